Context: an optimization exercise on an open-source flow, tuned for small area and a short achievable clock period. The choices shown serve that exercise and are no tape-out recipe. Only simulation tests tie the RTL to the original design; equivalence was not proved. Runs are listed by start time; runs that overlapped did not see each other's results, and the first one shown may already differ from the original design. Some runs may be left out. An edit can pass the tests and still lose a function that they never use. Power is estimated from default activity; no workload was simulated.

File: flow/design.v
module rbFIFO(clock,rst,dataIn,push,pop,dataOut,full,empty);
    parameter	    MSBD = 63;
    parameter	    LAST = 31;
    parameter	    MSBA = 4;
    input	    clock;
    input           rst;
    input [MSBD:0]  dataIn;
    input	    push;
    input	    pop;
    output [MSBD:0] dataOut;
    output	    full;
    output	    empty;
    reg [MSBD:0]    mem[0:LAST];
    reg [MSBA:0]    tail;
    reg [MSBA:0]    head;
    reg		    empty;
    reg		    full;
    always @ (posedge clock) begin
	if (rst) begin tail = 0;
			head = 0;
			full = 0;
	              empty = 1;
    end
	else if (push & ~full) begin
	    mem[tail] = dataIn;
	    tail = tail + 1;
	    if (head == tail) full = 1;
	    empty = 0;
	end  
	else if (pop & ~empty) begin
	    head = head + 1;
	    if (tail == head)empty = 1;
	    full = 0;
	end  
    end  
    assign dataOut = mem[head];
endmodule  
File: flow/run.sh
#!/bin/bash
# synth_recipe.tcl (not shown) runs the flow's synth.tcl, then flattens the netlist and writes it again
# the make line also repeats each setting of config.mk as NAME=value (left out here)
make -C /OpenROAD-flow-scripts/flow DESIGN_CONFIG=/design/flow/config.mk WORK_HOME=/design/flow/orfs CLKGATE_MAP_FILE= SYNTH_SCRIPT=/design/flow/synth_recipe.tcl finish
File: flow/config.mk
export PLATFORM = sky130hd
export DESIGN_NAME = rbFIFO
export DESIGN_NICKNAME = rbFIFO
export VERILOG_FILES = /design/flow/design.v
export SDC_FILE = /design/flow/constraint.sdc
export NUM_CORES = 4
export LEC_CHECK = 0
export CAP_MARGIN = 20
export CORE_MARGIN = 2
export CORE_UTILIZATION = 40
export SLEW_MARGIN = 20
File: flow/constraint.sdc
create_clock -name core_clock -period 5.5 [get_ports {clock}]
set_input_delay 1.1000 -clock core_clock [delete_from_list [all_inputs] [get_ports {clock}]]
set_output_delay 1.1000 -clock core_clock [all_outputs]
set_load 0.01 [all_outputs]
==> results of run 1 <==
## Yosys cell counts, types with 8 or more instances
cell	n	area (um2)
mux4_2	491	11100
nor3_1	16	80.1
xnor2_1	10	87.6
edfxtp_1	2048	61500
dfxtp_1	17	340
buf_4	24	180
o22ai_1	242	1510
mux4_1	16	420
nor2_1	48	180
buf_2	75	375
clkbuf_1	31	116
nand2_1	17	63.8
nor4_1	52	325
nand3b_1	10	75.1
buf_6	32	360
mux2i_1	8	80.1
## cell families after synthesis
kind of cell	count (synthesis)
simple gates	190
flops	2065
fa+ha+maj	5
buf+inv	180
compound gates	270
xor+xnor	13
mux	518
## metal layers
| layer | wire length, um | GRT usage (%) | vias to the layer above |
|---|---|---|---|
| met3 | 13800 | 3.18 | 226 |
| met4 | 3270 | 4.56 | 10 |
| met2 | 94400 | 31.4 | 1381 |
| met1 | 81800 | 28.0 | 19906 |
| li1 | - | - | 14718 |
| met5 | 62 | 0 | - |
## cell type report
| cell class | instances | area share (%) |
|---|---|---|
| Antenna cell | 2 | 0.00563 |
| Clock buffer | 250 | 5.81 |
| Sequential cell | 2065 | 69.5 |
| Timing Repair Buffer | 277 | 3.44 |
| Multi-Input combinational cell | 996 | 16.6 |
| Clock inverter | 106 | 1.00 |
| Tap cell | 2526 | 3.55 |
| Inverter | 3 | 0.0127 |
## cell usage in the layout, fill, tap and decap left out, drive strengths merged, types with 4 or more instances in the layout
cell	instances
bufinv	10
a21oi	7
or2	8
mux2i	8
dfxtp	17
o22a	4
nor4	52
mux4	507
nand2	19
nand3	9
xnor2	10
inv	14
clkdlybuf4s50	128
nand2b	4
o21ai	6
nor3	16
nor2b	4
clkbuf	250
nor2	48
o221ai	4
or3	5
nand4	5
clkinv	82
o22ai	242
edfxtp	2048
nand3b	12
ha	5
buf	149
## power by group
| part | switching (uW) | internal, uW |
|---|---|---|
| registers | 26.0 | 17400 |
| clock network | 5760 | 7130 |
| logic | 595 | 472 |
## sequential cells by signal (all words and copies together), names as in the netlist, named ones only
name	flops
mem	2048
head	5
tail	5
empty	1
full	1
## worst max-delay path, delay by kind of cell (launching register included)
kind | cells | cell delay [ps]
compound gates | 1 | 220
buf+inv | 3 | 1010
flops | 1 | 710
simple gates | 3 | 1350
## stage by stage
step | instance area, um2 | instances | total power (uW) | hold WS (ps)
6_report | 89000 | 6225 | 31300 | 551
2_1_floorplan | 77600 | 3241 | 18300 | 501
4_1_cts | 88900 | 6221 | 31600 | 559
3_5_place_dp | 82800 | 5863 | 18800 | 544
5_1_grt | 88900 | 6223 | 32300 | 589
3_3_place_gp | 82800 | 5863 | 18800 | 535
## path summary, 6_finish.rpt
path                                start          end  slack (ps)  cells after the start
worst max-delay path            flip-flop  dataOut[32]         230                      7
worst min-delay path                 full         full         550                      2
worst max register to register       full  mem[22][15]        2520                      5
worst min register to register       full         full         550                      2
==> flow_summary.json, run 1 <==
{
  "synth.avg_cell_area_um2": 23.9,
  "io_pins": 134,
  "crit_path_end_kind": "output port",
  "clockRootBuffer": "clkbuf_16",
  "async_reset_ff_share_pct": 0,
  "setup_violations": 0,
  "finish.utilization_pct": 46.2,
  "critical_path_required_ps": 4400,
  "final_hold_viol_count": 0,
  "clock_sinks": 2065,
  "place_congestion": 0.728,
  "synth_xor_xnor_area_share_pct": 0.147,
  "cpMostUsedCell": "buf_4",
  "peakVddDrop_mv": 0.393,
  "vias": 36241,
  "die_x_um": 444,
  "cts_max_path_buffers": 3,
  "cp_slowest_cell": "dfxtp_1",
  "clk_pin_slew_ps": 60,
  "grt_use_total_pct": 19.5,
  "max_cap_violations": 0,
  "cts_tree": "built",
  "synth_area_um2": 77600,
  "dp_hpwl_mm": 96.2,
  "timing.fmax_mhz": 190,
  "nets": 3612,
  "portBuffers": 133,
  "synth_top_family_by_area": "multiplexers",
  "syn_nets": 3314,
  "yosys.area_share.simple_pct": 1.35,
  "initial_core_util_pct": 40.3,
  "worstSetupPathType": "reg -> out",
  "grt_first_pass_wirelength_mm": 273,
  "regArea_um2": 61900,
  "antenna_found_initial": 13,
  "power_density_nw_per_um2": 352,
  "drtIter0Drc": 4420,
  "ys_warn_count": 1,
  "ys_types": 49,
  "start_kind": "flip-flop",
  "post_cts_buffers": 2,
  "multi_input_area_um2": 14800,
  "via_per_inst": 5.82,
  "synth_compound_area_share_pct": 2.19,
  "syn_to_final_growth_pct": 14.6,
  "grt_setup_unrepaired": "no",
  "grt_overflow": 0,
  "status": "finished clean",
  "grt_pass1_vias": 36605,
  "synthMuxAreaShare_pct": 14.9,
  "hold_class": "reg -> reg",
  "cts_made_buffers": 196,
  "die_area_um2": 198000,
  "drc": 0,
  "first_pass_iters": 6,
  "synth_seq_cells": 2065,
  "synth_ff_type": "edfxtp_1",
  "layout_min_cycle_time_ps": 5270,
  "post_cts_resized": 0,
  "netlist_instances": 3241,
  "worstMarginPinSlew_ps": 1090,
  "h-tree-depth": 4,
  "crit_path_cell_trace": "nor2b_1, nand2_4, buf_4, o22ai_1, nor4_1, buf_4, clkdlybuf4s50_1",
  "ctsHoldBuffers": 0,
  "routed_wl_mm": 193,
  "finalCritPeriodShare_pct": 95.9,
  "dp_slack_ps": 874,
  "drive_above_1_share_pct": 25.6,
  "ys_seq_area_share_pct": 79.7,
  "rows": 161,
  "fill_cells": 15743,
  "setup_ws_ps": 227,
  "die_h_um": 444,
  "synth_edf_count": 2048,
  "worstPathArrival_ps": 4170,
  "slew_headroom_pct": 27.3,
  "placeableCoreArea_um2": 193000,
  "leakagePower_uw": 0.0264,
  "wire_per_inst_um": 31.1,
  "finalMaxSlewViolations": 0,
  "synthAdderAreaFrac_pct": 0.0806,
  "ant_nets": 0,
  "finalSetupTns_ps": 0,
  "clock_latency_ps": 840,
  "critical-path-max-stage-delay_ps": 710,
  "grt_max_degree": 97,
  "cp_max_fo": 26,
  "finClkSkew_ps": 20.5
}
==> inputs of run 2 (changes only) <==
==> flow/design.v (replaced) <==
module rbFIFO(clock,rst,dataIn,push,pop,dataOut,full,empty);
    input         clock;
    input         rst;
    input  [63:0] dataIn;
    input         push;
    input         pop;
    output [63:0] dataOut;
    output        full;
    output        empty;
    reg    [63:0] mem [1:31];
    reg    [63:0] dout;
    reg     [4:0] rt;       
    reg     [4:0] rh;       
    reg           full;
    reg           empty;
    function [4:0] inc;
        input [4:0] s;
        inc = {s[3:0], s[4] ^ s[2]};
    endfunction
    wire [4:0] rt_inc    = inc(rt);
    wire [4:0] rh_inc    = inc(rh);
    wire       ram_empty = (rh == rt) & ~full;    
    wire       afull     = (rt_inc == rh);         
    wire       push_eff  = push & ~full;
    wire       pop_eff   = pop & ~empty & ~push_eff;
    reg  [31:1] wsel;
    reg  [31:1] rsel;
    integer i;
    always @* begin
        for (i = 1; i < 32; i = i + 1) begin
            wsel[i] = (rt == i) & ~full;
            rsel[i] = (rh == i);
        end
    end
    reg [63:0] rdata;
    always @* begin
        rdata = 64'd0;
        for (i = 1; i < 32; i = i + 1)
            rdata = rdata | (mem[i] & {64{rsel[i]}});
    end
    always @(posedge clock) begin
        for (i = 1; i < 32; i = i + 1)
            if (wsel[i]) mem[i] <= dataIn;
    end
    always @(posedge clock) begin
        if (empty)
            dout <= dataIn;
        else if (pop_eff & ~ram_empty)
            dout <= rdata;
    end
    always @(posedge clock) begin
        if (rst) begin
            rt    <= 5'd1;
            rh    <= 5'd1;
            full  <= 1'b0;
            empty <= 1'b1;
        end else if (push_eff) begin
            if (~empty) rt <= rt_inc;
            full  <= afull;
            empty <= 1'b0;
        end else if (pop_eff) begin
            if (ram_empty) empty <= 1'b1;
            else rh <= rh_inc;
            full <= 1'b0;
        end
    end
    assign dataOut = dout;
endmodule
==> run 2 against run 1 <==
Still clean; global-route usage is 4.2 points higher; first-iteration DRC count is 40% higher; sequential share of layout area is 0.98 points higher; die area fell by 0.88%; power decreased by 0.25%; synthesized cell count grew 37%; critical path depth unchanged; final cell count increased by 16%; setup slack better by 1500 ps; count of clock-buffer cells in the layout grew 5; register-to-register slack got worse by 780 ps; critical path type is now reg -> reg; largest cell class unchanged; largest power group unchanged.
==> flow_summary.json, run 2 <==
{
  "grt_setup_unrepaired": "no",
  "startpoint": "rh[1]",
  "leakagePower_uw": 0.0267,
  "antenna_found_initial": 17,
  "nets": 4649,
  "ys_seq_area_share_pct": 80.3,
  "switching_share_pct": 20.4,
  "cts_max_path_buffers": 3,
  "critical_path_required_ps": 6060,
  "place_area_um2": 81600,
  "drc": 0,
  "p_switching_uw": 6390,
  "grt_pass1_vias": 44099,
  "power.internal_uw": 24900,
  "io_pins": 134,
  "grt_max_degree": 131,
  "finish.utilization_pct": 45.9,
  "post_cts_resized": 0,
  "crit_end": "dout[30]",
  "finalSetupTns_ps": 0,
  "grt_overflow": 0,
  "ys_warn_count": 2,
  "slew_headroom_pct": 22.6,
  "fin_area_um2": 87600,
  "routed_wl_mm": 237,
  "synth_seq_cells": 2060,
  "grt_use_total_pct": 23.7,
  "cpMostUsedCell": "buf_4",
  "finClkSkew_ps": 33.8,
  "drive_above_1_share_pct": 10.2,
  "layout_min_cycle_time_ps": 3760,
  "synth.most_common_cell": "edfxtp_1",
  "worstPathArrival_ps": 4320,
  "place_congestion": 0.793,
  "r2r-start": "rh[1]",
  "critPathBufInv": 2,
  "wire_per_inst_um": 32.6,
  "drtIter0Drc": 6171,
  "die_x_um": 443,
  "cts_made_buffers": 196,
  "setup_ws_ps": 1740,
  "cp_max_fo": 36,
  "via_per_inst": 6.35,
  "worstSetupPathType": "reg -> reg",
  "final_hold_viol_count": 0,
  "initial_core_util_pct": 40.4,
  "ys_types": 60,
  "r2r_end": "dout[30]",
  "placeableCoreArea_um2": 191000,
  "clockRootBuffer": "clkbuf_16",
  "die_area_um2": 196000,
  "rows": 160,
  "crit_path_end_kind": "flip-flop",
  "first_pass_iters": 5,
  "dp_slack_ps": 1740,
  "synth_area_leaders": "edfxtp_1, nand3_1, a22oi_1",
  "synth_edf_count": 2048,
  "grt_first_pass_wirelength_mm": 334,
  "r2r_slack_ps": 1740,
  "worstMarginPinSlew_ps": 1160,
  "synth_common_cells": "edfxtp_1, nand3_1, a22oi_1",
  "post_cts_buffers": 0,
  "power_density_nw_per_um2": 357,
  "syn_to_final_growth_pct": 13.8,
  "cp_slowest_cell": "or4b_4",
  "finalCritPeriodShare_pct": 68.3,
  "vias": 46026,
  "ctsHoldBuffers": 0,
  "h-tree-depth": 4,
  "final_common_cell": "edfxtp_1",
  "peakVddDrop_mv": 0.279,
  "async_reset_ff_share_pct": 0,
  "cp.depth": 7,
  "dp_hpwl_mm": 118,
  "ant_nets": 0,
  "reg2regPathDepth": 7,
  "synth.avg_cell_area_um2": 17.3,
  "clock_sinks": 2060,
  "portBuffers": 133,
  "clk_pin_slew_ps": 70,
  "pwr-share-seq_pct": 56.1,
  "yosysTopAreaCell": "edfxtp_1",
  "synth_top_area_share_pct": 80.0,
  "critPathTopFamily": "simple AND/OR/NAND/NOR gates",
  "status": "finished clean",
  "setup_violations": 0,
  "synth_ff_type": "edfxtp_1",
  "combPwrFrac_pct": 2.7,
  "cts_tree": "built",
  "hold_class": "reg -> reg",
  "timing.fmax_mhz": 266,
  "finalMaxSlewViolations": 0,
  "critical-path-max-stage-delay_ps": 850,
  "pwr-share-clk_pct": 41.2,
  "die_h_um": 443,
  "final_cell_mix": "edfxtp_1, nand3_1, a22oi_1",
  "start_kind": "flip-flop",
  "crit_path_cell_trace": "buf_4, or4b_4, buf_4, o221ai_1, a221o_1, or4_1, o32a_1",
  "syn_nets": 4524,
  "max_cap_violations": 0,
  "clock_latency_ps": 830,
  "netlist_instances": 4456,
  "largest_register_ffs": 1984,
  "synth_area_um2": 76900
}
[run 2: metal layers]
metal,up-vias,track usage [%],share of wire [%],routed length (um)
met5,-,0,0.047,111
li1,18711,-,-,-
met3,435,4.15,9.8,23200
met2,2731,38.6,48,113000
met4,18,7.28,3.0,7060
met1,24131,32.5,39,92800
[run 2: area by class of cell]
cell class              count  area, um2
diodes                      2       5.00
clock buffers             255       5250
clock inverters           101        732
fillers                 16202     103000
inverters                   4       20.0
multi-input cells        2057      14100
flip-flops and latches   2060      61700
well taps                2511       3140
repair buffers            262       2580
[run 2: power groups by stage]
| stage | clock network [uW] | registers, uW | logic [uW] |
|---|---|---|---|
| 5_1_grt | 13600 | 17500 | 907 |
| 4_1_cts | 13000 | 17500 | 859 |
| 6_report | 12900 | 17500 | 853 |
| 3_3_place_gp | 0 | 17900 | 838 |
| 2_1_floorplan | 0 | 17800 | 261 |
| 3_5_place_dp | 0 | 17900 | 856 |
[run 2: per-stage QoR]
step	hold WS, ps	power (uW)	cells
3_5_place_dp	609	18700	6891
3_3_place_gp	601	18700	6890
2_1_floorplan	556	18100	4456
4_1_cts	627	31400	7247
6_report	624	31300	7252
5_1_grt	644	32000	7252
[run 2: worst min path at each step]
stage | startpoint | end | cells after the start
after floorplan | full | full | 2
after global placement | rt[1] | rt[2] | 2
after detailed placement | rt[1] | rt[2] | 2
after CTS | rt[1] | rt[2] | 2
after global routing | rt[1] | rt[2] | 2
final | rt[1] | rt[2] | 2
[run 2: cell families after synthesis]
logic type / after synthesis / synth area share (%)
buffers and inverters: 339 / 1.89
flip-flops: 2060 / 80.3
AND/OR/NAND/NOR: 1204 / 8.42
multiplexers: 152 / 1.99
AO/OA/AOI/OAI: 690 / 7.29
XOR/XNOR: 11 / 0.125
[run 2: worst reg2reg max path, stage by stage, from the launching register on]
cell and delay [ps]:
dfxtp_1 510, buf_4 410, or4b_4 850, buf_4 440
o221ai_1 180, a221o_1 310, or4_1 500, o32a_1 300
==> inputs of run 3 (changes only) <==
--- a/flow/config.mk
+++ b/flow/config.mk
@@ -6,6 +6,8 @@
 export NUM_CORES = 4
 export LEC_CHECK = 0
+export ABC_CLOCK_PERIOD_IN_PS = 2500
 export CAP_MARGIN = 20
 export CORE_MARGIN = 2
 export CORE_UTILIZATION = 40
+export SETUP_SLACK_MARGIN = 3.0
 export SLEW_MARGIN = 20
==> run 3 against run 2 <==
Final cell count increased by 6.6%; critical path type unchanged; still clean on timing, DRC and antenna; highest routed layer unchanged; sequential power about the same; largest cell class unchanged; register-to-register slack improved by 880 ps; utilization up 4.4 points; largest power group unchanged; via count increased by 13%; flip-flop and latch count unchanged; synthesized area unchanged; combinational power grew 22%; fmax up 30%; final area up 9.6%.
==> flow_summary.json, run 3 <==
{
  "worstPathArrival_ps": 3490,
  "wire_per_inst_um": 39.4,
  "p_switching_uw": 6690,
  "cts_tree": "built",
  "synth_common_cells": "edfxtp_1, nand3_1, a22oi_1",
  "grt_max_degree": 79,
  "max_cap_violations": 0,
  "combPwrFrac_pct": 3.3,
  "finalCritPeriodShare_pct": 52.4,
  "finalMaxSlewViolations": 0,
  "synth_area_um2": 76900,
  "synth.most_common_cell": "edfxtp_1",
  "die_h_um": 443,
  "ant_nets": 0,
  "place_congestion": 0.787,
  "clock_sinks": 2060,
  "pwr-share-seq_pct": 55.5,
  "peakVddDrop_mv": 0.272,
  "drive_above_1_share_pct": 23.1,
  "grt_overflow": 0,
  "power.internal_uw": 24900,
  "final_common_cell": "edfxtp_1",
  "ctsHoldBuffers": 0,
  "syn_nets": 4524,
  "critical_path_required_ps": 6100,
  "io_pins": 134,
  "first_pass_iters": 6,
  "grt_setup_unrepaired": "yes",
  "yosysTopAreaCell": "edfxtp_1",
  "r2r_slack_ps": 2620,
  "timing.fmax_mhz": 347,
  "syn_to_final_growth_pct": 24.7,
  "final_cell_mix": "edfxtp_1, nand3_1, a22oi_1",
  "grt-busiest-layer": "met2",
  "synth_seq_cells": 2060,
  "setup_violations": 0,
  "leakagePower_uw": 0.0306,
  "dp_hpwl_mm": 117,
  "clk_pin_slew_ps": 60,
  "use_met2_pct": 43.7,
  "clockRootBuffer": "clkbuf_16",
  "start_kind": "flip-flop",
  "final_cell_count_no_fill": 7732,
  "placeableCoreArea_um2": 191000,
  "netlist_instances": 4456,
  "ys_warn_count": 2,
  "synth.avg_cell_area_um2": 17.3,
  "h-tree-depth": 4,
  "rows": 160,
  "dp_cells": 6891,
  "ys_types": 60,
  "slew_headroom_pct": 24.4,
  "cts_max_path_buffers": 3,
  "fill_cells": 15165,
  "portBuffers": 133,
  "pwr-share-clk_pct": 41.2,
  "synth_area_leaders": "edfxtp_1, nand3_1, a22oi_1",
  "largest_register_ffs": 1984,
  "finalSetupTns_ps": 0,
  "cp_max_fo": 6,
  "crit_path_end_kind": "flip-flop",
  "hold_class": "reg -> reg",
  "worstSetupPathType": "reg -> reg",
  "vias": 51938,
  "finClkSkew_ps": 72.3,
  "cts_made_buffers": 196,
  "drc": 0,
  "clock_latency_ps": 870,
  "synth_edf_count": 2048,
  "use_met1_pct": 37.9,
  "die_x_um": 443,
  "synth_ff_type": "edfxtp_1",
  "routed_wl_mm": 304,
  "drtIter0Drc": 9690,
  "grt_first_pass_wirelength_mm": 396,
  "regArea_um2": 61800,
  "die_area_um2": 196000,
  "async_reset_ff_share_pct": 0,
  "synth_top_area_share_pct": 80.0,
  "grt_use_total_pct": 29.3,
  "layout_min_cycle_time_ps": 2880,
  "multi_input_area_um2": 15400,
  "grt_util_met3_pct": 9.80,
  "switching_share_pct": 21.2,
  "power_density_nw_per_um2": 329,
  "status": "finished clean",
  "ys_seq_area_share_pct": 80.3,
  "grt_pass1_vias": 47428,
  "antenna_found_initial": 30,
  "worstMarginPinSlew_ps": 1130,
  "via_per_inst": 6.72,
  "final_hold_viol_count": 0,
  "nets": 5121,
  "initial_core_util_pct": 40.4
}
## run 3: cell count changes in the layout (fill, tap and decap cells not counted), moves of 37 or more
cell | before | now
or4_1 | 55 | 12
clkdlybuf4s50_1 | 114 | 35
buf_16 | 3 | 94
nand3_1 | 685 | 646
or4_4 | 0 | 43
nand3_2 | 0 | 37
buf_4 | 100 | 234
buf_12 | 25 | 125
buf_6 | 0 | 89
buf_2 | 19 | 75
## run 3: layout make-up
cell class                 instances  share of cell area, %
sequential                      2060                   64.4
inverter                           4                 0.0326
timing repair buffer             698                   9.97
clock inverter                    93                  0.766
clock buffer                     259                   5.47
antenna                           14                 0.0365
tap                             2511                   3.28
timing repair inverter             2                 0.0209
multi-input combinational       2091                   16.0
## run 3: kinds of logic after synthesis
kind of cell / Yosys count / share of synthesized area, %
DFF: 2060 / 80.3
and+or+nand+nor: 1204 / 8.42
AOI/OAI and AO/OA: 690 / 7.29
buffers and inverters: 339 / 1.89
muxes: 152 / 1.99
xor gates and xnor gates: 11 / 0.125
## run 3: power groups by stage
stage          logic (uW)  clock network [uW]  registers, uW
4_1_cts               965               13000          17500
5_1_grt              1070               13600          17500
6_report             1040               13000          17500
3_5_place_dp          853                   0          17900
3_3_place_gp          835                   0          17900
2_1_floorplan         265                   0          17800
## run 3: path summary, 6_finish.rpt
path,startpoint,to,cells after the start
min,full,full,2
max reg2reg,rh[4],dout[35],9
min reg2reg,full,full,2
max,rh[4],dout[35],9
## run 3: per-stage QoR
stage | instance area (um2) | worst slack, ps | total power [uW] | utilization [%] | hold slack [ps]
2_1_floorplan | 77000 | 2400 | 18100 | - | 561
3_3_place_gp | 81500 | 1720 | 18700 | 42.8 | 584
3_5_place_dp | 81600 | 1650 | 18700 | 42.8 | 587
4_1_cts | 94100 | 2750 | 31500 | 49.4 | 558
5_1_grt | 95900 | 2620 | 32200 | 50.3 | 592
6_report | 95900 | 2620 | 31600 | 50.3 | 557
## run 3: timing repair
| item | in CTS | in global routing |
|---|---|---|
| buffers inserted | 272 | 65 |
| hold endpoints to repair | 0 | 0 |
| pin swaps | 175 | 132 |
| endpoints found under the setup margin | 1578 | 673 |
| gates cloned | 115 | 22 |
| gates resized for setup | 688 | 178 |
## run 3: per-layer routing
metal,vias to the layer above,part of all wire (%),routed length (um)
met2,4730,43,132000
met4,40,6.7,20400
met3,1079,16,47600
met5,-,0.10,312
met1,26326,34,104000
li1,19763,-,-
## run 3: critical path, cell delays in order, from the launching register on
cell and delay, ps:
dfxtp_4 380, buf_12 140, buf_12 140, buf_12 120
buf_16 160, mux2i_2 260, o221ai_1 160, a221o_1 310
or4_4 570, o32a_1 340
==> inputs of run 4 (changes only) <==
--- a/flow/config.mk
+++ b/flow/config.mk
@@ -9,5 +9,5 @@
 export CAP_MARGIN = 20
 export CORE_MARGIN = 2
-export CORE_UTILIZATION = 40
+export CORE_UTILIZATION = 65
 export SETUP_SLACK_MARGIN = 3.0
 export SLEW_MARGIN = 20
==> run 4 against run 3 <==
Still clean; wire length down 14%; clock power is essentially flat; power down 0.29%; critical path type unchanged; critical endpoint is now dout[25]; largest cell class unchanged.
==> flow_summary.json, run 4 <==
{
  "routed_wl_mm": 262,
  "critPathTopFamily": "simple AND/OR/NAND/NOR gates",
  "die_x_um": 348,
  "final_common_cell": "edfxtp_1",
  "start_kind": "flip-flop",
  "grt_pass1_vias": 46719,
  "synth_ff_type": "edfxtp_1",
  "io_pins": 134,
  "synth_top_area_share_pct": 80.0,
  "first_pass_iters": 8,
  "drive_above_1_share_pct": 19.6,
  "cts_max_path_buffers": 3,
  "initial_core_util_pct": 65.3,
  "synth_seq_cells": 2060,
  "grt_use_total_pct": 43.1,
  "total_power_uw": 31500,
  "h-tree-depth": 4,
  "portBuffers": 133,
  "leakagePower_uw": 0.0291,
  "finalSetupTns_ps": 0,
  "worstMarginPinSlew_ps": 1180,
  "critical-path-max-stage-delay_ps": 420,
  "grt_first_pass_wirelength_mm": 358,
  "synth.most_common_cell": "edfxtp_1",
  "syn_to_final_growth_pct": 18.9,
  "clock_latency_ps": 840,
  "setup_violations": 0,
  "clock_sinks": 2060,
  "final_cell_mix": "edfxtp_1, nand3_1, a22oi_1",
  "ys_types": 60,
  "die_area_um2": 121000,
  "dp_hpwl_mm": 108,
  "drtIter0Drc": 9692,
  "ys_warn_count": 2,
  "finalMaxSlewViolations": 0,
  "power_density_nw_per_um2": 344,
  "synth_edf_count": 2048,
  "cp_slowest_cell": "or4_4",
  "status": "finished clean",
  "layout_min_cycle_time_ps": 2780,
  "fill_cells": 6349,
  "finClkSkew_ps": 27.5,
  "grt_max_degree": 133,
  "peakVddDrop_mv": 0.351,
  "ys_seq_area_share_pct": 80.3,
  "crit_path_end_kind": "flip-flop",
  "worstSetupPathType": "reg -> reg",
  "async_reset_ff_share_pct": 0,
  "die_h_um": 348,
  "drc": 0,
  "slew_headroom_pct": 21.0,
  "cts_made_buffers": 196,
  "synth_area_um2": 76900,
  "cts_tree": "built",
  "placeableCoreArea_um2": 118000,
  "synth_common_cells": "edfxtp_1, nand3_1, a22oi_1",
  "clk_pin_slew_ps": 60,
  "wire_per_inst_um": 39.9,
  "vias": 49877,
  "timing.fmax_mhz": 360,
  "cpMostUsedCell": "buf_12",
  "max_cap_violations": 0,
  "worstPathArrival_ps": 3340,
  "grt_setup_unrepaired": "yes",
  "antenna_found_initial": 18,
  "rows": 126,
  "netlist_instances": 4456,
  "nets": 4929,
  "critPathBufInv": 5,
  "yosysTopAreaCell": "edfxtp_1",
  "synth.avg_cell_area_um2": 17.3,
  "finalCritPeriodShare_pct": 50.5,
  "crit_path_cell_trace": "buf_12, buf_6, and3b_4, and2_4, buf_12, buf_12, buf_6, a221o_1, or4_4, o32a_1",
  "synth_area_leaders": "edfxtp_1, nand3_1, a22oi_1",
  "place_congestion": 0.812,
  "via_per_inst": 7.59,
  "cp_max_fo": 5,
  "final_hold_viol_count": 0,
  "critical_path_required_ps": 6060,
  "grt_overflow": 0,
  "syn_nets": 4524,
  "clockRootBuffer": "clkbuf_16",
  "ant_nets": 0,
  "hold_class": "reg -> reg",
  "largest_register_ffs": 1984
}
-- run 4: cell counts after synthesis --
No cell type changed its count.
-- run 4: routing by layer --
layer  part of all wire, %  global-route usage [%]
met5                 0.056                       0
met1                    33                    58.8
met2                    44                    64.1
met3                    15                    11.1
met4                   7.0                    24.4
-- run 4: path summary, 6_finish.rpt --
| check | endpoint | cells past startpoint | slack, ps | from |
|---|---|---|---|---|
| max | dout[25] | 10 | 2720 | rh[0] |
| min reg2reg | rt[1] | 2 | 580 | rt[0] |
| max reg2reg | dout[25] | 10 | 2720 | rh[0] |
| min | rt[1] | 2 | 580 | rt[0] |
-- run 4: what timing repair did --
action / CTS / global route
cloned: 73 / 7
setup buffers: 167 / 42
pin swaps: 134 / 69
gates resized for setup: 584 / 125
hold buffers: 0 / 0
setup endpoints to repair: 1028 / 804
-- run 4: cell families after synthesis --
group                  Yosys count  synth area share (%)
flip-flops                    2060                  80.3
AND/OR/NAND/NOR               1204                  8.42
AO/OA/AOI/OAI                  690                  7.29
buffers and inverters          339                  1.89
multiplexers                   152                  1.99
XOR/XNOR                        11                 0.125
-- run 4: tightest hold or removal path, cell delays in order, from the launching register on --
cell	delay [ps]
dfxtp_1	390
nand2_1	90
a21oi_1	50
-- run 4: power breakdown --
group / switching [uW] / internal (uW)
registers: 75.6 / 17400
logic: 645 / 314
clock network: 5760 / 7270
total: 6480 / 25000
-- run 4: through the flow --
stage	cell area, um2	instances	hold WS, ps	utilization (%)	setup WS, ps
2_1_floorplan	77000	4456	561	-	2400
6_report	91500	6569	582	77.7	2720
4_1_cts	90600	6509	571	76.9	2780
3_3_place_gp	80300	5909	555	68.2	1880
5_1_grt	91500	6562	609	77.7	2710
3_5_place_dp	80300	5909	560	68.2	1890
-- run 4: cell type report --
type                    instances  area [um2]  share of cell area (%)
repair buffers                513        6450                    7.05
multi-input cells            2086       15200                    16.6
diodes                         10        25.0                  0.0274
clock inverters               121         937                    1.02
well taps                    1536        1920                    2.10
clock buffers                 239        5170                    5.65
inverters                       4        31.3                  0.0342
flip-flops and latches       2060       61800                    67.5
==> inputs of run 5 (changes only) <==
==> flow/design.v (replaced) <==
module rbFIFO(clock,rst,dataIn,push,pop,dataOut,full,empty);
    input         clock;
    input         rst;
    input  [63:0] dataIn;
    input         push;
    input         pop;
    output [63:0] dataOut;
    output        full;
    output        empty;
    reg    [63:0] mem [1:31];
    reg    [63:0] dout;
    reg     [4:0] rt;         
    reg     [4:0] rh;         
    reg    [31:1] rsel;       
    reg           full;
    reg           empty;
    reg           ram_empty;  
    reg           afull;      
    function [4:0] inc;
        input [4:0] s;
        inc = {s[3:0], s[4] ^ s[2]};
    endfunction
    wire push_eff = push & ~full;
    wire pop_eff  = pop & ~empty & ~push_eff;
    wire load     = empty | (pop_eff & ~ram_empty);
    reg [4:0] rt_n, rh_n;
    reg       full_n, empty_n, adv;
    always @* begin
        rt_n    = rt;
        rh_n    = rh;
        full_n  = full;
        empty_n = empty;
        adv     = 1'b0;
        if (rst) begin
            rt_n    = 5'd1;
            rh_n    = 5'd1;
            full_n  = 1'b0;
            empty_n = 1'b1;
        end else if (push_eff) begin
            if (~empty) rt_n = inc(rt);
            full_n  = afull;
            empty_n = 1'b0;
        end else if (pop_eff) begin
            if (ram_empty) empty_n = 1'b1;
            else begin
                rh_n = inc(rh);
                adv  = 1'b1;
            end
            full_n = 1'b0;
        end
    end
    integer i;
    always @(posedge clock) begin
        rt        <= rt_n;
        rh        <= rh_n;
        full      <= full_n;
        empty     <= empty_n;
        ram_empty <= (rh_n == rt_n) & ~full_n;
        afull     <= (inc(rt_n) == rh_n);
        if (rst)
            rsel <= 31'd1;
        else if (adv)
            for (i = 1; i < 32; i = i + 1)
                rsel[inc(i)] <= rsel[i];
    end
    always @(posedge clock) begin
        for (i = 1; i < 32; i = i + 1)
            if ((rt == i) & ~full) mem[i] <= dataIn;
    end
    wire [63:0] wd [0:31];
    wire [31:0] sd;
    assign wd[0] = dataIn;
    assign sd[0] = empty;
    genvar g, b;
    generate
        for (g = 1; g < 32; g = g + 1) begin : gw
            assign wd[g] = mem[g];
            assign sd[g] = rsel[g] & ~empty;
        end
    endgenerate
    wire [63:0] rdata;
    wire [63:0] dout_n;
    generate
        for (b = 0; b < 64; b = b + 1) begin : gb
            wire [10:0] n;
            for (g = 0; g < 10; g = g + 1) begin : gs
                rbfifo_aoi222 u (.a0(wd[3*g][b]), .s0(sd[3*g]),
                                 .a1(wd[3*g+1][b]), .s1(sd[3*g+1]),
                                 .a2(wd[3*g+2][b]), .s2(sd[3*g+2]),
                                 .y(n[g]));
            end
            rbfifo_aoi22 u10 (.a0(wd[30][b]), .s0(sd[30]),
                              .a1(wd[31][b]), .s1(sd[31]), .y(n[10]));
            assign rdata[b] = ~&n;
            rbfifo_mux2 um (.a(dout[b]), .b(rdata[b]), .s(load), .y(dout_n[b]));
        end
    endgenerate
    always @(posedge clock)
        dout <= dout_n;
    assign dataOut = dout;
endmodule
module rbfifo_aoi222(a0, s0, a1, s1, a2, s2, y);
    input  a0, s0, a1, s1, a2, s2;
    output y;
    assign y = ~((a0 & s0) | (a1 & s1) | (a2 & s2));
endmodule
module rbfifo_aoi22(a0, s0, a1, s1, y);
    input  a0, s0, a1, s1;
    output y;
    assign y = ~((a0 & s0) | (a1 & s1));
endmodule
module rbfifo_mux2(a, b, s, y);
    input  a, b, s;
    output y;
    assign y = s ? b : a;
endmodule
--- a/flow/config.mk
+++ b/flow/config.mk
@@ -6,5 +6,4 @@
 export NUM_CORES = 4
 export LEC_CHECK = 0
-export ABC_CLOCK_PERIOD_IN_PS = 2500
 export CAP_MARGIN = 20
 export CORE_MARGIN = 2
@@ -12,2 +11,4 @@
 export SETUP_SLACK_MARGIN = 3.0
 export SLEW_MARGIN = 20
+export SYNTH_HIERARCHICAL = 1
+export SYNTH_MINIMUM_KEEP_SIZE = 0
==> run 5 against run 4 <==
Hold slack got worse by 110 ps; highest routed layer unchanged; still clean on timing, DRC and antenna; power increased by 1.5%; wire length decreased by 6.3%; non-clock buffer count decreased by 62; clock power about the same; largest power group unchanged; synthesized cell count decreased by 24%; critical path type unchanged; combinational power increased by 19%; setup slack got worse by 74 ps.
==> flow_summary.json, run 5 <==
{
  "grt_max_degree": 59,
  "worstSetupPathType": "reg -> reg",
  "finalMaxSlewViolations": 0,
  "leakagePower_uw": 0.0279,
  "die_x_um": 338,
  "timing.fmax_mhz": 351,
  "synth_top_family_by_area": "compound AO/OA/AOI/OAI gates",
  "finalSetupTns_ps": 0,
  "first_pass_iters": 11,
  "cpMostUsedCell": "buf_12",
  "cts_max_path_buffers": 3,
  "worstMarginPinSlew_ps": 1160,
  "initial_core_util_pct": 65.6,
  "wire_per_inst_um": 43.2,
  "dp_cells": 5091,
  "synth_common_cells": "edfxtp_1, a222oi_1, nand4_1",
  "synth_edf_count": 1984,
  "status": "finished clean",
  "synthMuxAreaShare_pct": 1.51,
  "cts_tree": "built",
  "synth.most_common_cell": "edfxtp_1",
  "final_cell_mix": "edfxtp_1, a222oi_1, clkbuf_16",
  "portBuffers": 133,
  "rows": 122,
  "synth_area_um2": 72700,
  "grt_setup_unrepaired": "yes",
  "grt_overflow": 0,
  "power.internal_uw": 25500,
  "final_cell_count_no_fill": 5692,
  "clockRootBuffer": "clkbuf_16",
  "grt_use_total_pct": 41.4,
  "grt_pass1_vias": 42260,
  "combPwrFrac_pct": 3.6,
  "regArea_um2": 61800,
  "cts_made_buffers": 194,
  "multi_input_area_um2": 11800,
  "fill_cells": 5666,
  "placeableCoreArea_um2": 111000,
  "start_kind": "flip-flop",
  "worstPathArrival_ps": 3530,
  "antenna_found_initial": 17,
  "finish.utilization_pct": 79.1,
  "synth.avg_cell_area_um2": 21.6,
  "switching_share_pct": 20.2,
  "largest_register_ffs": 1984,
  "critical_path_required_ps": 6180,
  "die_h_um": 338,
  "crit_path_end_kind": "flip-flop",
  "p_switching_uw": 6470,
  "clk_pin_slew_ps": 60,
  "ys_seq_area_share_pct": 84.9,
  "final_hold_viol_count": 0,
  "syn_nets": 3441,
  "layout_min_cycle_time_ps": 2850,
  "finClkSkew_ps": 24.3,
  "syn_to_final_growth_pct": 20.6,
  "pwr-share-clk_pct": 40.9,
  "slew_headroom_pct": 22.7,
  "async_reset_ff_share_pct": 0,
  "clock_latency_ps": 810,
  "synthAdderAreaFrac_pct": 0,
  "yosysTopAreaCell": "edfxtp_1",
  "crit_path_cell_trace": "buf_6, buf_12, buf_12, buf_16, buf_12, buf_12, nor2b_4, buf_12, buf_12, a222oi_1, nand4_1, nor2_2, nand4_1, mux2_4",
  "power_density_nw_per_um2": 365,
  "ant_nets": 0,
  "pwr-share-seq_pct": 55.5,
  "yosys.area_share.simple_pct": 3.08,
  "ys_warn_count": 9,
  "drtIter0Drc": 11479,
  "cp_max_fo": 6,
  "critPathTopFamily": "buffers and inverters",
  "vias": 44832,
  "setup_violations": 0,
  "netlist_instances": 3373,
  "max_cap_violations": 0,
  "final_common_cell": "edfxtp_1",
  "dp_hpwl_mm": 103,
  "finalCritPeriodShare_pct": 51.9,
  "drc": 0,
  "clock_sinks": 2093,
  "routed_wl_mm": 246,
  "hold_class": "reg -> reg",
  "h-tree-depth": 4,
  "critical-path-max-stage-delay_ps": 420,
  "critPathBufInv": 8,
  "nets": 4091,
  "place_congestion": 0.821,
  "die_area_um2": 115000,
  "synth_xor_xnor_area_share_pct": 0.0723,
  "ys_types": 45,
  "synth_seq_cells": 2093,
  "via_per_inst": 7.88,
  "synth_area_leaders": "edfxtp_1, a222oi_1, dfxtp_1",
  "cp_slowest_cell": "a222oi_1",
  "grt_first_pass_wirelength_mm": 326,
  "io_pins": 134,
  "synth_top_area_share_pct": 81.9,
  "synth_compound_area_share_pct": 10.3,
  "drive_above_1_share_pct": 23.3,
  "synth_ff_type": "edfxtp_1",
  "peakVddDrop_mv": 0.383,
  "total_power_uw": 32000
}
run 5: final timing paths:
path	start	depth (start not counted)	end	slack (ps)
setup / recovery	empty	14	dout[31]	2650
hold / removal	rsel[26]	2	rsel[21]	480
setup reg to reg	empty	14	dout[31]	2650
hold reg to reg	rsel[26]	2	rsel[21]	480
run 5: final cells by class:
cell class | instances | area share (%)
clock buffers | 288 | 6.37
flip-flops and latches | 2093 | 70.5
inverters | 3 | 0.0128
well taps | 1488 | 2.12
multi-input cells | 1280 | 13.4
clock inverters | 73 | 0.664
repair buffers | 451 | 6.79
diodes | 16 | 0.0457
run 5: routing by layer:
| metal | vias up | wire length [um] | track usage, % |
|---|---|---|---|
| met3 | 800 | 45100 | 14.2 |
| met1 | 22323 | 80200 | 57.8 |
| met4 | 10 | 14300 | 19.5 |
| li1 | 16971 | - | - |
| met5 | - | 67 | 0 |
| met2 | 4728 | 106000 | 59.5 |
run 5: repair_timing:
action,4_1_cts,5_1_grt
pin swaps,116,107
endpoints found under the setup margin,1279,675
buffers inserted,102,44
hold buffers,0,0
gates cloned,55,22
resized for setup,477,115
run 5: logic make-up (layout without fill, tap and decap cells):
kind of cell,count (synthesis),after routing
compound gates,749,749
buf+inv,23,815
other cells,0,16
xor+xnor,6,6
mux,76,76
simple gates,426,449
flops,2093,2093
run 5: per-module statistics from Yosys, one instance, submodules excluded:
| module | times used | cell area [um2] |
|---|---|---|
| rbFIFO | 1 | 64500 |
| rbfifo_aoi222 | 640 | 10.0 |
| rbfifo_mux2 | 64 | 15.0 |
| rbfifo_aoi22 | 64 | 12.5 |
run 5: per-stage QoR:
stage | hold WS [ps] | cell area, um2 | setup WS (ps)
2_1_floorplan | 440 | 73000 | 2470
3_3_place_gp | 454 | 77400 | 1710
3_5_place_dp | 467 | 77500 | 1570
4_1_cts | 477 | 86600 | 2450
5_1_grt | 499 | 87600 | 2600
6_report | 476 | 87700 | 2650
run 5: worst reg2reg max path: stages (launching register included):
cell and delay (ps):
dfxtp_4 340, buf_6 90, buf_12 110, buf_12 100
buf_16 110, buf_12 110, buf_12 110, nor2b_4 70
buf_12 190, buf_12 190, a222oi_1 420, nand4_1 220
nor2_2 230, nand4_1 150, mux2_4 300
run 5: power by group through the flow:
stage	clock network (uW)	logic (uW)	registers (uW)
after global routing	13700	1190	17700
final	13100	1140	17700
after global placement	0	949	18100
after detailed placement	0	980	18100
after CTS	13100	1080	17700
after floorplan	0	354	18100
==> inputs of run 6 (changes only) <==
--- a/flow/design.v
+++ b/flow/design.v
@@ -13,4 +13,5 @@
     reg     [4:0] rh;         
     reg    [31:1] rsel;       
+    reg    [31:1] wsel;       
     reg           full;
     reg           empty;
@@ -25,5 +26,5 @@
     wire load     = empty | (pop_eff & ~ram_empty);
     reg [4:0] rt_n, rh_n;
-    reg       full_n, empty_n, adv;
+    reg       full_n, empty_n;
     always @* begin
         rt_n    = rt;
@@ -31,5 +32,4 @@
         full_n  = full;
         empty_n = empty;
-        adv     = 1'b0;
         if (rst) begin
             rt_n    = 5'd1;
@@ -43,8 +43,5 @@
         end else if (pop_eff) begin
             if (ram_empty) empty_n = 1'b1;
-            else begin
-                rh_n = inc(rh);
-                adv  = 1'b1;
-            end
+            else rh_n = inc(rh);
             full_n = 1'b0;
         end
@@ -58,13 +55,12 @@
         ram_empty <= (rh_n == rt_n) & ~full_n;
         afull     <= (inc(rt_n) == rh_n);
-        if (rst)
-            rsel <= 31'd1;
-        else if (adv)
-            for (i = 1; i < 32; i = i + 1)
-                rsel[inc(i)] <= rsel[i];
+        for (i = 1; i < 32; i = i + 1)
+            wsel[i] <= (rt_n == i) & ~full_n;
+        for (i = 1; i < 32; i = i + 1)
+            rsel[i] <= (rh_n == i) & ~empty_n;
     end
     always @(posedge clock) begin
         for (i = 1; i < 32; i = i + 1)
-            if ((rt == i) & ~full) mem[i] <= dataIn;
+            if (wsel[i]) mem[i] <= dataIn;
     end
     wire [63:0] wd [0:31];
@@ -76,5 +72,5 @@
         for (g = 1; g < 32; g = g + 1) begin : gw
             assign wd[g] = mem[g];
-            assign sd[g] = rsel[g] & ~empty;
+            assign sd[g] = rsel[g];
         end
     endgenerate
--- a/flow/config.mk
+++ b/flow/config.mk
@@ -9,5 +9,5 @@
 export CORE_MARGIN = 2
 export CORE_UTILIZATION = 65
-export SETUP_SLACK_MARGIN = 3.0
+export SETUP_SLACK_MARGIN = 3.1
 export SLEW_MARGIN = 20
 export SYNTH_HIERARCHICAL = 1
==> run 6 against run 5 <==
Final cell count fell by 4.1%; count of clock-buffer cells in the layout fell by 10; die area rose by 0.52%; synthesized cell count fell by 0.71%; first-iteration DRC count fell by 20%; fmax rose by 18%; sequential share of layout area rose by 4.1 points; via count fell by 6.6%; non-clock buffer count fell by 206; largest cell class unchanged.
==> flow_summary.json, run 6 <==
{
  "antenna_found_initial": 14,
  "nets": 3851,
  "die_x_um": 339,
  "synth_area_um2": 73100,
  "clk_pin_slew_ps": 60,
  "synth_edf_count": 1984,
  "pwr-share-seq_pct": 55.7,
  "die_area_um2": 115000,
  "grt_pass1_vias": 40802,
  "grt_use_total_pct": 37.6,
  "finalCritPeriodShare_pct": 44.0,
  "initial_core_util_pct": 65.2,
  "portBuffers": 133,
  "setup_violations": 0,
  "worstMarginPinSlew_ps": 1160,
  "drive_above_1_share_pct": 18.5,
  "crit_path_end_kind": "flip-flop",
  "drc": 0,
  "synth_seq_cells": 2124,
  "netlist_instances": 3349,
  "finalSetupTns_ps": 0,
  "dp_hpwl_mm": 101,
  "synth.most_common_cell": "edfxtp_1",
  "combPwrFrac_pct": 2.8,
  "leakagePower_uw": 0.0265,
  "hold_ws_ps": 478,
  "syn_nets": 3417,
  "yosysTopAreaCell": "edfxtp_1",
  "status": "finished clean",
  "clockRootBuffer": "clkbuf_16",
  "peakVddDrop_mv": 0.359,
  "start_kind": "flip-flop",
  "worstPathArrival_ps": 3100,
  "h-tree-depth": 4,
  "grt_first_pass_wirelength_mm": 301,
  "io_pins": 134,
  "finClkSkew_ps": 20.1,
  "rows": 123,
  "ys_types": 46,
  "ys_warn_count": 9,
  "routed_wl_mm": 217,
  "synth_ff_type": "edfxtp_1",
  "max_cap_violations": 0,
  "wire_per_inst_um": 39.8,
  "grt_overflow": 0,
  "die_h_um": 339,
  "grt_max_degree": 50,
  "first_pass_iters": 10,
  "hold_class": "reg -> reg",
  "ys_seq_area_share_pct": 85.3,
  "cp_max_fo": 19,
  "finalMaxSlewViolations": 0,
  "synth_top_area_share_pct": 81.5,
  "power.internal_uw": 26000,
  "cts_tree": "built",
  "synth.avg_cell_area_um2": 21.8,
  "slew_headroom_pct": 23.0,
  "layout_min_cycle_time_ps": 2420,
  "place_congestion": 0.800,
  "async_reset_ff_share_pct": 0,
  "pwr-share-clk_pct": 41.5,
  "final_common_cell": "edfxtp_1",
  "final_hold_viol_count": 0,
  "critical_path_required_ps": 6180,
  "finish.utilization_pct": 75.0,
  "via_per_inst": 7.68,
  "power_density_nw_per_um2": 384,
  "clock_sinks": 2124,
  "switching_share_pct": 19.6,
  "p_switching_uw": 6330,
  "placeableCoreArea_um2": 112000,
  "cts_max_path_buffers": 3,
  "largest_register_ffs": 1984,
  "synth_common_cells": "edfxtp_1, a222oi_1, nand4_1",
  "syn_to_final_growth_pct": 15.0,
  "drtIter0Drc": 9202,
  "worstSetupPathType": "reg -> reg",
  "cts_made_buffers": 197,
  "vias": 41889,
  "grt_setup_unrepaired": "yes",
  "synth_area_leaders": "edfxtp_1, a222oi_1, dfxtp_1",
  "ant_nets": 0,
  "clock_latency_ps": 800,
  "final_cell_mix": "edfxtp_1, a222oi_1, clkbuf_16",
  "timing.fmax_mhz": 414
}
run 6: worst paths after layout:
path | depth (start not counted) | to | startpoint | slack (ps)
worst max-delay path | 8 | dout[37] | empty | 3080
worst min-delay path | 1 | dout[31] | dout[31] | 480
worst max register to register | 8 | dout[37] | empty | 3080
worst min register to register | 1 | dout[31] | dout[31] | 480
run 6: kinds of logic (layout without fill, tap and decap cells):
logic type	count (synthesis)	after routing	share of synthesized area, %
AOI/OAI and AO/OA	745	745	10.2
and+or+nand+nor	383	384	2.81
other	0	8	0
xor gates and xnor gates	8	8	0.0959
buffers and inverters	16	615	0.0890
muxes	73	73	1.44
DFF	2124	2124	85.3
run 6: cell type report:
cell class | instances | area (um2)
timing repair buffer | 245 | 2180
sequential | 2124 | 62700
inverter | 5 | 18.8
fill | 6338 | 28000
clock buffer | 278 | 5580
clock inverter | 87 | 803
multi-input combinational | 1210 | 10800
tap | 1500 | 1880
antenna | 8 | 20.0
run 6: critical path, cell delays in order (launching register included):
cell and delay, ps:
dfxtp_4 340, buf_4 180, buf_12 190, buf_8 240, a222oi_1 460, nand4_1 210, nor2_2 230, nand4_1 120
mux2_4 280
run 6: metal layers:
| metal | up-vias | track usage, % | routed length, um |
|---|---|---|---|
| li1 | 16444 | - | - |
| met1 | 21166 | 51.8 | 74000 |
| met2 | 3700 | 57.3 | 100000 |
| met3 | 567 | 10.9 | 33800 |
| met4 | 12 | 16.0 | 8930 |
| met5 | - | 0 | 248 |
run 6: per-module statistics from Yosys (local to each module, per instance):
module | copies in the design | cells | cell area, um2 | flops+latches
rbFIFO | 1 | 2581 | 64900 | 2124
rbfifo_aoi22 | 64 | 1 | 12.5 | 0
rbfifo_aoi222 | 640 | 1 | 10.0 | 0
rbfifo_mux2 | 64 | 1 | 15.0 | 0
run 6: power groups by stage:
stage                     Sequential, uW  Combinational (uW)  Clock [uW]
after floorplan                    18300                 307           0
after global placement             18300                 865           0
after detailed placement           18300                 892           0
after CTS                          18000                 882       13500
after global routing               18000                 959       14100
final                              18000                 901       13400
run 6: repair_timing:
item | CTS | global route
setup buffers | 14 | 2
endpoints found under the hold margin | 0 | 0
pin swaps | 0 | 8
hold buffers | 0 | 0
cloned | 2 | 0
endpoints found under the setup margin | 161 | 77
gates resized for setup | 417 | 42
run 6: per-stage QoR:
| step | setup WS (ps) | power [uW] | cells | instance area (um2) |
|---|---|---|---|---|
| after detailed placement | 1630 | 19200 | 5066 | 77300 |
| after CTS | 3020 | 32300 | 5447 | 83900 |
| after floorplan | 2780 | 18600 | 3349 | 73200 |
| final | 3080 | 32300 | 5457 | 84000 |
| after global placement | 1690 | 19200 | 5066 | 77300 |
| after global routing | 3060 | 33000 | 5451 | 84000 |
==> inputs of run 7 (changes only) <==
--- a/flow/design.v
+++ b/flow/design.v
@@ -47,4 +47,5 @@
         end
     end
+    wire ram_empty_n = (rh_n == rt_n) & ~full_n;
     integer i;
     always @(posedge clock) begin
@@ -53,10 +54,10 @@
         full      <= full_n;
         empty     <= empty_n;
-        ram_empty <= (rh_n == rt_n) & ~full_n;
+        ram_empty <= ram_empty_n;
         afull     <= (inc(rt_n) == rh_n);
         for (i = 1; i < 32; i = i + 1)
             wsel[i] <= (rt_n == i) & ~full_n;
         for (i = 1; i < 32; i = i + 1)
-            rsel[i] <= (rh_n == i) & ~empty_n;
+            rsel[i] <= (rh_n == i) & ~ram_empty_n;
     end
     always @(posedge clock) begin
@@ -67,5 +68,5 @@
     wire [31:0] sd;
     assign wd[0] = dataIn;
-    assign sd[0] = empty;
+    assign sd[0] = ram_empty;
     genvar g, b;
     generate
==> run 7 against run 6 <==
Still clean; count of clock-buffer cells in the layout rose by 7; wire length fell by 2.7%; sequential power about the same; clock skew is 2.3 ps lower; synthesized cell count down 0.30%; critical path type unchanged; highest routed layer unchanged.
==> flow_summary.json, run 7 <==
{
  "synth_area_um2": 73100,
  "synth_seq_cells": 2124,
  "worstPathArrival_ps": 3170,
  "netlist_instances": 3339,
  "cp_slowest_cell": "or3_4",
  "critical-path-max-stage-delay_ps": 400,
  "final_cell_mix": "edfxtp_1, a222oi_1, clkbuf_16",
  "slew_headroom_pct": 25.1,
  "power.internal_uw": 25800,
  "finish.utilization_pct": 75.5,
  "io_pins": 134,
  "clock_latency_ps": 800,
  "syn_to_final_growth_pct": 14.8,
  "finalMaxSlewViolations": 0,
  "start_kind": "flip-flop",
  "routed_wl_mm": 211,
  "grt_max_degree": 53,
  "grt_pass1_vias": 41105,
  "status": "finished clean",
  "async_reset_ff_share_pct": 0,
  "ys_seq_area_share_pct": 85.4,
  "worstSetupPathType": "reg -> reg",
  "yosysTopAreaCell": "edfxtp_1",
  "setup_violations": 0,
  "synth_edf_count": 1984,
  "cts_made_buffers": 196,
  "synth.most_common_cell": "edfxtp_1",
  "final_common_cell": "edfxtp_1",
  "via_per_inst": 7.64,
  "antenna_found_initial": 8,
  "nets": 3838,
  "combPwrFrac_pct": 3.7,
  "portBuffers": 133,
  "pwr-share-seq_pct": 55.9,
  "largest_register_ffs": 1984,
  "cts_max_path_buffers": 3,
  "syn_nets": 3407,
  "drive_above_1_share_pct": 19.0,
  "initial_core_util_pct": 65.7,
  "grt_use_total_pct": 36.5,
  "power_density_nw_per_um2": 385,
  "place_congestion": 0.793,
  "layout_min_cycle_time_ps": 2480,
  "hold_class": "reg -> reg",
  "grt_first_pass_wirelength_mm": 296,
  "h-tree-depth": 4,
  "peakVddDrop_mv": 0.342,
  "crit_path_cell_trace": "buf_6, nand2b_4, or3_4, buf_4, buf_4, o311ai_2, nor4_4, buf_4, buf_12, buf_16, nor4_4",
  "drtIter0Drc": 9556,
  "final_hold_viol_count": 0,
  "crit_path_end_kind": "flip-flop",
  "cts_tree": "built",
  "drc": 0,
  "ys_types": 43,
  "synth.avg_cell_area_um2": 21.9,
  "placeableCoreArea_um2": 111000,
  "synth_common_cells": "edfxtp_1, a222oi_1, nand4_1",
  "synth_top_area_share_pct": 81.5,
  "leakagePower_uw": 0.0264,
  "critical_path_required_ps": 6190,
  "clock_sinks": 2124,
  "pwr-share-clk_pct": 40.4,
  "first_pass_iters": 15,
  "hold_ws_ps": 478,
  "ys_warn_count": 9,
  "synth_area_leaders": "edfxtp_1, a222oi_1, dfxtp_1",
  "die_h_um": 339,
  "wire_per_inst_um": 38.9,
  "switching_share_pct": 20.0,
  "clk_pin_slew_ps": 70,
  "vias": 41502,
  "die_area_um2": 115000,
  "die_x_um": 339,
  "grt_setup_unrepaired": "yes",
  "timing.fmax_mhz": 404,
  "cpMostUsedCell": "buf_4",
  "grt_overflow": 0,
  "cp_max_fo": 8,
  "synth_ff_type": "edfxtp_1",
  "ant_nets": 0,
  "max_cap_violations": 0,
  "finalSetupTns_ps": 0,
  "p_switching_uw": 6480,
  "finClkSkew_ps": 17.8,
  "worstMarginPinSlew_ps": 1120,
  "clockRootBuffer": "clkbuf_16",
  "dp_hpwl_mm": 102,
  "rows": 122,
  "finalCritPeriodShare_pct": 45.0
}
-- run 7: changes by cell type after synthesis, sizes merged, moves of 6 or more --
cell,before,now
buf,4,10
nand2,11,17
nor3,0,11
a21oi,15,4
nor2,132,109
nor4,5,20
-- run 7: cells by family (layout without fill, tap and decap cells) --
| family | Yosys count | in the layout | synth area share (%) |
|---|---|---|---|
| other | 0 | 5 | 0 |
| AOI/OAI and AO/OA | 722 | 722 | 10.0 |
| xor gates and xnor gates | 9 | 9 | 0.108 |
| muxes | 71 | 71 | 1.41 |
| DFF | 2124 | 2124 | 85.4 |
| buffers and inverters | 24 | 624 | 0.142 |
| and+or+nand+nor | 389 | 389 | 2.92 |
-- run 7: final cells by class --
| cell class | count | area, um2 |
|---|---|---|
| flip-flops and latches | 2124 | 62700 |
| multi-input cells | 1191 | 10900 |
| clock buffers | 285 | 5570 |
| inverters | 7 | 32.5 |
| diodes | 5 | 12.5 |
| repair buffers | 250 | 2130 |
| fillers | 6240 | 27300 |
| clock inverters | 82 | 621 |
| well taps | 1488 | 1860 |
-- run 7: path summary, 6_finish.rpt --
check / from / end / slack, ps / cells after the start
setup / recovery: empty / rsel[31] / 3020 / 11
hold / removal: dout[40] / dout[40] / 480 / 1
setup reg to reg: empty / rsel[31] / 3020 / 11
hold reg to reg: dout[40] / dout[40] / 480 / 1
-- run 7: Yosys stat by module, one instance, submodules excluded --
module / area [um2] / flip-flops and latches / times used
rbFIFO: 64900 / 2124 / 1
rbfifo_aoi22: 12.5 / 0 / 64
rbfifo_aoi222: 10.0 / 0 / 640
rbfifo_mux2: 15.0 / 0 / 64
-- run 7: repair_timing --
item                       CTS  global route
hold buffers                 0             0
gates resized for setup    410            94
pin swaps                    8            17
buffers inserted            19             7
setup endpoints to repair  181            78
gates cloned                 3             0
-- run 7: worst max-delay path: cells and delay by family, from the launching register on --
family	cells	cell delay (ps)
AND/OR/NAND/NOR	4	870
AO/OA/AOI/OAI	1	340
buffers and inverters	6	830
flip-flops	1	340
-- run 7: per-stage QoR --
step	worst slack, ps	instance area, um2	power (uW)	instances
global placement	1530	77200	19500	5030
CTS	3030	83500	32300	5419
detailed placement	1460	77200	19600	5030
floorplan	2630	73200	18900	3339
global route	2910	83900	33100	5428
finish	3020	83900	32300	5432
-- run 7: layer usage --
metal	part of all wire [%]	vias up	track usage, %
li1	-	16405	-
met1	34	20955	51.1
met2	47	3674	56.9
met3	16	464	9.40
met4	3.6	4	13.0
met5	0.014	-	0
-- run 7: power by group through the flow --
| stage | sequential, uW | combinational (uW) | clock [uW] |
|---|---|---|---|
| global route | 18100 | 1260 | 13800 |
| finish | 18100 | 1190 | 13100 |
| floorplan | 18400 | 444 | 0 |
| global placement | 18400 | 1150 | 0 |
| CTS | 18100 | 1150 | 13100 |
| detailed placement | 18400 | 1190 | 0 |
==> inputs of run 8 (changes only) <==
--- a/flow/config.mk
+++ b/flow/config.mk
@@ -9,4 +9,6 @@
 export CORE_MARGIN = 2
 export CORE_UTILIZATION = 65
+export CTS_CLUSTER_DIAMETER = 100
+export CTS_CLUSTER_SIZE = 30
 export SETUP_SLACK_MARGIN = 3.1
 export SLEW_MARGIN = 20
==> run 8 against run 7 <==
Flip-flop and latch count unchanged; clock skew increased by 8.9 ps; critical path type is now in -> reg; utilization decreased by 3.5 points; highest routed layer is now met4.
==> flow_summary.json, run 8 <==
{
  "cp_slowest_cell": "mux2i_4",
  "final_hold_viol_count": 0,
  "finClkSkew_ps": 26.6,
  "first_pass_iters": 11,
  "portBuffers": 133,
  "grt_util_met3_pct": 7.89,
  "clockRootBuffer": "clkbuf_16",
  "synth_top_area_share_pct": 81.5,
  "final_common_cell": "edfxtp_1",
  "synth_area_leaders": "edfxtp_1, a222oi_1, dfxtp_1",
  "grt_setup_unrepaired": "yes",
  "place_area_um2": 77200,
  "ys_types": 43,
  "rows": 122,
  "syn_nets": 3407,
  "hold_class": "reg -> reg",
  "synth_compound_area_share_pct": 10.0,
  "netlist_instances": 3339,
  "layout_min_cycle_time_ps": 2510,
  "grt_use_total_pct": 35.7,
  "leakagePower_uw": 0.0245,
  "largest_register_ffs": 1984,
  "syn_to_final_growth_pct": 9.54,
  "clk_pin_slew_ps": 110,
  "synth.most_common_cell": "edfxtp_1",
  "synthAdderAreaFrac_pct": 0,
  "dp_hpwl_mm": 102,
  "grt-busiest-layer": "met2",
  "crit_path_cell_trace": "buf_2, nor3b_4, buf_6, mux2i_4, or2_4, nor2_2, a211oi_2, nor4_4, buf_4, buf_6, buf_12, nor4_4",
  "drtIter0Drc": 9903,
  "cp_max_fo": 8,
  "grt_max_degree": 53,
  "vias": 40610,
  "synth_xor_xnor_area_share_pct": 0.108,
  "fin_area_um2": 80000,
  "routed_wl_mm": 209,
  "setup_violations": 0,
  "drive_above_1_share_pct": 16.4,
  "initial_core_util_pct": 65.7,
  "synth_top_family_by_area": "compound AO/OA/AOI/OAI gates",
  "critical-path-max-stage-delay_ps": 290,
  "start_kind": "input pin",
  "place_congestion": 0.793,
  "synth_area_um2": 73100,
  "critical_path_required_ps": 6100,
  "synthMuxAreaShare_pct": 1.41,
  "critPathTopFamily": "simple AND/OR/NAND/NOR gates",
  "ys_seq_area_share_pct": 85.4,
  "async_reset_ff_share_pct": 0,
  "placeableCoreArea_um2": 111000,
  "max_cap_violations": 0,
  "drc": 0,
  "ys_warn_count": 9,
  "clock_latency_ps": 710,
  "peakVddDrop_mv": 0.250,
  "crit_path_end_kind": "flip-flop",
  "synth_seq_cells": 2124,
  "synth_ff_type": "edfxtp_1",
  "cts_max_path_buffers": 3,
  "timing.fmax_mhz": 398,
  "total_power_uw": 26600,
  "status": "finished clean",
  "worstHoldPathCells": 1,
  "synth_edf_count": 1984,
  "cp.depth": 12,
  "use_met2_pct": 55.7,
  "via_per_inst": 7.80,
  "finalCritPeriodShare_pct": 45.7,
  "wire_per_inst_um": 40.0,
  "grt_first_pass_wirelength_mm": 289,
  "die_x_um": 339,
  "power_density_nw_per_um2": 332,
  "nets": 3729,
  "yosysTopAreaCell": "edfxtp_1",
  "finalMaxSlewViolations": 0,
  "cts_tree": "built",
  "die_area_um2": 115000,
  "synth.avg_cell_area_um2": 21.9,
  "die_h_um": 339,
  "yosys.area_share.simple_pct": 2.92,
  "antenna_found_initial": 5,
  "critPathBufInv": 5,
  "use_met1_pct": 51.1,
  "reg2regPathDepth": 12,
  "final_cell_mix": "edfxtp_1, a222oi_1, nand4_1",
  "cts_made_buffers": 80,
  "worstMarginPinSlew_ps": 1140,
  "ant_nets": 0,
  "slew_headroom_pct": 23.8,
  "finalSetupTns_ps": 0,
  "clock_sinks": 2124,
  "grt_pass1_vias": 39741,
  "finish.utilization_pct": 72.0,
  "synth_common_cells": "edfxtp_1, a222oi_1, nand4_1",
  "h-tree-depth": 3,
  "final_cell_count_no_fill": 5208,
  "grt_overflow": 0,
  "worstSetupPathType": "in -> reg",
  "worstPathArrival_ps": 3120,
  "dp_cells": 5030,
  "io_pins": 134
}
## run 8: cell counts after synthesis
No cell type changed its count.
## run 8: kinds of logic after synthesis
group | count (synthesis)
multiplexers | 71
AO/OA/AOI/OAI | 722
flip-flops | 2124
XOR/XNOR | 9
buffers and inverters | 24
AND/OR/NAND/NOR | 389
## run 8: final cells by class
type	count	area, um2
Sequential cell	2124	62700
Inverter	7	32.5
Antenna cell	3	7.51
Tap cell	1488	1860
Timing Repair Buffer	257	2190
Multi-Input combinational cell	1191	11000
Clock buffer	137	2240
Fill cell	6681	31100
Clock inverter	1	8.76
## run 8: final timing paths
kind,from,slack [ps],endpoint
worst min-delay path,dout[34],480,dout[34]
worst max-delay path,push,2990,rsel[30]
worst min register to register,dout[34],480,dout[34]
worst max register to register,full,3020,rsel[30]
## run 8: routing by layer
layer | vias up | wire (um)
met5 | - | 0
met4 | 0 | 8190
met3 | 438 | 30500
met2 | 3364 | 97400
met1 | 20803 | 72400
li1 | 16005 | -
## run 8: timing repair
item	in CTS	in global routing
hold buffers	0	0
endpoints found under the setup margin	184	102
gates cloned	3	1
resized for setup	384	128
setup buffers	20	13
pin swaps	12	24
## run 8: stage by stage
| stage | setup slack (ps) | hold WS, ps |
|---|---|---|
| after floorplan | 2630 | 533 |
| after global placement | 1530 | 472 |
| after detailed placement | 1460 | 469 |
| after CTS | 3090 | 488 |
| after global routing | 2930 | 500 |
| final | 2990 | 485 |
## run 8: modules after synthesis (local to each module, per instance)
module         copies in the design  flops+latches  cell area (um2)
rbFIFO                            1           2124            64900
rbfifo_aoi222                   640              0             10.0
rbfifo_mux2                      64              0             15.0
rbfifo_aoi22                     64              0             12.5
## run 8: power breakdown
| part | switching [uW] | internal (uW) |
|---|---|---|
| Sequential | 208 | 17800 |
| Combinational | 688 | 530 |
| Clock | 4500 | 2830 |
| Total | 5400 | 21200 |
==> inputs of run 9 (changes only) <==
--- a/flow/design.v
+++ b/flow/design.v
@@ -22,42 +22,42 @@
         inc = {s[3:0], s[4] ^ s[2]};
     endfunction
+    wire ram_one = (inc(rh) == rt);          
+    wire ram_29  = (inc(inc(rt)) == rh);     
+    reg [31:1] hcur, hnxt, tcur, tnxt;       
+    integer i;
+    always @* begin
+        for (i = 1; i < 32; i = i + 1) begin
+            hcur[i]      = (rh == i);
+            hnxt[inc(i)] = (rh == i);
+            tcur[i]      = (rt == i);
+            tnxt[inc(i)] = (rt == i);
+        end
+    end
     wire push_eff = push & ~full;
     wire pop_eff  = pop & ~empty & ~push_eff;
-    wire load     = empty | (pop_eff & ~ram_empty);
-    reg [4:0] rt_n, rh_n;
-    reg       full_n, empty_n;
-    always @* begin
-        rt_n    = rt;
-        rh_n    = rh;
-        full_n  = full;
-        empty_n = empty;
-        if (rst) begin
-            rt_n    = 5'd1;
-            rh_n    = 5'd1;
-            full_n  = 1'b0;
-            empty_n = 1'b1;
-        end else if (push_eff) begin
-            if (~empty) rt_n = inc(rt);
-            full_n  = afull;
-            empty_n = 1'b0;
-        end else if (pop_eff) begin
-            if (ram_empty) empty_n = 1'b1;
-            else rh_n = inc(rh);
-            full_n = 1'b0;
-        end
-    end
-    wire ram_empty_n = (rh_n == rt_n) & ~full_n;
-    integer i;
+    wire tadv     = push_eff & ~empty;       
+    wire hadv     = pop_eff & ~ram_empty;    
+    wire load     = empty | hadv;            
+    wire full_n      = ~rst & (push_eff ? afull : (~pop_eff & full));
+    wire empty_n     = rst | (~push_eff & (pop_eff ? ram_empty : empty));
+    wire ram_empty_n = rst | (push_eff ? empty : (pop_eff ? (ram_empty | ram_one) : ram_empty));
+    wire afull_n     = ~rst & (push_eff ? ram_29 : (pop_eff ? full : afull));
     always @(posedge clock) begin
-        rt        <= rt_n;
-        rh        <= rh_n;
         full      <= full_n;
         empty     <= empty_n;
         ram_empty <= ram_empty_n;
-        afull     <= (inc(rt_n) == rh_n);
-        for (i = 1; i < 32; i = i + 1)
-            wsel[i] <= (rt_n == i) & ~full_n;
-        for (i = 1; i < 32; i = i + 1)
-            rsel[i] <= (rh_n == i) & ~ram_empty_n;
+        afull     <= afull_n;
+        if (rst) begin
+            rt <= 5'd1;
+            rh <= 5'd1;
+        end else begin
+            if (tadv) rt <= inc(rt);
+            if (hadv) rh <= inc(rh);
+        end
+        rsel <= (hadv ? hnxt : hcur) & {31{~ram_empty_n}};
+        if (rst)
+            wsel <= 31'd1;
+        else
+            wsel <= (tadv ? tnxt : tcur) & {31{~full_n}};
     end
     always @(posedge clock) begin
@@ -67,13 +67,13 @@
     wire [63:0] wd [0:31];
     wire [31:0] sd;
-    assign wd[0] = dataIn;
-    assign sd[0] = ram_empty;
     genvar g, b;
     generate
         for (g = 1; g < 32; g = g + 1) begin : gw
-            assign wd[g] = mem[g];
-            assign sd[g] = rsel[g];
+            assign wd[g-1] = mem[g];
+            assign sd[g-1] = rsel[g];
         end
     endgenerate
+    assign wd[31] = dataIn;
+    assign sd[31] = ram_empty;
     wire [63:0] rdata;
     wire [63:0] dout_n;
==> run 9 against run 8 <==
Critical path depth shrank 5; final cell count is 3.1% higher; count of clock-buffer cells in the layout up 8; critical endpoint is now dout[6]; highest routed layer is now met5.
==> flow_summary.json, run 9 <==
{
  "die_area_um2": 117000,
  "synthAdderAreaFrac_pct": 0,
  "clockRootBuffer": "clkbuf_16",
  "die_x_um": 342,
  "synth_top_family_by_area": "compound AO/OA/AOI/OAI gates",
  "status": "finished clean",
  "yosysTopAreaCell": "edfxtp_1",
  "largest_register_ffs": 1984,
  "synth_area_um2": 74100,
  "ys_seq_area_share_pct": 84.2,
  "grt_use_total_pct": 35.8,
  "netlist_instances": 3484,
  "hold_ws_ps": 488,
  "dp_hpwl_mm": 104,
  "grt_overflow": 0,
  "final_hold_viol_count": 0,
  "hold_class": "reg -> reg",
  "layout_min_cycle_time_ps": 2380,
  "synth_common_cells": "edfxtp_1, a222oi_1, nand4_1",
  "cts_tree": "built",
  "worstSetupPathType": "in -> reg",
  "setup_violations": 0,
  "r2r_slack_ps": 3140,
  "worstPathArrival_ps": 2970,
  "timing.fmax_mhz": 420,
  "peakVddDrop_mv": 0.256,
  "synth.most_common_cell": "edfxtp_1",
  "portBuffers": 133,
  "synth_area_leaders": "edfxtp_1, a222oi_1, dfxtp_1",
  "vias": 41852,
  "syn_to_final_growth_pct": 9.15,
  "synth_xor_xnor_area_share_pct": 0.160,
  "max_cap_violations": 0,
  "synthMuxAreaShare_pct": 1.37,
  "finish.utilization_pct": 71.7,
  "cts_max_path_buffers": 3,
  "r2r_end": "dout[10]",
  "yosys.area_share.simple_pct": 3.49,
  "drive_above_1_share_pct": 15.4,
  "start_kind": "input pin",
  "first_pass_iters": 11,
  "crit_path_end_kind": "flip-flop",
  "grt_first_pass_wirelength_mm": 294,
  "leakagePower_uw": 0.0249,
  "setup_ws_ps": 3120,
  "wire_per_inst_um": 39.1,
  "async_reset_ff_share_pct": 0,
  "ant_nets": 0,
  "nets": 3869,
  "grt_max_degree": 46,
  "synth_ff_type": "edfxtp_1",
  "ys_types": 66,
  "worstMarginPinSlew_ps": 1100,
  "cp_max_fo": 17,
  "finalSetupTns_ps": 0,
  "startpoint": "pop",
  "synth_top_area_share_pct": 80.4,
  "rows": 123,
  "synth_compound_area_share_pct": 10.5,
  "synth.avg_cell_area_um2": 21.3,
  "initial_core_util_pct": 65.7,
  "antenna_found_initial": 10,
  "grt_setup_unrepaired": "yes",
  "slew_headroom_pct": 26.5,
  "finalMaxSlewViolations": 0,
  "dp_slack_ps": 1830,
  "die_h_um": 342,
  "clock_sinks": 2124,
  "crit_end": "dout[6]",
  "routed_wl_mm": 210,
  "reg2regPathDepth": 4,
  "place_congestion": 0.848,
  "critical_path_required_ps": 6090,
  "clock_latency_ps": 720,
  "ys_warn_count": 9,
  "clk_pin_slew_ps": 110,
  "synth_seq_cells": 2124,
  "drc": 0,
  "final_cell_mix": "edfxtp_1, a222oi_1, nand4_1",
  "placeableCoreArea_um2": 113000,
  "via_per_inst": 7.79,
  "drtIter0Drc": 8959,
  "finalCritPeriodShare_pct": 43.3,
  "grt_pass1_vias": 41052,
  "syn_nets": 3552,
  "r2r-start": "rsel[25]",
  "io_pins": 134,
  "final_common_cell": "edfxtp_1",
  "h-tree-depth": 3,
  "finClkSkew_ps": 28.9,
  "synth_edf_count": 1984,
  "power_density_nw_per_um2": 324,
  "cts_made_buffers": 80
}
==> run 9: changes by cell type in the layout (fill, tap and decap cells not counted), sizes merged, moves of 15 or more <==
cell / previous run / this run
buf: 178 / 210
a21oi: 4 / 28
clkdlybuf4s15: 17 / 1
nor3: 11 / 26
nand2: 17 / 36
nor2: 109 / 90
==> run 9: worst min-delay path by stage <==
stage / cells past startpoint / slack [ps] / startpoint / to
global placement: 1 / 470 / dout[31] / dout[31]
detailed placement: 1 / 480 / dout[42] / dout[42]
finish: 1 / 490 / dout[46] / dout[46]
global route: 1 / 500 / dout[46] / dout[46]
CTS: 1 / 490 / dout[46] / dout[46]
floorplan: 2 / 530 / afull / afull
==> run 9: area by class of cell <==
cell class	instances	area, um2
sequential	2124	62700
fill	6724	31900
multi-input combinational	1314	11600
clock buffer	145	2350
timing repair buffer	276	2310
tap	1500	1880
clock inverter	3	25.0
inverter	5	22.5
antenna	3	7.51
==> run 9: kinds of logic after synthesis <==
| family | Yosys count |
|---|---|
| buf+inv | 48 |
| xor+xnor | 12 |
| mux | 68 |
| flops | 2124 |
| compound gates | 782 |
| simple gates | 450 |
==> run 9: power by group <==
part           leakage (uW)  switching (uW)  internal, uW
clock network       0.00113            4540          2960
logic               0.00461             510           339
registers            0.0191             125         17800
==> run 9: what timing repair did <==
action	4_1_cts	5_1_grt
cloned	2	1
setup buffers	22	14
endpoints found under the setup margin	148	108
hold buffers	0	0
resized for setup	380	50
pin swaps	1	4
==> run 9: per-layer routing <==
| layer | vias to the layer above | part of all wire, % | global-route usage [%] |
|---|---|---|---|
| met2 | 3526 | 47 | 56.3 |
| li1 | 16597 | - | - |
| met4 | 4 | 3.8 | 12.0 |
| met5 | - | 0.017 | 0 |
| met3 | 472 | 15 | 8.30 |
| met1 | 21253 | 34 | 50.3 |
==> run 9: critical path, cell delays in order <==
cell             delay, ps
clkdlybuf4s50_1        550
and2b_2                260
nand3_4                150
nand2b_4               170
buf_12                 150
buf_16                 220
mux2_4                 330
==> run 9: stage by stage <==
stage / power, uW / instances / cell area [um2]
after detailed placement: 19100 / 5179 / 78200
final: 26200 / 5370 / 80900
after floorplan: 18600 / 3484 / 74200
after global placement: 19100 / 5179 / 78200
after CTS: 26300 / 5351 / 80700
after global routing: 26900 / 5369 / 80900
==> run 9: modules after synthesis, one instance, submodules excluded <==
module,flip-flops and latches,area (um2)
rbFIFO,2124,66000
rbfifo_mux2,0,15.0
rbfifo_aoi22,0,12.5
rbfifo_aoi222,0,10.0
==> inputs of run 10 (changes only) <==
--- a/flow/config.mk
+++ b/flow/config.mk
@@ -9,7 +9,7 @@
 export CORE_MARGIN = 2
 export CORE_UTILIZATION = 65
-export CTS_CLUSTER_DIAMETER = 100
-export CTS_CLUSTER_SIZE = 30
-export SETUP_SLACK_MARGIN = 3.1
+export CTS_CLUSTER_DIAMETER = 80
+export CTS_CLUSTER_SIZE = 24
+export SETUP_SLACK_MARGIN = 3.15
 export SLEW_MARGIN = 20
 export SYNTH_HIERARCHICAL = 1
==> run 10 against run 9 <==
Clock power grew 12%; register-to-register slack better by 40 ps; setup slack better by 17 ps; via count up 0.73%; highest routed layer unchanged; power increased by 3.6%; synthesized cell count unchanged.
==> flow_summary.json, run 10 <==
{
  "h-tree-depth": 3,
  "clock_latency_ps": 740,
  "dp_slack_ps": 1830,
  "grt_max_degree": 46,
  "portBuffers": 133,
  "leakagePower_uw": 0.0251,
  "pwr-share-clk_pct": 31.0,
  "dp_hpwl_mm": 104,
  "dp_cells": 5179,
  "routed_wl_mm": 211,
  "drive_above_1_share_pct": 15.8,
  "cp_slowest_cell": "dfxtp_4",
  "async_reset_ff_share_pct": 0,
  "synth.most_common_cell": "edfxtp_1",
  "netlist_instances": 3484,
  "regArea_um2": 62700,
  "critPathTopFamily": "flip-flops",
  "ant_nets": 0,
  "die_area_um2": 117000,
  "final_common_cell": "edfxtp_1",
  "synth_edf_count": 1984,
  "max_cap_violations": 0,
  "pwr-share-seq_pct": 65.8,
  "antenna_found_initial": 11,
  "clk_pin_slew_ps": 90,
  "vias": 42156,
  "critPathBufInv": 1,
  "finalMaxSlewViolations": 0,
  "slew_headroom_pct": 26.7,
  "ys_warn_count": 9,
  "crit_path_end_kind": "output port",
  "largest_register_ffs": 1984,
  "synth.avg_cell_area_um2": 21.3,
  "syn_nets": 3552,
  "finalCritPeriodShare_pct": 43.0,
  "nets": 3887,
  "final_hold_viol_count": 0,
  "combPwrFrac_pct": 3.2,
  "grt_overflow": 0,
  "critical_path_required_ps": 4400,
  "final_cell_mix": "edfxtp_1, a222oi_1, nand4_1",
  "cp.depth": 1,
  "hold_ws_ps": 484,
  "worstPathArrival_ps": 1270,
  "status": "finished clean",
  "worstHoldPathCells": 1,
  "synth_ff_type": "edfxtp_1",
  "grt_pass1_vias": 41222,
  "setup_ws_ps": 3130,
  "worstSetupPathType": "reg -> out",
  "yosysTopAreaCell": "edfxtp_1",
  "final_cell_count_no_fill": 5408,
  "grt_use_total_pct": 35.9,
  "clock_sinks": 2124,
  "finalSetupTns_ps": 0,
  "first_pass_iters": 13,
  "syn_to_final_growth_pct": 10.2,
  "p_switching_uw": 5390,
  "synth_common_cells": "edfxtp_1, a222oi_1, nand4_1",
  "synth_seq_cells": 2124,
  "die_h_um": 342,
  "reg2regPathDepth": 6,
  "clockRootBuffer": "clkbuf_16",
  "critical-path-max-stage-delay_ps": 410,
  "cts_max_path_buffers": 3,
  "setup_violations": 0,
  "start_kind": "flip-flop",
  "synth_area_um2": 74100,
  "synth_area_leaders": "edfxtp_1, a222oi_1, dfxtp_1",
  "grt_first_pass_wirelength_mm": 295,
  "total_power_uw": 27200,
  "drtIter0Drc": 9214,
  "rows": 123,
  "power_density_nw_per_um2": 333,
  "finClkSkew_ps": 33.3,
  "grt_setup_unrepaired": "yes",
  "cp_max_fo": 2,
  "hold_class": "reg -> reg",
  "layout_min_cycle_time_ps": 2370,
  "peakVddDrop_mv": 0.311,
  "io_pins": 134,
  "synth_top_area_share_pct": 80.4,
  "wire_per_inst_um": 39.1,
  "ctsHoldBuffers": 0,
  "switching_share_pct": 19.8,
  "cts_tree": "built",
  "ys_types": 66,
  "ys_seq_area_share_pct": 84.2,
  "initial_core_util_pct": 65.7,
  "drc": 0,
  "fill_cells": 6625,
  "crit_path_cell_trace": "buf_6",
  "cts_made_buffers": 99,
  "placeableCoreArea_um2": 113000,
  "die_x_um": 342,
  "power.internal_uw": 21800,
  "timing.fmax_mhz": 423,
  "place_congestion": 0.848,
  "worstMarginPinSlew_ps": 1100,
  "via_per_inst": 7.80,
  "multi_input_area_um2": 11600
}
[run 10: layout make-up]
cell class | instances | share of cell area (%)
tap | 1500 | 2.30
clock buffer | 180 | 3.57
antenna | 6 | 0.0184
sequential | 2124 | 76.8
inverter | 5 | 0.0276
clock inverter | 4 | 0.0766
multi-input combinational | 1315 | 14.2
timing repair buffer | 274 | 2.99
[run 10: what timing repair did]
item / in CTS / in global routing
buffers inserted: 22 / 12
resized for setup: 428 / 42
setup endpoints to repair: 160 / 115
cloned: 2 / 2
pin swaps: 1 / 5
[run 10: worst reg2reg max path, delay by kind of cell, from the launching register on]
| family | cells | cell delay, ps |
|---|---|---|
| and+or+nand+nor | 3 | 590 |
| DFF | 1 | 510 |
| buffers and inverters | 1 | 350 |
| muxes | 1 | 290 |
| AOI/OAI and AO/OA | 1 | 470 |
[run 10: Yosys stat by module (local to each module, per instance)]
module	flip-flops and latches	cell area (um2)	cells
rbFIFO	2124	66000	2716
rbfifo_aoi222	0	10.0	1
rbfifo_aoi22	0	12.5	1
rbfifo_mux2	0	15.0	1
[run 10: cells by family after synthesis]
kind of cell	Yosys count	share of synthesized area, %
buffers and inverters	48	0.336
AO/OA/AOI/OAI	782	10.5
flip-flops	2124	84.2
XOR/XNOR	12	0.160
multiplexers	68	1.37
AND/OR/NAND/NOR	450	3.49
[run 10: path summary, 6_finish.rpt]
path / from / end / slack (ps)
setup / recovery: dout[0] / dataOut[0] / 3130
hold / removal: dout[1] / dout[1] / 480
setup reg to reg: rsel[4] / dout[2] / 3180
hold reg to reg: dout[1] / dout[1] / 480
[run 10: power by group through the flow]
stage               combinational (uW)  sequential, uW  clock (uW)
floorplan                          294           18300           0
detailed placement                 845           18300           0
CTS                                845           17900        8450
global route                       927           17900        9010
global placement                   809           18200           0
finish                             869           17900        8420
[run 10: stage by stage]
step	area [um2]	util, %
final	81700	72.4
after global routing	81700	72.4
after global placement	78200	69.3
after detailed placement	78200	69.3
after CTS	81400	72.1
after floorplan	74200	-
[run 10: routing by layer]
layer / share of wire [%] / global-route usage [%] / up-vias
li1: - / - / 16666
met1: 34 / 50.7 / 21348
met2: 47 / 56.0 / 3651
met3: 15 / 8.23 / 487
met4: 3.8 / 12.7 / 4
met5: 0.013 / 0 / -
==> inputs of run 11 (changes only) <==
--- a/flow/design.v
+++ b/flow/design.v
@@ -80,5 +80,5 @@
     generate
         for (b = 0; b < 64; b = b + 1) begin : gb
-            wire [10:0] n;
+            wire [11:0] n;
             for (g = 0; g < 10; g = g + 1) begin : gs
                 rbfifo_aoi222 u (.a0(wd[3*g][b]), .s0(sd[3*g]),
@@ -87,6 +87,6 @@
                                  .y(n[g]));
             end
-            rbfifo_aoi22 u10 (.a0(wd[30][b]), .s0(sd[30]),
-                              .a1(wd[31][b]), .s1(sd[31]), .y(n[10]));
+            assign n[10] = ~(wd[30][b] & sd[30]);
+            assign n[11] = ~(wd[31][b] & sd[31]);
             assign rdata[b] = ~&n;
             rbfifo_mux2 um (.a(dout[b]), .b(rdata[b]), .s(load), .y(dout_n[b]));
@@ -102,9 +102,4 @@
     assign y = ~((a0 & s0) | (a1 & s1) | (a2 & s2));
 endmodule
-module rbfifo_aoi22(a0, s0, a1, s1, y);
-    input  a0, s0, a1, s1;
-    output y;
-    assign y = ~((a0 & s0) | (a1 & s1));
-endmodule
 module rbfifo_mux2(a, b, s, y);
     input  a, b, s;
==> run 11 against run 10 <==
Critical endpoint is now dout[30]; flip-flop and latch count did not move; via count is 0.39% higher; utilization fell by 0.12 points; power shrank 0.90%; count of clock-buffer cells in the layout increased by 3; largest cell class unchanged; clock skew fell by 10 ps; setup slack lost 87 ps; combinational power decreased by 12%; register-to-register slack worse by 50 ps; still clean on timing, DRC and antenna.
==> flow_summary.json, run 11 <==
{
  "grt_setup_unrepaired": "yes",
  "wire_per_inst_um": 39.6,
  "nets": 3876,
  "start_kind": "input pin",
  "netlist_instances": 3498,
  "total_power_uw": 26900,
  "synth_edf_count": 1984,
  "hold_ws_ps": 483,
  "grt_overflow": 0,
  "clockRootBuffer": "clkbuf_16",
  "fin_area_um2": 81300,
  "rows": 123,
  "clock_sinks": 2124,
  "drc": 0,
  "place_area_um2": 77600,
  "final_common_cell": "edfxtp_1",
  "dp_hpwl_mm": 101,
  "max_cap_violations": 0,
  "ctsHoldBuffers": 0,
  "grt_max_degree": 53,
  "layout_min_cycle_time_ps": 2450,
  "critical_path_required_ps": 6110,
  "portBuffers": 133,
  "synth_seq_cells": 2124,
  "initial_core_util_pct": 65.6,
  "slew_headroom_pct": 19.9,
  "timing.fmax_mhz": 408,
  "synth.most_common_cell": "edfxtp_1",
  "crit_path_end_kind": "flip-flop",
  "leakagePower_uw": 0.0252,
  "cts_tree": "built",
  "power_density_nw_per_um2": 331,
  "worstSetupPathType": "in -> reg",
  "hold_class": "reg -> reg",
  "status": "finished clean",
  "synth.avg_cell_area_um2": 21.1,
  "first_pass_iters": 13,
  "finalSetupTns_ps": 0,
  "grt_first_pass_wirelength_mm": 295,
  "finalCritPeriodShare_pct": 44.6,
  "peakVddDrop_mv": 0.355,
  "ant_nets": 0,
  "largest_register_ffs": 1984,
  "setup_violations": 0,
  "final_cell_mix": "edfxtp_1, a222oi_1, nand4_1",
  "cts_max_path_buffers": 3,
  "cts_made_buffers": 98,
  "grt_pass1_vias": 40994,
  "clk_pin_slew_ps": 90,
  "placeableCoreArea_um2": 112000,
  "drtIter0Drc": 9361,
  "ys_types": 64,
  "setup_ws_ps": 3050,
  "clock_latency_ps": 730,
  "drive_above_1_share_pct": 14.1,
  "die_x_um": 341,
  "ys_warn_count": 9,
  "grt_use_total_pct": 36.1,
  "routed_wl_mm": 214,
  "cp_max_fo": 9,
  "place_congestion": 0.831,
  "async_reset_ff_share_pct": 0,
  "dp_slack_ps": 1630,
  "synth_ff_type": "edfxtp_1",
  "via_per_inst": 7.85,
  "synth_top_area_share_pct": 80.7,
  "reg2regPathDepth": 6,
  "synth_area_um2": 73800,
  "synth_common_cells": "edfxtp_1, a222oi_1, nand4_1",
  "finClkSkew_ps": 22.9,
  "ys_seq_area_share_pct": 84.5,
  "die_h_um": 341,
  "syn_to_final_growth_pct": 10.2,
  "worstPathArrival_ps": 3060,
  "finalMaxSlewViolations": 0,
  "worstMarginPinSlew_ps": 1200,
  "worstHoldPathCells": 1,
  "io_pins": 134,
  "die_area_um2": 116000,
  "antenna_found_initial": 7,
  "yosysTopAreaCell": "edfxtp_1",
  "synth_area_leaders": "edfxtp_1, a222oi_1, dfxtp_1",
  "syn_nets": 3566,
  "h-tree-depth": 3,
  "vias": 42320,
  "final_hold_viol_count": 0
}
-- run 11: cell types whose count changed in the layout (fill, tap and decap cells not counted), moves of 9 or more --
cell,delta
dfxtp_2,+13
clkdlybuf4s50_1,+18
buf_4,-16
dfxtp_4,-9
buf_6,-13
a22oi_1,+67
buf_2,+13
dlygate4sd2_1,-25
a22oi_2,-64
-- run 11: final timing paths --
kind	from	end	slack, ps
max reg2reg	ram_empty	dout[30]	3130
min	dout[49]	dout[49]	480
min reg2reg	dout[49]	dout[49]	480
max	pop	dout[30]	3050
-- run 11: per-layer routing --
layer  GRT usage [%]  vias up  share of wire [%]
met4            12.4       10                3.7
met5               0        -              0.029
met2            56.7     3636                 47
li1                -    16661                  -
met1            51.7    21542                 35
met3            7.17      471                 15
-- run 11: timing repair --
action | CTS | global route
gates cloned | 2 | 7
pin swaps | 5 | 9
resized for setup | 400 | 52
setup endpoints to repair | 196 | 111
setup buffers | 33 | 22
-- run 11: logic make-up (layout without fill, tap and decap cells) --
| group | after synthesis | after routing | synth area share [%] |
|---|---|---|---|
| simple gates | 442 | 443 | 3.42 |
| flops | 2124 | 2124 | 84.5 |
| xor+xnor | 12 | 12 | 0.142 |
| buf+inv | 66 | 459 | 0.376 |
| mux | 69 | 69 | 1.39 |
| other cells | 0 | 1 | 0 |
| compound gates | 785 | 786 | 10.2 |
-- run 11: critical path, stage by stage --
cell             delay, ps
clkdlybuf4s50_1        530
nor2b_4                260
nand3_4                170
nand2b_4               200
buf_16                 200
buf_16                 200
mux2_4                 330
-- run 11: layout make-up --
class	count	area (um2)
clock inverters	2	25.0
well taps	1500	1880
repair buffers	266	2500
fillers	6675	31200
flip-flops and latches	2124	62700
inverters	8	33.8
diodes	1	2.50
multi-input cells	1310	11300
clock buffers	183	2880
-- run 11: power breakdown --
part	switching [uW]	internal (uW)	total, uW
Clock	4720	3560	8280
Sequential	128	17800	17900
Combinational	455	309	764
Total	5300	21600	26900
-- run 11: stage by stage --
step | instances | util (%)
after CTS | 5364 | 71.9
after detailed placement | 5144 | 68.9
after global placement | 5144 | 68.9
after floorplan | 3498 | -
final | 5394 | 72.3
after global routing | 5393 | 72.3
-- run 11: Yosys stat by module, one instance, submodules excluded --
module,cell area (um2),flops+latches,copies in the design
rbFIFO,66400,2124,1
rbfifo_mux2,15.0,0,64
rbfifo_aoi222,10.0,0,640
==> inputs of run 12 (changes only) <==
--- a/flow/config.mk
+++ b/flow/config.mk
@@ -8,5 +8,5 @@
 export CAP_MARGIN = 20
 export CORE_MARGIN = 2
-export CORE_UTILIZATION = 65
+export CORE_UTILIZATION = 72
 export CTS_CLUSTER_DIAMETER = 80
 export CTS_CLUSTER_SIZE = 24
==> run 12 against run 11 <==
Critical path depth down 1; clock power down 0.6%; sequential power hardly changed; highest routed layer unchanged; still clean on timing, DRC and antenna; critical endpoint is now dout[11]; non-clock buffer count decreased by 17; utilization rose by 7.3 points; wire length is 0.24% lower; sequential share of layout area grew 0.31 points; global-route usage grew 4.0 points; synthesized area is the same; final cell count is 2.7% lower; synthesized cell count unchanged; power is 0.30% lower.
==> flow_summary.json, run 12 <==
{
  "status": "finished clean",
  "cp_slowest_cell": "a222oi_1",
  "ys_seq_area_share_pct": 84.5,
  "synth_top_area_share_pct": 80.7,
  "via_per_inst": 8.14,
  "ant_nets": 0,
  "crit_path_cell_trace": "buf_6, a222oi_1, nand4_1, nor2_1, nand4_1, mux2_4",
  "clock_sinks": 2124,
  "netlist_instances": 3498,
  "synth_edf_count": 1984,
  "vias": 42736,
  "cts_max_path_buffers": 3,
  "synth_area_um2": 73800,
  "multi_input_area_um2": 11300,
  "crit_path_end_kind": "flip-flop",
  "place_area_um2": 77400,
  "syn_nets": 3566,
  "drive_above_1_share_pct": 13.4,
  "antenna_found_initial": 6,
  "largest_register_ffs": 1984,
  "finClkSkew_ps": 29.3,
  "h-tree-depth": 3,
  "synth_area_leaders": "edfxtp_1, a222oi_1, dfxtp_1",
  "worstMarginPinSlew_ps": 1180,
  "wire_per_inst_um": 40.6,
  "hold_class": "reg -> reg",
  "grt_use_total_pct": 40.1,
  "peakVddDrop_mv": 0.314,
  "critPathBufInv": 1,
  "worstPathArrival_ps": 2970,
  "cp_max_fo": 52,
  "drc": 0,
  "drtIter0Drc": 10573,
  "setup_ws_ps": 3130,
  "critical_path_required_ps": 6100,
  "dp_hpwl_mm": 101,
  "die_area_um2": 105000,
  "fin_area_um2": 81000,
  "max_cap_violations": 0,
  "clock_latency_ps": 720,
  "dp_slack_ps": 1670,
  "setup_violations": 0,
  "ys_types": 64,
  "worstSetupPathType": "reg -> reg",
  "io_pins": 134,
  "ys_warn_count": 9,
  "synth_common_cells": "edfxtp_1, a222oi_1, nand4_1",
  "grt_first_pass_wirelength_mm": 291,
  "die_x_um": 324,
  "placeableCoreArea_um2": 102000,
  "synth.avg_cell_area_um2": 21.1,
  "final_common_cell": "edfxtp_1",
  "regArea_um2": 62700,
  "portBuffers": 133,
  "rows": 117,
  "final_hold_viol_count": 0,
  "finalCritPeriodShare_pct": 43.0,
  "clk_pin_slew_ps": 90,
  "critical-path-max-stage-delay_ps": 480,
  "power_density_nw_per_um2": 332,
  "yosysTopAreaCell": "edfxtp_1",
  "final_cell_mix": "edfxtp_1, a222oi_1, nand4_1",
  "synth.most_common_cell": "edfxtp_1",
  "grt_overflow": 0,
  "syn_to_final_growth_pct": 9.74,
  "grt_setup_unrepaired": "yes",
  "ctsHoldBuffers": 0,
  "finalMaxSlewViolations": 0,
  "async_reset_ff_share_pct": 0,
  "cts_made_buffers": 98,
  "nets": 3859,
  "timing.fmax_mhz": 423,
  "leakagePower_uw": 0.0252,
  "place_congestion": 0.851,
  "layout_min_cycle_time_ps": 2370,
  "grt_max_degree": 53,
  "first_pass_iters": 11,
  "finalSetupTns_ps": 0,
  "cpMostUsedCell": "nand4_1",
  "initial_core_util_pct": 72.5,
  "die_h_um": 324,
  "start_kind": "flip-flop",
  "clockRootBuffer": "clkbuf_16",
  "synth_seq_cells": 2124,
  "synth_ff_type": "edfxtp_1",
  "routed_wl_mm": 213,
  "critPathTopFamily": "simple AND/OR/NAND/NOR gates",
  "slew_headroom_pct": 21.4,
  "fill_cells": 5114,
  "grt_pass1_vias": 41211,
  "cts_tree": "built"
}
-- run 12: cell counts after synthesis --
No cell type changed its count.
-- run 12: cells by family after synthesis --
| kind of cell | share of synthesized area [%] |
|---|---|
| and+or+nand+nor | 3.42 |
| buffers and inverters | 0.376 |
| xor gates and xnor gates | 0.142 |
| muxes | 1.39 |
| DFF | 84.5 |
| AOI/OAI and AO/OA | 10.2 |
-- run 12: worst register-to-register path: stages (launching register included) --
cell and delay [ps]:
dfxtp_4 440, buf_6 310, a222oi_1 610, nand4_1 180, nor2_1 300, nand4_1 150, mux2_4 280
-- run 12: final timing paths --
| check | depth (start not counted) | end | slack (ps) | start |
|---|---|---|---|---|
| hold / removal | 1 | dout[40] | 480 | dout[40] |
| setup reg to reg | 6 | dout[11] | 3130 | rsel[18] |
| hold reg to reg | 1 | dout[40] | 480 | dout[40] |
| setup / recovery | 6 | dout[11] | 3130 | rsel[18] |
-- run 12: layer usage --
layer / global-route usage (%) / part of all wire [%]
met4: 17.7 / 4.5
met3: 9.94 / 17
met5: 0 / 0.029
met2: 62.1 / 47
met1: 55.4 / 32
-- run 12: final cells by class --
| class | count | area share (%) |
|---|---|---|
| antenna | 4 | 0.0124 |
| clock buffer | 183 | 3.55 |
| tap | 1368 | 2.11 |
| timing repair buffer | 249 | 2.89 |
| multi-input combinational | 1310 | 13.9 |
| clock inverter | 2 | 0.0309 |
| sequential | 2124 | 77.4 |
| inverter | 8 | 0.0371 |
-- run 12: what timing repair did --
action / CTS / global route
cloned: 3 / 0
pin swaps: 3 / 3
endpoints found under the setup margin: 198 / 100
setup buffers: 19 / 22
gates resized for setup: 388 / 56
-- run 12: power breakdown --
part	leakage (uW)	internal [uW]	switching, uW
combinational	0.00471	287	461
clock	0.00138	3560	4670
sequential	0.0191	17800	114
-- run 12: stage by stage --
step	power, uW	hold slack, ps	cells	utilization [%]
final	26900	484	5248	79.6
after global routing	27400	493	5245	79.6
after global placement	18900	472	5014	76.1
after floorplan	18500	533	3498	-
after detailed placement	19000	475	5014	76.1
after CTS	26800	484	5221	79.1
-- run 12: Yosys stat by module, one instance, submodules excluded --
module,cell area (um2),copies in the design,flops+latches,cells inside
rbFIFO,66400,1,2124,2794
rbfifo_mux2,15.0,64,0,1
rbfifo_aoi222,10.0,640,0,1
==> inputs of run 13 (changes only) <==
--- a/flow/design.v
+++ b/flow/design.v
@@ -38,5 +38,4 @@
     wire tadv     = push_eff & ~empty;       
     wire hadv     = pop_eff & ~ram_empty;    
-    wire load     = empty | hadv;            
     wire full_n      = ~rst & (push_eff ? afull : (~pop_eff & full));
     wire empty_n     = rst | (~push_eff & (pop_eff ? ram_empty : empty));
@@ -77,4 +76,11 @@
     assign sd[31] = ram_empty;
     wire [63:0] rdata;
+    wire  [3:0] load_q;
+    generate
+        for (g = 0; g < 4; g = g + 1) begin : gl
+            rbfifo_load ul (.push(push), .pop(pop), .full(full), .empty(empty),
+                            .ram_empty(ram_empty), .load(load_q[g]));
+        end
+    endgenerate
     wire [63:0] dout_n;
     generate
@@ -90,5 +96,5 @@
             assign n[11] = ~(wd[31][b] & sd[31]);
             assign rdata[b] = ~&n;
-            rbfifo_mux2 um (.a(dout[b]), .b(rdata[b]), .s(load), .y(dout_n[b]));
+            rbfifo_mux2 um (.a(dout[b]), .b(rdata[b]), .s(load_q[b/16]), .y(dout_n[b]));
         end
     endgenerate
@@ -107,2 +113,7 @@
     assign y = s ? b : a;
 endmodule
+module rbfifo_load(push, pop, full, empty, ram_empty, load);
+    input  push, pop, full, empty, ram_empty;
+    output load;
+    assign load = empty | (pop & ~empty & ~(push & ~full) & ~ram_empty);
+endmodule
==> run 13 against run 12 <==
Still clean; final area decreased by 0.23%; clock skew decreased by 0.60 ps; non-clock buffer count decreased by 15; count of clock-buffer cells in the layout decreased by 7; utilization decreased by 0.18 points; power decreased by 0.37%; highest routed layer unchanged.
==> flow_summary.json, run 13 <==
{
  "clock_latency_ps": 740,
  "setup_violations": 0,
  "start_kind": "flip-flop",
  "worstMarginPinSlew_ps": 1180,
  "netlist_instances": 3525,
  "ys_seq_area_share_pct": 84.4,
  "synth_seq_cells": 2124,
  "synth_ff_type": "edfxtp_1",
  "switching_share_pct": 19.6,
  "synth_edf_count": 1984,
  "total_power_uw": 26800,
  "synth.avg_cell_area_um2": 21.0,
  "final_cell_mix": "edfxtp_1, a222oi_1, nand4_1",
  "drtIter0Drc": 11123,
  "p_switching_uw": 5250,
  "die_x_um": 324,
  "syn_to_final_growth_pct": 9.31,
  "pwr-share-clk_pct": 30.3,
  "grt_setup_unrepaired": "yes",
  "synth_area_um2": 73900,
  "ys_types": 66,
  "cp_max_fo": 39,
  "combPwrFrac_pct": 2.8,
  "max_cap_violations": 0,
  "clock_sinks": 2124,
  "grt_max_degree": 50,
  "worstSetupPathType": "reg -> reg",
  "antenna_found_initial": 8,
  "placeableCoreArea_um2": 102000,
  "cts_tree": "built",
  "ant_nets": 0,
  "hold_class": "reg -> reg",
  "nets": 3866,
  "power_density_nw_per_um2": 331,
  "rows": 117,
  "dp_cells": 5036,
  "grt_first_pass_wirelength_mm": 298,
  "finClkSkew_ps": 28.7,
  "ys_warn_count": 9,
  "finalSetupTns_ps": 0,
  "drc": 0,
  "status": "finished clean",
  "layout_min_cycle_time_ps": 2460,
  "cts_made_buffers": 98,
  "final_common_cell": "edfxtp_1",
  "synth_area_leaders": "edfxtp_1, a222oi_1, dfxtp_1",
  "clockRootBuffer": "clkbuf_16",
  "place_congestion": 0.866,
  "routed_wl_mm": 214,
  "die_area_um2": 105000,
  "leakagePower_uw": 0.0251,
  "finalMaxSlewViolations": 0,
  "cts_max_path_buffers": 3,
  "initial_core_util_pct": 72.7,
  "crit_path_end_kind": "flip-flop",
  "peakVddDrop_mv": 0.285,
  "timing.fmax_mhz": 407,
  "worstPathArrival_ps": 3140,
  "slew_headroom_pct": 21.0,
  "syn_nets": 3593,
  "h-tree-depth": 3,
  "synth.most_common_cell": "edfxtp_1",
  "setup_ws_ps": 3040,
  "grt_use_total_pct": 40.3,
  "final_hold_viol_count": 0,
  "finalCritPeriodShare_pct": 44.7,
  "vias": 42895,
  "async_reset_ff_share_pct": 0,
  "yosysTopAreaCell": "edfxtp_1",
  "largest_register_ffs": 1984,
  "grt_pass1_vias": 41594,
  "synth_top_area_share_pct": 80.6,
  "wire_per_inst_um": 40.6,
  "power.internal_uw": 21500,
  "portBuffers": 133,
  "via_per_inst": 8.16,
  "final_cell_count_no_fill": 5256,
  "dp_hpwl_mm": 101,
  "io_pins": 134,
  "drive_above_1_share_pct": 12.9,
  "pwr-share-seq_pct": 66.9,
  "die_h_um": 324,
  "ctsHoldBuffers": 0,
  "synth_common_cells": "edfxtp_1, a222oi_1, nand4_1",
  "dp_slack_ps": 1950,
  "clk_pin_slew_ps": 100,
  "critical_path_required_ps": 6180,
  "grt_overflow": 0,
  "first_pass_iters": 11
}
[run 13: changes by cell type after synthesis, moves of 5 or more]
cell | before | now
clkbuf_1 | 28 | 39
nand2_1 | 27 | 35
nor4_1 | 10 | 24
nor4_2 | 7 | 2
a22oi_1 | 72 | 77
a32oi_1 | 3 | 9
nor2_1 | 93 | 101
nor3_1 | 31 | 24
a31oi_1 | 9 | 4
buf_2 | 15 | 9
[run 13: per-stage QoR]
step	instance area (um2)	utilization [%]	hold slack, ps
final	80800	79.4	483
after global placement	77500	76.2	472
after detailed placement	77500	76.2	468
after global routing	80800	79.4	490
after floorplan	73900	-	533
after CTS	80600	79.2	483
[run 13: worst max-delay path, cell delays in order (launching register included)]
cell      delay (ps)
dfxtp_4          930
buf_4            630
a222oi_1         190
nand4_1          340
mux2_4           210
[run 13: per-layer routing]
| layer | vias to the layer above | routed length [um] | track usage (%) |
|---|---|---|---|
| li1 | 16659 | - | - |
| met1 | 21249 | 69500 | 57.7 |
| met3 | 603 | 39800 | 12.7 |
| met5 | - | 13 | 0 |
| met4 | 2 | 10100 | 16.3 |
| met2 | 4382 | 94200 | 58.8 |
[run 13: timing repair]
| action | 4_1_cts | 5_1_grt |
|---|---|---|
| pin swaps | 1 | 4 |
| endpoints found under the setup margin | 173 | 65 |
| buffers inserted | 22 | 7 |
| gates resized for setup | 398 | 47 |
[run 13: per-module statistics from Yosys, one instance, submodules excluded]
module | flip-flops and latches | cells
rbFIFO | 2124 | 2809
rbfifo_load | 0 | 3
rbfifo_mux2 | 0 | 1
rbfifo_aoi222 | 0 | 1
[run 13: final timing paths]
| check | end | cells after the start | slack, ps | from |
|---|---|---|---|---|
| max | dout[62] | 4 | 3040 | rsel[3] |
| min | dout[20] | 1 | 480 | dout[20] |
| max reg2reg | dout[62] | 4 | 3040 | rsel[3] |
| min reg2reg | dout[20] | 1 | 480 | dout[20] |
[run 13: area by class of cell]
| type | instances | area, um2 |
|---|---|---|
| Clock buffer | 176 | 2770 |
| Antenna cell | 6 | 15.0 |
| Tap cell | 1368 | 1710 |
| Fill cell | 5114 | 20900 |
| Multi-Input combinational cell | 1332 | 11300 |
| Timing Repair Buffer | 234 | 2140 |
| Inverter | 8 | 33.8 |
| Sequential cell | 2124 | 62700 |
| Clock inverter | 8 | 85.1 |
[run 13: kinds of logic after synthesis]
logic type	Yosys count	share of synthesized area, %
DFF	2124	84.4
muxes	73	1.45
buffers and inverters	69	0.386
xor gates and xnor gates	14	0.184
AOI/OAI and AO/OA	780	10.1
and+or+nand+nor	465	3.53
[run 13: power groups by stage]
stage	registers, uW	logic, uW	clock network, uW
2_1_floorplan	18300	244	0
3_3_place_gp	18300	694	0
3_5_place_dp	18300	730	0
4_1_cts	17900	714	8130
5_1_grt	17900	789	8660
6_report	17900	744	8120
==> inputs of run 14 (changes only) <==
--- a/flow/config.mk
+++ b/flow/config.mk
@@ -8,5 +8,5 @@
 export CAP_MARGIN = 20
 export CORE_MARGIN = 2
-export CORE_UTILIZATION = 72
+export CORE_UTILIZATION = 65
 export CTS_CLUSTER_DIAMETER = 80
 export CTS_CLUSTER_SIZE = 24
==> run 14 against run 13 <==
Final area is 1.0% higher; sequential share of layout area down 0.81 points; clock skew grew 7.5 ps; hold slack hardly changed; register-to-register slack is essentially flat; wire length is 7.6% higher; via count increased by 1.0%; critical path depth unchanged; synthesized area unchanged; count of clock-buffer cells in the layout decreased by 2; combinational power grew 2%; largest cell class unchanged.
==> flow_summary.json, run 14 <==
{
  "drc": 0,
  "status": "finished clean",
  "grt_overflow": 0,
  "ctsHoldBuffers": 0,
  "synth_area_um2": 73900,
  "synthMuxAreaShare_pct": 1.45,
  "grt_setup_unrepaired": "yes",
  "yosys.area_share.simple_pct": 3.53,
  "pwr-share-seq_pct": 66.6,
  "power_density_nw_per_um2": 329,
  "combPwrFrac_pct": 2.8,
  "grt_pass1_vias": 41537,
  "worstPathArrival_ps": 3110,
  "ys_seq_area_share_pct": 84.4,
  "cp_slowest_cell": "dfxtp_4",
  "peakVddDrop_mv": 0.271,
  "leakagePower_uw": 0.0254,
  "async_reset_ff_share_pct": 0,
  "switching_share_pct": 19.8,
  "cts_tree": "built",
  "dp_hpwl_mm": 108,
  "cts_made_buffers": 99,
  "cts_max_path_buffers": 3,
  "synth_seq_cells": 2124,
  "final_cell_mix": "edfxtp_1, a222oi_1, nand4_1",
  "vias": 43342,
  "layout_min_cycle_time_ps": 2460,
  "slew_headroom_pct": 16.9,
  "finalCritPeriodShare_pct": 44.7,
  "grt_first_pass_wirelength_mm": 313,
  "p_switching_uw": 5320,
  "synth_compound_area_share_pct": 10.1,
  "clockRootBuffer": "clkbuf_16",
  "reg2regPathDepth": 4,
  "finalSetupTns_ps": 0,
  "final_cell_count_no_fill": 5424,
  "die_x_um": 341,
  "ant_nets": 0,
  "wire_per_inst_um": 42.4,
  "finClkSkew_ps": 36.1,
  "synth.avg_cell_area_um2": 21.0,
  "finalMaxSlewViolations": 0,
  "critical_path_required_ps": 6150,
  "crit_path_cell_trace": "buf_4, a22oi_1, nand4_1, mux2_4",
  "place_area_um2": 77700,
  "clk_pin_slew_ps": 90,
  "worstSetupPathType": "reg -> reg",
  "fin_area_um2": 81700,
  "grt_max_degree": 54,
  "synth_xor_xnor_area_share_pct": 0.184,
  "synthAdderAreaFrac_pct": 0,
  "clock_latency_ps": 730,
  "synth_top_family_by_area": "compound AO/OA/AOI/OAI gates",
  "final_common_cell": "edfxtp_1",
  "cp_max_fo": 45,
  "placeableCoreArea_um2": 113000,
  "io_pins": 134,
  "worstMarginPinSlew_ps": 1250,
  "drtIter0Drc": 10544,
  "pwr-share-clk_pct": 30.6,
  "setup_violations": 0,
  "synth_ff_type": "edfxtp_1",
  "ys_types": 66,
  "final_hold_viol_count": 0,
  "largest_register_ffs": 1984,
  "syn_to_final_growth_pct": 10.5,
  "timing.fmax_mhz": 407,
  "drive_above_1_share_pct": 13.9,
  "hold_class": "reg -> reg",
  "synth_common_cells": "edfxtp_1, a222oi_1, nand4_1",
  "power.internal_uw": 21600,
  "portBuffers": 133,
  "place_congestion": 0.799,
  "dp_cells": 5176,
  "worstHoldPathCells": 1,
  "synth_top_area_share_pct": 80.6,
  "clock_sinks": 2124,
  "first_pass_iters": 13,
  "die_h_um": 341,
  "h-tree-depth": 3,
  "nets": 3909,
  "start_kind": "flip-flop",
  "crit_path_end_kind": "flip-flop",
  "syn_nets": 3593,
  "max_cap_violations": 0,
  "initial_core_util_pct": 65.6,
  "antenna_found_initial": 9,
  "via_per_inst": 7.99,
  "ys_warn_count": 9,
  "synth_area_leaders": "edfxtp_1, a222oi_1, dfxtp_1",
  "routed_wl_mm": 230,
  "die_area_um2": 116000,
  "yosysTopAreaCell": "edfxtp_1",
  "critical-path-max-stage-delay_ps": 1070,
  "netlist_instances": 3525,
  "rows": 123,
  "synth_edf_count": 1984,
  "grt_use_total_pct": 38.9,
  "synth.most_common_cell": "edfxtp_1"
}
run 14: cell counts after synthesis:
No cell type changed its count.
run 14: cell type report:
class / instances / area [um2]
repair buffers: 276 / 2830
fillers: 6604 / 31000
diodes: 5 / 12.5
clock buffers: 174 / 2800
inverters: 8 / 33.8
multi-input cells: 1332 / 11300
flip-flops and latches: 2124 / 62700
well taps: 1500 / 1880
clock inverters: 5 / 61.3
run 14: worst paths after layout:
kind / from / to / slack, ps
setup / recovery: rsel[31] / dout[51] / 3040
hold / removal: dout[10] / dout[10] / 480
setup reg to reg: rsel[31] / dout[51] / 3040
hold reg to reg: dout[10] / dout[10] / 480
run 14: kinds of logic (layout without fill, tap and decap cells):
logic type | count (synthesis) | after routing
and+or+nand+nor | 465 | 465
muxes | 73 | 73
other | 0 | 5
AOI/OAI and AO/OA | 780 | 780
buffers and inverters | 69 | 463
DFF | 2124 | 2124
xor gates and xnor gates | 14 | 14
run 14: per-stage QoR:
| step | hold slack (ps) | utilization, % | power, uW | setup WS (ps) |
|---|---|---|---|---|
| 6_report | 483 | 72.5 | 26900 | 3040 |
| 5_1_grt | 493 | 72.5 | 27500 | 3120 |
| 4_1_cts | 482 | 72.1 | 26900 | 3010 |
| 3_5_place_dp | 475 | 69.0 | 19000 | 1920 |
| 3_3_place_gp | 471 | 69.0 | 19000 | 1840 |
| 2_1_floorplan | 533 | - | 18500 | 3170 |
run 14: critical path, delay by kind of cell (launching register included):
family / cells / cell delay (ps)
compound gates: 1 / 170
buf+inv: 1 / 610
mux: 1 / 210
flops: 1 / 1070
simple gates: 1 / 310
run 14: repair_timing:
item	4_1_cts	5_1_grt
endpoints found under the setup margin	191	85
gates resized for setup	411	52
pin swaps	2	2
cloned	3	2
setup buffers	37	21
run 14: power by group through the flow:
| stage | Clock (uW) | Sequential (uW) | Combinational [uW] |
|---|---|---|---|
| CTS | 8220 | 17900 | 746 |
| global route | 8790 | 17900 | 803 |
| detailed placement | 0 | 18300 | 752 |
| finish | 8220 | 17900 | 756 |
| global placement | 0 | 18300 | 717 |
| floorplan | 0 | 18300 | 244 |
run 14: layer usage:
layer,global-route usage [%],wire length (um),up-vias
li1,-,-,16759
met1,54.5,75300,21796
met2,60.0,105000,4203
met3,9.88,38400,576
met4,15.0,10800,8
met5,0,49,-
run 14: modules after synthesis (local to each module, per instance):
| module | flip-flops and latches | cell area, um2 | cells inside |
|---|---|---|---|
| rbFIFO | 2124 | 66500 | 2809 |
| rbfifo_load | 0 | 18.8 | 3 |
| rbfifo_mux2 | 0 | 15.0 | 1 |
| rbfifo_aoi222 | 0 | 10.0 | 1 |
==> inputs of run 15 (changes only) <==
--- a/flow/config.mk
+++ b/flow/config.mk
@@ -11,5 +11,5 @@
 export CTS_CLUSTER_DIAMETER = 80
 export CTS_CLUSTER_SIZE = 24
-export SETUP_SLACK_MARGIN = 3.15
+export SETUP_SLACK_MARGIN = 3.3
 export SLEW_MARGIN = 20
 export SYNTH_HIERARCHICAL = 1
==> run 15 against run 14 <==
Critical path depth decreased by 3; fmax is 4.7% higher; non-clock buffer count grew 44; via count decreased by 1.0%; count of clock-buffer cells in the layout up 3; still clean on timing, DRC and antenna; utilization increased by 0.87 points; power is 0.30% higher; sequential power is essentially flat; combinational power up 12%; critical path type is now reg -> out; setup slack gained 110 ps.
==> flow_summary.json, run 15 <==
{
  "status": "finished clean",
  "grt_setup_unrepaired": "yes",
  "yosys.area_share.simple_pct": 3.53,
  "critical-path-max-stage-delay_ps": 410,
  "start_kind": "flip-flop",
  "r2r_slack_ps": 3240,
  "critPathBufInv": 1,
  "placeableCoreArea_um2": 113000,
  "leakagePower_uw": 0.0261,
  "largest_register_ffs": 1984,
  "cp_max_fo": 2,
  "dp_slack_ps": 1920,
  "vias": 42907,
  "synth_compound_area_share_pct": 10.1,
  "routed_wl_mm": 230,
  "max_cap_violations": 0,
  "worstSetupPathType": "reg -> out",
  "grt_first_pass_wirelength_mm": 308,
  "finalSetupTns_ps": 0,
  "synth_ff_type": "edfxtp_1",
  "io_pins": 134,
  "die_area_um2": 116000,
  "ctsHoldBuffers": 0,
  "syn_nets": 3593,
  "synth_area_leaders": "edfxtp_1, a222oi_1, dfxtp_1",
  "grt_use_total_pct": 38.2,
  "grt_overflow": 0,
  "synth_top_area_share_pct": 80.6,
  "die_h_um": 341,
  "setup_violations": 0,
  "drive_above_1_share_pct": 15.2,
  "synth_xor_xnor_area_share_pct": 0.184,
  "finish.utilization_pct": 73.4,
  "grt_pass1_vias": 41394,
  "h-tree-depth": 3,
  "initial_core_util_pct": 65.6,
  "final_common_cell": "edfxtp_1",
  "slew_headroom_pct": 16.3,
  "clock_latency_ps": 730,
  "wire_per_inst_um": 42.0,
  "clockRootBuffer": "clkbuf_16",
  "clock_sinks": 2124,
  "ys_warn_count": 9,
  "finClkSkew_ps": 23.7,
  "setup_ws_ps": 3150,
  "dp_hpwl_mm": 106,
  "final_cell_mix": "edfxtp_1, a222oi_1, nand4_1",
  "fill_cells": 6520,
  "antenna_found_initial": 13,
  "cts_made_buffers": 98,
  "syn_to_final_growth_pct": 11.8,
  "power_density_nw_per_um2": 326,
  "hold_class": "reg -> reg",
  "portBuffers": 133,
  "async_reset_ff_share_pct": 0,
  "netlist_instances": 3525,
  "synthAdderAreaFrac_pct": 0,
  "ys_seq_area_share_pct": 84.4,
  "cp_slowest_cell": "dfxtp_4",
  "synth.avg_cell_area_um2": 21.0,
  "synth_seq_cells": 2124,
  "synthMuxAreaShare_pct": 1.45,
  "synth.most_common_cell": "edfxtp_1",
  "worstPathArrival_ps": 1250,
  "total_power_uw": 27000,
  "yosysTopAreaCell": "edfxtp_1",
  "cts_tree": "built",
  "final_cell_count_no_fill": 5471,
  "via_per_inst": 7.84,
  "first_pass_iters": 11,
  "ys_types": 66,
  "drtIter0Drc": 9608,
  "clk_pin_slew_ps": 90,
  "critPathTopFamily": "flip-flops",
  "ant_nets": 0,
  "nets": 3952,
  "critical_path_required_ps": 4400,
  "timing.fmax_mhz": 426,
  "final_hold_viol_count": 0,
  "finalCritPeriodShare_pct": 42.7,
  "synth_edf_count": 1984,
  "rows": 123,
  "die_x_um": 341,
  "crit_path_cell_trace": "buf_6",
  "grt_max_degree": 53,
  "synth_area_um2": 73900,
  "finalMaxSlewViolations": 0,
  "worstMarginPinSlew_ps": 1260,
  "layout_min_cycle_time_ps": 2350,
  "place_congestion": 0.803,
  "cts_max_path_buffers": 3,
  "crit_path_end_kind": "output port",
  "synth_common_cells": "edfxtp_1, a222oi_1, nand4_1",
  "peakVddDrop_mv": 0.264,
  "synth_top_family_by_area": "compound AO/OA/AOI/OAI gates",
  "drc": 0,
  "dp_cells": 5173
}
run 15: worst paths after layout:
| check | cells past startpoint | to | start |
|---|---|---|---|
| max reg2reg | 4 | dout[15] | rsel[6] |
| max | 1 | dataOut[50] | dout[50] |
| min | 1 | dout[22] | dout[22] |
| min reg2reg | 1 | dout[22] | dout[22] |
run 15: Yosys stat by module (local to each module, per instance):
module | cells | copies in the design
rbfifo_aoi222 | 1 | 640
rbfifo_mux2 | 1 | 64
rbfifo_load | 3 | 4
rbFIFO | 2809 | 1
run 15: timing repair:
action,CTS,global route
hold endpoints to repair,0,0
resized for setup,510,62
setup buffers,59,47
setup endpoints to repair,205,170
gates cloned,0,5
pin swaps,2,8
run 15: per-layer routing:
metal	GRT usage (%)	wire (um)
met2	58.9	106000
met1	52.5	76000
met5	0	16
met3	8.16	35200
met4	19.5	13100
run 15: layout make-up:
class	count	area (um2)	area share, %
clock inverters	4	33.8	0.0409
repair buffers	320	3740	4.53
clock buffers	177	2810	3.40
multi-input cells	1332	11400	13.8
diodes	6	15.0	0.0182
flip-flops and latches	2124	62700	75.9
well taps	1500	1880	2.27
inverters	8	33.8	0.0409
run 15: stage by stage:
stage	instance area [um2]	hold slack (ps)
finish	82600	496
detailed placement	77700	468
global route	82600	510
global placement	77700	474
CTS	81800	499
floorplan	74000	533
run 15: cells by family (layout without fill, tap and decap cells):
kind of cell / after synthesis / count (layout)
xor+xnor: 14 / 14
mux: 73 / 73
flops: 2124 / 2124
other cells: 0 / 6
compound gates: 780 / 780
buf+inv: 69 / 509
simple gates: 465 / 465
run 15: power breakdown:
group	total [uW]	internal [uW]	switching (uW)
clock network	8200	3490	4710
registers	17900	17800	147
logic	843	367	476
==> inputs of run 16 (changes only) <==
--- a/flow/config.mk
+++ b/flow/config.mk
@@ -6,5 +6,5 @@
 export NUM_CORES = 4
 export LEC_CHECK = 0
-export CAP_MARGIN = 20
+export CAP_MARGIN = 10
 export CORE_MARGIN = 2
 export CORE_UTILIZATION = 65
@@ -12,5 +12,5 @@
 export CTS_CLUSTER_SIZE = 24
 export SETUP_SLACK_MARGIN = 3.3
-export SLEW_MARGIN = 20
+export SLEW_MARGIN = 10
 export SYNTH_HIERARCHICAL = 1
 export SYNTH_MINIMUM_KEEP_SIZE = 0
==> run 16 against run 15 <==
Still clean; critical path depth stayed put; clock skew is 1.1 ps lower; clock power hardly changed; count of clock-buffer cells in the layout stayed put; hold slack better by 0.99 ps; register-to-register slack hardly changed; wire length is 0.10% higher; global-route usage stayed put; die area stayed put; non-clock buffer count stayed put; synthesized area stayed put; setup slack better by 7.6 ps; largest cell class unchanged.
==> flow_summary.json, run 16 <==
{
  "die_x_um": 341,
  "finalCritPeriodShare_pct": 42.5,
  "dp_hpwl_mm": 106,
  "worstMarginPinSlew_ps": 1240,
  "synth_edf_count": 1984,
  "worstPathArrival_ps": 1240,
  "place_area_um2": 77700,
  "cp_max_fo": 2,
  "fin_area_um2": 82700,
  "antenna_found_initial": 14,
  "final_cell_mix": "edfxtp_1, a222oi_1, nand4_1",
  "cts_max_path_buffers": 3,
  "routed_wl_mm": 230,
  "start_kind": "flip-flop",
  "via_per_inst": 7.89,
  "netlist_instances": 3525,
  "finClkSkew_ps": 22.6,
  "cp_slowest_cell": "dfxtp_4",
  "worstSetupPathType": "reg -> out",
  "grt_max_degree": 53,
  "fill_cells": 6515,
  "cp.depth": 1,
  "initial_core_util_pct": 65.6,
  "drc": 0,
  "clock_sinks": 2124,
  "setup_violations": 0,
  "portBuffers": 133,
  "layout_min_cycle_time_ps": 2340,
  "synth_area_leaders": "edfxtp_1, a222oi_1, dfxtp_1",
  "die_h_um": 341,
  "grt_overflow": 0,
  "final_cell_count_no_fill": 5469,
  "ys_types": 66,
  "clockRootBuffer": "clkbuf_16",
  "slew_headroom_pct": 17.1,
  "syn_nets": 3593,
  "synth_ff_type": "edfxtp_1",
  "synth.most_common_cell": "edfxtp_1",
  "reg2regPathDepth": 4,
  "place_congestion": 0.803,
  "grt_pass1_vias": 41394,
  "die_area_um2": 116000,
  "leakagePower_uw": 0.0261,
  "ant_nets": 0,
  "dp_slack_ps": 1920,
  "vias": 43124,
  "grt_setup_unrepaired": "yes",
  "yosysTopAreaCell": "edfxtp_1",
  "final_common_cell": "edfxtp_1",
  "timing.fmax_mhz": 428,
  "grt_use_total_pct": 38.2,
  "finalSetupTns_ps": 0,
  "critPathBufInv": 1,
  "peakVddDrop_mv": 0.263,
  "h-tree-depth": 3,
  "placeableCoreArea_um2": 113000,
  "synth_common_cells": "edfxtp_1, a222oi_1, nand4_1",
  "wire_per_inst_um": 42.1,
  "crit_path_cell_trace": "buf_6",
  "crit_path_end_kind": "output port",
  "nets": 3952,
  "critical_path_required_ps": 4400,
  "synth_area_um2": 73900,
  "status": "finished clean",
  "crit_end": "dataOut[50]",
  "drive_above_1_share_pct": 15.0,
  "syn_to_final_growth_pct": 11.9,
  "r2r_slack_ps": 3230,
  "drtIter0Drc": 9942,
  "rows": 123,
  "hold_ws_ps": 497,
  "r2r-start": "rsel[6]",
  "synth_seq_cells": 2124,
  "largest_register_ffs": 1984,
  "io_pins": 134,
  "dp_cells": 5173,
  "final_hold_viol_count": 0,
  "cts_tree": "built",
  "grt_first_pass_wirelength_mm": 308,
  "critical-path-max-stage-delay_ps": 410,
  "synth.avg_cell_area_um2": 21.0,
  "max_cap_violations": 0,
  "setup_ws_ps": 3160,
  "ys_warn_count": 9,
  "synth_top_area_share_pct": 80.6,
  "ys_seq_area_share_pct": 84.4,
  "clock_latency_ps": 720,
  "finalMaxSlewViolations": 0,
  "hold_class": "reg -> reg",
  "power_density_nw_per_um2": 326,
  "startpoint": "dout[50]",
  "critPathTopFamily": "flip-flops",
  "r2r_end": "dout[15]",
  "clk_pin_slew_ps": 90,
  "cts_made_buffers": 98,
  "async_reset_ff_share_pct": 0,
  "first_pass_iters": 9
}
==> run 16: cell types whose count changed in the layout (fill, tap and decap cells not counted) <==
cell / before / now
buf_6: 69 / 68
buf_8: 9 / 8
dlymetal6s2s_1: 41 / 44
buf_4: 118 / 116
nor2_2: 6 / 5
nor2_1: 96 / 97
dlygate4sd2_1: 10 / 13
clkbuf_16: 107 / 108
diode_2: 6 / 4
buf_12: 44 / 47
buf_2: 6 / 0
==> run 16: how the worst min path moves through the flow <==
stage / start / endpoint / slack [ps] / cells past startpoint
after CTS: dout[7] / dout[7] / 500 / 1
after global routing: dout[40] / dout[40] / 510 / 1
final: dout[22] / dout[22] / 500 / 1
after global placement: dout[47] / dout[47] / 470 / 1
after floorplan: dout[0] / dout[0] / 530 / 1
after detailed placement: dout[36] / dout[36] / 470 / 1
==> run 16: kinds of logic (layout without fill, tap and decap cells) <==
kind of cell           count (synthesis)  after routing  share of synthesized area, %
other                                  0              4                             0
XOR/XNOR                              14             14                         0.184
flip-flops                          2124           2124                          84.4
buffers and inverters                 69            509                         0.386
AND/OR/NAND/NOR                      465            465                          3.53
multiplexers                          73             73                          1.45
AO/OA/AOI/OAI                        780            780                          10.1
==> run 16: timing repair <==
action                     in CTS  in global routing
setup endpoints to repair     205                170
pin swaps                       2                  7
setup buffers                  59                 46
gates cloned                    0                  6
hold buffers                    0                  0
gates resized for setup       510                 67
==> run 16: power breakdown <==
part	internal [uW]	switching (uW)	leakage [uW]	total (uW)
Combinational	368	476	0.00563	844
Sequential	17800	147	0.0191	17900
Clock	3490	4700	0.00135	8200
==> run 16: per-layer routing <==
metal,routed length (um),track usage [%],share of wire [%],vias to the layer above
met5,23,0,0.010,-
met4,13300,19.5,5.8,4
met3,34500,8.16,15,528
met2,106000,58.9,46,3878
met1,76700,52.5,33,21875
li1,-,-,-,16839
==> run 16: per-stage QoR <==
stage	utilization, %	total power [uW]
final	73.4	27000
after global routing	73.4	27600
after CTS	72.6	27000
after detailed placement	69.0	19000
after global placement	69.0	19000
after floorplan	-	18500
==> run 16: final cells by class <==
class | count | area [um2] | area share (%)
Clock buffer | 177 | 2810 | 3.40
Inverter | 8 | 33.8 | 0.0408
Clock inverter | 4 | 33.8 | 0.0408
Antenna cell | 4 | 10.0 | 0.0121
Multi-Input combinational cell | 1332 | 11400 | 13.8
Tap cell | 1500 | 1880 | 2.27
Timing Repair Buffer | 320 | 3820 | 4.62
Sequential cell | 2124 | 62700 | 75.9
==> run 16: modules after synthesis, one instance, submodules excluded <==
module,flops+latches,cell area [um2],cells
rbfifo_load,0,18.8,3
rbfifo_aoi222,0,10.0,1
rbFIFO,2124,66500,2809
rbfifo_mux2,0,15.0,1
==> inputs of run 17 (changes only) <==
==> flow/config.mk (replaced) <==
export PLATFORM = sky130hd
export DESIGN_NAME = rbFIFO
export DESIGN_NICKNAME = rbFIFO
export VERILOG_FILES = /design/flow/design.v
export SDC_FILE = /design/flow/constraint.sdc
export NUM_CORES = 4
export LEC_CHECK = 0
export CAP_MARGIN = 20
export CORE_MARGIN = 2
export CORE_UTILIZATION = 65
export CTS_CLUSTER_DIAMETER = 90
export CTS_CLUSTER_SIZE = 28
export SETUP_SLACK_MARGIN = 3.3
export SLEW_MARGIN = 20
export SYNTH_HIERARCHICAL = 1
export SYNTH_MINIMUM_KEEP_SIZE = 0
==> run 17 against run 16 <==
Via count shrank 1.0%; largest cell class unchanged; register-to-register slack better by 40 ps; still clean on timing, DRC and antenna; final cell count decreased by 0.59%; clock power shrank 6.6%; critical endpoint is now dataOut[63]; synthesized cell count is the same; combinational power about the same; wire length is essentially flat; power is 2.0% lower.
==> flow_summary.json, run 17 <==
{
  "critical_path_required_ps": 4400,
  "antenna_found_initial": 15,
  "finalMaxSlewViolations": 0,
  "ant_nets": 0,
  "ys_seq_area_share_pct": 84.4,
  "setup_violations": 0,
  "timing.fmax_mhz": 426,
  "vias": 42679,
  "initial_core_util_pct": 65.6,
  "worstPathArrival_ps": 1250,
  "async_reset_ff_share_pct": 0,
  "dp_cells": 5173,
  "dp_hpwl_mm": 106,
  "ys_types": 66,
  "drive_above_1_share_pct": 14.7,
  "yosysTopAreaCell": "edfxtp_1",
  "critical-path-max-stage-delay_ps": 420,
  "grt_setup_unrepaired": "yes",
  "crit_path_end_kind": "output port",
  "final_cell_mix": "edfxtp_1, a222oi_1, nand4_1",
  "grt_first_pass_wirelength_mm": 310,
  "die_area_um2": 116000,
  "final_hold_viol_count": 0,
  "layout_min_cycle_time_ps": 2350,
  "grt_max_degree": 53,
  "synth_edf_count": 1984,
  "rows": 123,
  "grt_use_total_pct": 38.5,
  "synth_area_um2": 73900,
  "synth_top_area_share_pct": 80.6,
  "nets": 3934,
  "status": "finished clean",
  "start_kind": "flip-flop",
  "die_h_um": 341,
  "portBuffers": 133,
  "synth.avg_cell_area_um2": 21.0,
  "wire_per_inst_um": 42.3,
  "slew_headroom_pct": 15.8,
  "drtIter0Drc": 10102,
  "max_cap_violations": 0,
  "clock_sinks": 2124,
  "place_congestion": 0.803,
  "fin_area_um2": 82200,
  "routed_wl_mm": 230,
  "finish.utilization_pct": 73.0,
  "critPathBufInv": 1,
  "clk_pin_slew_ps": 110,
  "clockRootBuffer": "clkbuf_16",
  "via_per_inst": 7.85,
  "cp_slowest_cell": "dfxtp_4",
  "worstMarginPinSlew_ps": 1260,
  "ys_warn_count": 9,
  "synth_area_leaders": "edfxtp_1, a222oi_1, dfxtp_1",
  "cts_max_path_buffers": 3,
  "worstSetupPathType": "reg -> out",
  "io_pins": 134,
  "final_common_cell": "edfxtp_1",
  "placeableCoreArea_um2": 113000,
  "syn_to_final_growth_pct": 11.2,
  "grt_pass1_vias": 41199,
  "final_cell_count_no_fill": 5437,
  "clock_latency_ps": 720,
  "total_power_uw": 26400,
  "hold_class": "reg -> reg",
  "netlist_instances": 3525,
  "die_x_um": 341,
  "synth_common_cells": "edfxtp_1, a222oi_1, nand4_1",
  "peakVddDrop_mv": 0.284,
  "cts_made_buffers": 85,
  "crit_path_cell_trace": "buf_6",
  "leakagePower_uw": 0.0259,
  "fill_cells": 6560,
  "h-tree-depth": 3,
  "power_density_nw_per_um2": 321,
  "critPathTopFamily": "flip-flops",
  "drc": 0,
  "cp_max_fo": 2,
  "place_area_um2": 77700,
  "finalSetupTns_ps": 0,
  "synth.most_common_cell": "edfxtp_1",
  "finalCritPeriodShare_pct": 42.7,
  "largest_register_ffs": 1984,
  "finClkSkew_ps": 42.6,
  "synth_seq_cells": 2124,
  "syn_nets": 3593,
  "grt_overflow": 0,
  "cts_tree": "built",
  "synth_ff_type": "edfxtp_1",
  "r2r_slack_ps": 3270,
  "first_pass_iters": 10
}
run 17: per-stage QoR:
stage          worst slack [ps]  hold slack, ps
6_report                   3150             498
5_1_grt                    3140             514
4_1_cts                    3120             502
3_5_place_dp               1920             468
3_3_place_gp               1970             474
2_1_floorplan              3250             533
run 17: cell type report:
cell class | count | area [um2] | share of cell area (%)
inverter | 8 | 33.8 | 0.0411
tap | 1500 | 1880 | 2.28
timing repair buffer | 315 | 3730 | 4.54
sequential | 2124 | 62700 | 76.3
clock buffer | 151 | 2420 | 2.94
multi-input combinational | 1332 | 11400 | 13.8
clock inverter | 2 | 38.8 | 0.0472
antenna | 5 | 12.5 | 0.0152
run 17: repair_timing:
action | CTS | global route
pin swaps | 3 | 7
endpoints found under the setup margin | 205 | 172
buffers inserted | 62 | 41
cloned | 2 | 1
resized for setup | 511 | 60
hold buffers | 0 | 0
run 17: cells by family (layout without fill, tap and decap cells):
| logic type | Yosys count | in the layout | share of synthesized area, % |
|---|---|---|---|
| flops | 2124 | 2124 | 84.4 |
| compound gates | 780 | 780 | 10.1 |
| simple gates | 465 | 465 | 3.53 |
| other cells | 0 | 5 | 0 |
| xor+xnor | 14 | 14 | 0.184 |
| buf+inv | 69 | 476 | 0.386 |
| mux | 73 | 73 | 1.45 |
run 17: per-layer routing:
metal	wire, um	GRT usage [%]	vias up
li1	-	-	16783
met5	38	0	-
met4	12800	19.7	6
met2	106000	59.0	3850
met3	34800	8.69	491
met1	76300	52.8	21549
run 17: modules after synthesis, one instance, submodules excluded:
| module | cells inside | flip-flops and latches | copies in the design |
|---|---|---|---|
| rbFIFO | 2809 | 2124 | 1 |
| rbfifo_load | 3 | 0 | 4 |
| rbfifo_mux2 | 1 | 0 | 64 |
| rbfifo_aoi222 | 1 | 0 | 640 |
run 17: final timing paths:
| path | from | to | cells past startpoint |
|---|---|---|---|
| worst max-delay path | dout[63] | dataOut[63] | 1 |
| worst min-delay path | dout[22] | dout[22] | 1 |
| worst max register to register | rsel[6] | dout[15] | 4 |
| worst min register to register | dout[22] | dout[22] | 1 |
run 17: power breakdown:
part / switching (uW) / internal, uW / leakage, uW
Sequential: 145 / 17800 / 0.0191
Clock: 4590 / 3080 / 0.00117
Combinational: 477 / 365 / 0.00556
==> inputs of run 18 (changes only) <==
--- a/flow/config.mk
+++ b/flow/config.mk
@@ -9,6 +9,7 @@
 export CORE_MARGIN = 2
 export CORE_UTILIZATION = 65
-export CTS_CLUSTER_DIAMETER = 90
-export CTS_CLUSTER_SIZE = 28
+export CTS_BUF_LIST = sky130_fd_sc_hd__clkbuf_8 sky130_fd_sc_hd__clkbuf_16
+export CTS_CLUSTER_DIAMETER = 80
+export CTS_CLUSTER_SIZE = 24
 export SETUP_SLACK_MARGIN = 3.3
 export SLEW_MARGIN = 20
==> run 18 against run 17 <==
Clock skew decreased by 19 ps; die area unchanged; critical path type unchanged; first-iteration DRC count decreased by 4.6%; hold slack got worse by 2.0 ps; wire length about the same; utilization increased by 0.40 points; power increased by 1.6%; still clean; count of clock-buffer cells in the layout decreased by 50; combinational power about the same; flip-flop and latch count unchanged; register-to-register slack about the same; synthesized cell count unchanged.
==> flow_summary.json, run 18 <==
{
  "critical_path_required_ps": 4400,
  "syn_nets": 3593,
  "synth_top_family_by_area": "compound AO/OA/AOI/OAI gates",
  "cts_max_path_buffers": 3,
  "synth_area_leaders": "edfxtp_1, a222oi_1, dfxtp_1",
  "cp_slowest_cell": "dfxtp_4",
  "layout_min_cycle_time_ps": 2340,
  "syn_to_final_growth_pct": 11.8,
  "crit_path_end_kind": "output port",
  "synthAdderAreaFrac_pct": 0,
  "synth_ff_type": "edfxtp_1",
  "clock_sinks": 2124,
  "grt_first_pass_wirelength_mm": 308,
  "first_pass_iters": 12,
  "grt_max_degree": 53,
  "p_switching_uw": 5350,
  "crit_path_cell_trace": "buf_6",
  "slew_headroom_pct": 15.2,
  "yosys.area_share.simple_pct": 3.53,
  "synth_compound_area_share_pct": 10.1,
  "startpoint": "dout[50]",
  "worstPathArrival_ps": 1240,
  "start_kind": "flip-flop",
  "final_common_cell": "edfxtp_1",
  "ys_types": 66,
  "finalCritPeriodShare_pct": 42.6,
  "place_congestion": 0.803,
  "setup_violations": 0,
  "leakagePower_uw": 0.0264,
  "switching_share_pct": 19.9,
  "grt_setup_unrepaired": "yes",
  "place_area_um2": 77700,
  "placeableCoreArea_um2": 113000,
  "netlist_instances": 3525,
  "critPathTopFamily": "flip-flops",
  "final_cell_mix": "edfxtp_1, a222oi_1, nand4_1",
  "rows": 123,
  "grt_pass1_vias": 41392,
  "dp_slack_ps": 1920,
  "synth_seq_cells": 2124,
  "synth_xor_xnor_area_share_pct": 0.184,
  "final_hold_viol_count": 0,
  "portBuffers": 133,
  "status": "finished clean",
  "finalSetupTns_ps": 0,
  "synth_edf_count": 1984,
  "critical-path-max-stage-delay_ps": 410,
  "critPathBufInv": 1,
  "grt_use_total_pct": 38.2,
  "routed_wl_mm": 230,
  "synthMuxAreaShare_pct": 1.45,
  "setup_ws_ps": 3160,
  "clk_pin_slew_ps": 90,
  "async_reset_ff_share_pct": 0,
  "synth.avg_cell_area_um2": 21.0,
  "dp_hpwl_mm": 106,
  "peakVddDrop_mv": 0.263,
  "timing.fmax_mhz": 427,
  "drive_above_1_share_pct": 15.2,
  "fin_area_um2": 82700,
  "initial_core_util_pct": 65.6,
  "pwr-share-clk_pct": 30.1,
  "combPwrFrac_pct": 3.1,
  "power_density_nw_per_um2": 325,
  "pwr-share-seq_pct": 66.8,
  "finClkSkew_ps": 23.4,
  "dp_cells": 5173,
  "clock_latency_ps": 720,
  "synth_common_cells": "edfxtp_1, a222oi_1, nand4_1",
  "clockRootBuffer": "clkbuf_16",
  "synth.most_common_cell": "edfxtp_1",
  "die_h_um": 341,
  "ctsHoldBuffers": 0,
  "power.internal_uw": 21500,
  "largest_register_ffs": 1984,
  "cp_max_fo": 2,
  "worstSetupPathType": "reg -> out",
  "ant_nets": 0,
  "finalMaxSlewViolations": 0,
  "worstMarginPinSlew_ps": 1270,
  "ys_seq_area_share_pct": 84.4,
  "die_area_um2": 116000,
  "cts_made_buffers": 98,
  "final_cell_count_no_fill": 5475,
  "ys_warn_count": 9,
  "fill_cells": 6516,
  "synth_top_area_share_pct": 80.6,
  "worstHoldStart": "dout[22]",
  "drc": 0,
  "hold_class": "reg -> reg",
  "synth_area_um2": 73900,
  "drtIter0Drc": 9635,
  "antenna_found_initial": 14,
  "nets": 3955,
  "io_pins": 134,
  "h-tree-depth": 3,
  "via_per_inst": 7.86,
  "max_cap_violations": 0,
  "wire_per_inst_um": 42.0,
  "grt_overflow": 0,
  "die_x_um": 341,
  "cts_tree": "built",
  "vias": 43049,
  "r2r-start": "rsel[6]",
  "yosysTopAreaCell": "edfxtp_1"
}
[run 18: changes by cell type in the layout (fill, tap and decap cells not counted), sizes merged, moves of 2 or more]
cell	delta
clkbuf	-44
inv	+77
bufbuf	-2
buf	+4
diode	+2
[run 18: through the flow]
stage | hold WS [ps] | power (uW) | utilization [%]
global placement | 474 | 19000 | 69.0
floorplan | 533 | 18500 | -
detailed placement | 468 | 19000 | 69.0
CTS | 499 | 26800 | 72.6
global route | 510 | 27500 | 73.4
finish | 496 | 26800 | 73.4
[run 18: layer usage]
layer | GRT usage, % | vias to the layer above | share of wire [%]
met1 | 52.5 | 21876 | 34
met2 | 58.9 | 3827 | 46
met3 | 8.22 | 499 | 15
li1 | - | 16843 | -
met5 | 0 | - | 0.010
met4 | 19.5 | 4 | 5.5
[run 18: cells by family after synthesis]
| family | after synthesis |
|---|---|
| buffers and inverters | 69 |
| AO/OA/AOI/OAI | 780 |
| AND/OR/NAND/NOR | 465 |
| XOR/XNOR | 14 |
| multiplexers | 73 |
| flip-flops | 2124 |
[run 18: final cells by class]
class                      instances  area, um2  share of cell area, %
clock inverter                    80        319                  0.386
inverter                           8       33.8                 0.0409
tap                             1500       1880                   2.27
timing repair buffer             323       3780                   4.57
sequential                      2124      62700                   75.9
multi-input combinational       1332      11400                   13.8
clock buffer                     101       2530                   3.06
antenna                            7       17.5                 0.0212
[run 18: path summary, 6_finish.rpt]
kind | slack, ps | cells after the start | endpoint
setup / recovery | 3160 | 1 | dataOut[50]
hold / removal | 500 | 1 | dout[22]
setup reg to reg | 3260 | 4 | dout[15]
hold reg to reg | 500 | 1 | dout[22]
[run 18: timing repair]
action                                  in CTS  in global routing
pin swaps                                    2                  9
endpoints found under the setup margin     205                170
setup buffers                               59                 50
resized for setup                          510                 63
gates cloned                                 0                  5
[run 18: power by group through the flow]
stage	Sequential, uW	Combinational [uW]	Clock [uW]
after detailed placement	18300	745	0
final	17900	843	8080
after CTS	17900	809	8090
after global placement	18300	711	0
after floorplan	18300	245	0
after global routing	17900	892	8650
[run 18: Yosys stat by module, one instance, submodules excluded]
| module | flip-flops and latches | area, um2 |
|---|---|---|
| rbFIFO | 2124 | 66500 |
| rbfifo_load | 0 | 18.8 |
| rbfifo_mux2 | 0 | 15.0 |
| rbfifo_aoi222 | 0 | 10.0 |

## separate check: timing with driven ports
The flow's constraints put no driver on any port. The routed layouts listed below were extracted and timed again, unchanged, in two steps.
Step 1, drivers: a clkbuf_16 drives clock and a buf_2 each remaining input, both assumed.
Step 2 adds t to the input delays and takes it off the output delays; t is the mean of the earliest and latest rising clock arrival at the registers after step 1. Input paths then give back, and output paths get back, about the clock's delay inside the block.
Slacks: ideal ports / drivers / drivers and shift; pairs: ideal ports / drivers.
| run | t, ns | setup slack, ns | worst hold slack (ns) | worst data-port slew with drivers (ns) |
|---|---|---|---|---|
| run 1 | 0.921 | 0.227 / 0.136 / 1.058 | 0.551 / 0.551 / 0.551 | 0.17 |
| run 2 | 0.901 | 1.741 / 1.741 / 1.728 | 0.624 / 0.624 / 0.624 | 0.16 |
| run 3 | 0.932 | 2.617 / 2.617 / 2.508 | 0.557 / 0.557 / 0.557 | 0.16 |
| run 4 | 0.903 | 2.721 / 2.697 / 2.484 | 0.582 / 0.582 / 0.582 | 0.16 |
| run 5 | 0.877 | 2.648 / 2.648 / 1.926 | 0.476 / 0.476 / 0.476 | 0.17 |
| run 6 | 0.860 | 3.082 / 3.013 / 2.279 | 0.478 / 0.478 / 0.478 | 0.14 |
| run 7 | 0.861 | 3.024 / 2.999 / 2.290 | 0.478 / 0.478 / 0.478 | 0.13 |
| run 8 | 0.775 | 2.988 / 3.021 / 2.270 | 0.485 / 0.485 / 0.485 | 0.13 |
| run 9 | 0.786 | 3.117 / 3.065 / 2.385 | 0.488 / 0.488 / 0.488 | 0.13 |
| run 10 | 0.803 | 3.134 / 3.054 / 2.397 | 0.484 / 0.484 / 0.484 | 0.13 |
| run 11 | 0.798 | 3.047 / 3.102 / 2.304 | 0.483 / 0.483 / 0.483 | 0.15 |
| run 12 | 0.779 | 3.133 / 3.100 / 2.422 | 0.484 / 0.484 / 0.484 | 0.12 |
| run 13 | 0.806 | 3.040 / 3.040 / 2.452 | 0.483 / 0.483 / 0.483 | 0.12 |
| run 14 | 0.788 | 3.043 / 3.043 / 2.441 | 0.483 / 0.483 / 0.483 | 0.16 |
| run 15 | 0.796 | 3.154 / 3.072 / 2.677 | 0.496 / 0.496 / 0.496 | 0.15 |
| run 16 | 0.793 | 3.162 / 3.079 / 2.658 | 0.497 / 0.497 / 0.497 | 0.16 |
| run 17 | 0.782 | 3.152 / 3.069 / 2.574 | 0.498 / 0.498 / 0.498 | 0.16 |
| run 18 | 0.793 | 3.155 / 3.073 / 2.670 | 0.496 / 0.496 / 0.496 | 0.15 |
After both steps every run listed still meets setup and hold. For run 6, which loses most, drivers alone change the setup slack by -0.069 ns; drivers and shift together by -0.803 ns.
